Context: an optimization exercise on an open-source flow, tuned for small area. The choices shown serve that exercise and are no tape-out recipe.
The RTL was checked by simulation tests, not by an equivalence proof against the original design.
The runs stand in the order in which they began. Some may have run side by side, so a run need not build on the results above it, and the first need not be the original design.
The series may have gaps, and a smaller design here may also do less where the tests do not look.
Power and IR drop assume default switching activity.

==> design/flow/design.v <==
module HalfAdder_1b ( A, B, S, CO );
	input			A, B;
	output			S, CO;
	assign {CO, S} = A + B;
endmodule
module FullAdder_1b ( A, B, CI, S, CO );
	input			A, B, CI;
	output			S, CO;
	assign {CO, S} = A + B + CI;
endmodule
module HalfAdder_4b ( A, B, S, CO );
	input	[3:0]	A, B;
	output	[3:0]	S;
	output			CO;
	wire	[2:0]	C;
	HalfAdder_1b a0 ( .A(A[0]), .B(B[0]),            .S(S[0]), .CO(C[0]) );
	FullAdder_1b a1 ( .A(A[1]), .B(B[1]), .CI(C[0]), .S(S[1]), .CO(C[1]) );
	FullAdder_1b a2 ( .A(A[2]), .B(B[2]), .CI(C[1]), .S(S[2]), .CO(C[2]) );
	FullAdder_1b a7 ( .A(A[3]), .B(B[3]), .CI(C[2]), .S(S[3]), .CO(CO) );
endmodule
module HalfAdder
	# ( parameter N=8 )
(
	input	wire	[N-1:0]	A, B,
	output	wire	[N-1:0]	S,
	output	wire			CO
);
	assign {CO, S} = A + B;
endmodule
module FullAdder
	# ( parameter N=8 )
(
	input	wire	[N-1:0]	A, B,
	input	wire			CI,
	output	wire	[N-1:0]	S,
	output	wire			CO
);
	assign {CO, S} = A + B + CI;
endmodule
module Register
# ( parameter N=8 )
(
	output	reg		[N-1:0]	Q,
	input	wire	[N-1:0]	DI,
	input	wire	CP, CLR_, CE
);
always @ ( posedge CP )
	if ( ~CLR_ )
		Q <= 0;
	else if ( CE )
		Q <= DI;
endmodule
module ShiftReg
# ( parameter N=8 )
(
	output	reg		[N-1:0]	Q,
	input	wire	DI,
	input	wire	CP, CLR_
);
always @ ( posedge CP )
	if ( ~CLR_ )
		Q <= {N{1'b0}};
	else
	begin
		Q[0]     <= DI;
		Q[N-1:1] <= Q[N-2:0];
	end
endmodule
module Multiplier_Flow_8x8b
(
	input	wire	[7:0]	A, B,
	output	wire	[15:0]	P,
	input	wire			CP, CLR_, CE
);
	reg		[7:0]	A_reg [6:0];
	reg		[7:0]	B_reg [6:0];
	wire	[7:0]	PP [7:0];
	wire	[8:0]	PPSum [6:1];
	wire	[15:0]	PPSum_reg [6:1];
	always @ ( posedge CP )
		if ( ~CLR_ )
		begin
			A_reg[0] <= 8'b0;
			A_reg[1] <= 8'b0;
			A_reg[2] <= 8'b0;
			A_reg[3] <= 8'b0;
			A_reg[4] <= 8'b0;
			A_reg[5] <= 8'b0;
			A_reg[6] <= 8'b0;
		end
		else if ( CE )
		begin
			A_reg[0] <= A;
			A_reg[1] <= A_reg[0];
			A_reg[2] <= A_reg[1];
			A_reg[3] <= A_reg[2];
			A_reg[4] <= A_reg[3];
			A_reg[5] <= A_reg[4];
			A_reg[6] <= A_reg[5];
		end
	always @ ( posedge CP )
		if ( ~CLR_ )
		begin
			B_reg[0] <= 8'b0;
			B_reg[1] <= 8'b0;
			B_reg[2] <= 8'b0;
			B_reg[3] <= 8'b0;
			B_reg[4] <= 8'b0;
			B_reg[5] <= 8'b0;
			B_reg[6] <= 8'b0;
		end
		else if ( CE )
		begin
			B_reg[0] <= B;
			B_reg[1] <= B_reg[0];
			B_reg[2] <= B_reg[1];
			B_reg[3] <= B_reg[2];
			B_reg[4] <= B_reg[3];
			B_reg[5] <= B_reg[4];
			B_reg[6] <= B_reg[5];
		end
	assign PP[0] = A_reg[0] & {8{B_reg[0][0]}};
	assign PP[1] = A_reg[0] & {8{B_reg[0][1]}};
	assign PP[2] = A_reg[1] & {8{B_reg[1][2]}};
	assign PP[3] = A_reg[2] & {8{B_reg[2][3]}};
	assign PP[4] = A_reg[3] & {8{B_reg[3][4]}};
	assign PP[5] = A_reg[4] & {8{B_reg[4][5]}};
	assign PP[6] = A_reg[5] & {8{B_reg[5][6]}};
	assign PP[7] = A_reg[6] & {8{B_reg[6][7]}};
	HalfAdder #(8) HA_1 ( .A({1'b0,PP[0][7:1]}), .B(PP[1]), .S(PPSum[1][7:0]), .CO(PPSum[1][8]) );
	Register #(10) REG_1 ( .DI({PPSum[1], PP[0][0]}), .Q(PPSum_reg[1][9:0]), 
							.CP(CP), .CLR_(CLR_), .CE(CE) );
	HalfAdder #(8) HA_2 ( .A(PPSum_reg[1][9:2]), .B(PP[2]), .S(PPSum[2][7:0]), .CO(PPSum[2][8]) );
	Register #(11) REG_2 ( .DI({PPSum[2], PPSum_reg[1][1:0]}), .Q(PPSum_reg[2][10:0]), 
							.CP(CP), .CLR_(CLR_), .CE(CE) );
	HalfAdder #(8) HA_3 ( .A(PPSum_reg[2][10:3]), .B(PP[3]), .S(PPSum[3][7:0]), .CO(PPSum[3][8]) );
	Register #(12) REG_3 ( .DI({PPSum[3], PPSum_reg[2][2:0]}), .Q(PPSum_reg[3][11:0]), 
							.CP(CP), .CLR_(CLR_), .CE(CE) );
	HalfAdder #(8) HA_4 ( .A(PPSum_reg[3][11:4]), .B(PP[4]), .S(PPSum[4][7:0]), .CO(PPSum[4][8]) );
	Register #(13) REG_4 ( .DI({PPSum[4], PPSum_reg[3][3:0]}), .Q(PPSum_reg[4][12:0]), 
							.CP(CP), .CLR_(CLR_), .CE(CE) );
	HalfAdder #(8) HA_5 ( .A(PPSum_reg[4][12:5]), .B(PP[5]), .S(PPSum[5][7:0]), .CO(PPSum[5][8]) );
	Register #(14) REG_5 ( .DI({PPSum[5], PPSum_reg[4][4:0]}), .Q(PPSum_reg[5][13:0]), 
							.CP(CP), .CLR_(CLR_), .CE(CE) );
	HalfAdder #(8) HA_6 ( .A(PPSum_reg[5][13:6]), .B(PP[6]), .S(PPSum[6][7:0]), .CO(PPSum[6][8]) );
	Register #(15) REG_6 ( .DI({PPSum[6], PPSum_reg[5][5:0]}), .Q(PPSum_reg[6][14:0]), 
							.CP(CP), .CLR_(CLR_), .CE(CE) );
	HalfAdder #(8) HA_7 ( .A(PPSum_reg[6][14:7]), .B(PP[7]), .S(P[14:7]), .CO(P[15]) );
	assign P[6:0] = PPSum_reg[6][6:0];
endmodule
module clkdiv 
# ( parameter in_freq = 50000000,
              out_freq = 1,
              width = 32,
              N = in_freq/out_freq
)
(
    input   wire    clk_in,
    output  reg     clk_out,
    output  reg     tick,
    input   wire    rst_
);
reg     [width-1:0] cnt;
always @ (posedge clk_in) begin
    if ( ~rst_ ) begin
        cnt     <= 0;
        clk_out <= 1'b0;
        tick    <= 1'b0;
    end
    else if ( cnt == N/2 ) begin
        cnt     <= cnt+1;
        clk_out <= ~clk_out;
        tick    <= ~clk_out;
    end
    else if ( cnt == N-1 ) begin
        cnt     <= 0;
        clk_out <= ~clk_out;
        tick    <= ~clk_out;
    end
    else if ( cnt > N-1 ) begin
        cnt     <= 0;
        tick    <= 1'b0;
    end
    else begin
        cnt     <= cnt+1;
        clk_out <= clk_out;
        tick    <= 1'b0;
    end
end
endmodule
module key_handler
(
    input   wire    key_in,
    output  wire    key_out,
    input   wire    clk, rst_, ce
);
reg     [2:0]   sta;
and uAnd(key_out, sta[2], sta[1], sta[0]);   
always @ (posedge clk) begin
    if (~rst_) begin
        sta[2:0] <= 3'b000;
    end
    else if (ce) begin
        sta[2:1] <= sta[1:0];
        sta[0]   <= ~key_in;     
    end
end
endmodule
module bcd2seg_ca(
    input   wire    [4:0]   bcd_code,
    output  reg     [7:0]   seg_code
);
always @ (bcd_code) begin
    case (bcd_code)
        5'h1: seg_code <= 8'b1111_1001;
        5'h2: seg_code <= 8'b1010_0100;
        5'h3: seg_code <= 8'b1011_0000;
        5'h4: seg_code <= 8'b1001_1001;
        5'h5: seg_code <= 8'b1001_0010;
        5'h6: seg_code <= 8'b1000_0010;
        5'h7: seg_code <= 8'b1111_1000;
        5'h8: seg_code <= 8'b1000_0000;
        5'h9: seg_code <= 8'b1001_0000;
        5'ha: seg_code <= 8'b1000_1000;
        5'hb: seg_code <= 8'b1000_0011;
        5'hc: seg_code <= 8'b1100_0110;
        5'hd: seg_code <= 8'b1010_0001;
        5'he: seg_code <= 8'b1000_0110;
        5'hf: seg_code <= 8'b1000_1110;  
        5'h0: seg_code <= 8'b1100_0000;
        5'h10: seg_code <= 8'b1111_1111;
        default: seg_code <= 8'b1111_1111;
    endcase
end
endmodule
module seg_display
(
    input   wire    [29:0]  bcd_data,
    output  wire    [7:0]   seg_data,
    output  reg     [5:0]   seg_cs,
    input   wire    clk, rst_, ce
);
reg     [4:0]   bcd;
reg     [3:0]   cnt;
bcd2seg_ca segdec(bcd, seg_data);
always @ (posedge clk) begin
    if ( ~rst_ ) begin
        cnt <= 4'b0;
        bcd <= 5'h10;
        seg_cs <= 6'b111111;
    end
    else if ( ce )
        case (cnt)
            4'h0: begin 
                seg_cs <= 6'b011111; 
                bcd <= bcd_data[4:0];   
                cnt <= cnt+1; end
            4'h1: begin 
                seg_cs <= 6'b101111; 
                bcd <= bcd_data[9:5];   
                cnt <= cnt+1; end
            4'h2: begin 
                seg_cs <= 6'b110111; 
                bcd <= bcd_data[14:10];  
                cnt <= cnt+1; end
            4'h3: begin 
                seg_cs <= 6'b111011; 
                bcd <= bcd_data[19:15]; 
                cnt <= cnt+1; end
            4'h4: begin 
                seg_cs <= 6'b111101; 
                bcd <= bcd_data[24:20]; 
                cnt <= cnt+1; end
            4'h5: begin 
                seg_cs <= 6'b111110; 
                bcd <= bcd_data[29:25]; 
                cnt <= 0;     end
            default: cnt <= 0;
        endcase
end
endmodule
module cd_top
(
    input   wire    clk_50mhz ,
    input   wire    rst_n ,
    output  wire    [7:0]   seg_data ,
    output  wire    [5:0]   seg_cs ,
    input   wire    [7:0]   key ,
    output  reg     [7:0]   led
);
wire    rst_;
wire    clk_300hz, clk_100hz, clk_2hz, clk_32khz, clk_128hz;
wire    tick_300hz, tick_100hz, tick_2hz, tick_32khz, tick_128hz;
clkdiv #(.N(48))   div_50m_300 (clk_50mhz, clk_300hz, tick_300hz, rst_);
clkdiv #(.N(176))  div_50m_100 (clk_50mhz, clk_100hz, tick_100hz, rst_);
clkdiv #(.N(6000)) div_50m_2   (clk_50mhz, clk_2hz,   tick_2hz,   rst_);
clkdiv #(.N(3))    div_50m_32k (clk_50mhz, clk_32khz, tick_32khz, rst_);
clkdiv #(.N(200))  div_50m_128 (clk_50mhz, clk_128hz, tick_128hz, rst_);
reg     [29:0]  seg_bcd_data;
seg_display segdpy (seg_bcd_data, seg_data, seg_cs, clk_50mhz, rst_, tick_300hz);
reg     [1:0]   led_mode;
reg     [1:0]   led_mode_last;
reg     [9:0]   breath_counter_gate_next[8];
wire    key_rst, key_2, key_incx, key_incy, key_ans, key_autoinc, key_bcd, key_ledmode;
key_handler k_rst     (key[0], key_rst,     clk_50mhz, rst_, tick_100hz);
key_handler k_2       (key[1], key_2,       clk_50mhz, rst_, tick_100hz);
key_handler k_incx    (key[2], key_incx,    clk_50mhz, rst_, tick_100hz);
key_handler k_incy    (key[3], key_incy,    clk_50mhz, rst_, tick_100hz);
key_handler k_ans     (key[4], key_ans,     clk_50mhz, rst_, tick_100hz);
key_handler k_autoinc (key[5], key_autoinc, clk_50mhz, rst_, tick_100hz);
key_handler k_bcd     (key[6], key_bcd,     clk_50mhz, rst_, tick_100hz);
key_handler k_ledmode (key[7], key_ledmode, clk_50mhz, rst_, tick_100hz);
assign rst_ = rst_n & ~key_rst;
reg     [7:0]   px, py;
wire    [15:0]  ans;
Multiplier_Flow_8x8b u_mul (px, py, ans, clk_50mhz, rst_, tick_300hz);
reg     [1:0]   sta_current, sta_next;
parameter   S2 = 2'b01, S3 = 2'b11, S4 = 2'b10;
always @ (posedge clk_50mhz) begin
    if (~rst_) begin
        sta_current <= S2;
    end
    else if (tick_100hz) begin
        sta_current <= sta_next;
    end
end
reg     key_2_last, key_incx_last, key_incy_last, key_ans_last, key_autoinc_last, key_bcd_last, key_ledmode_last;
reg     [6:0]   autoinc_hold_time;
reg             bcd_mode;
always @ (posedge clk_50mhz) begin
    if (~rst_) begin
        key_2_last <= 1'b0;
        key_incx_last <= 1'b0;
        key_incy_last <= 1'b0;
        key_ans_last <= 1'b0;
        key_autoinc_last <= 1'b0;
        key_bcd_last <= 1'b0;
        key_ledmode_last <= 1'b0;
        autoinc_hold_time <= 4'b0;
        bcd_mode <= 1'b0;
        led_mode <= 2'b00;
        px <= 8'b0;
        py <= 8'b0;
        sta_next <= S2;
    end
    else if (tick_100hz) begin
        if (key_2) begin
            key_2_last <= 1'b1;
            if (~key_2_last) begin
                sta_next <= (sta_current==S2)?S3:S2;
            end
        end
        else begin
            key_2_last <= 1'b0;
        end
        if (key_incx) begin
            key_incx_last <= 1'b1;
            if (~key_incx_last && sta_current==S3) begin
                px <= px+1;
            end
        end
        else begin
            key_incx_last <= 1'b0;
        end
        if (key_incy) begin
            key_incy_last <= 1'b1;
            if (~key_incy_last && sta_current==S3) begin
                py <= py+1;
            end
        end
        else begin
            key_incy_last <= 1'b0;
        end
        if (key_ans) begin
            key_ans_last <= 1'b1;
            if (~key_ans_last && sta_current==S3) begin
                sta_next <= S4;
            end
            else if (~key_ans_last && sta_current==S4) begin
                sta_next <= S3;
            end
        end
        else begin
            key_ans_last <= 1'b0;
        end
        if (key_autoinc) begin
            key_autoinc_last <= 1'b1;
            if (key_autoinc_last && sta_current==S3) begin
                if (autoinc_hold_time > 100) begin
                    autoinc_hold_time <= 0;
                    sta_next <= S4;
                end
                else begin
                    autoinc_hold_time <= autoinc_hold_time+1;
                end
            end
            else if (key_autoinc_last && sta_current==S4) begin
                if (autoinc_hold_time > 100) begin
                    autoinc_hold_time <= 0;
                    px <= px+1;
                    py <= py+1;
                    sta_next <= S3;
                end
                else begin
                    autoinc_hold_time <= autoinc_hold_time+1;
                end
            end
        end
        else begin
            key_autoinc_last <= 1'b0;
        end
        if (key_bcd) begin
            key_bcd_last <= 1'b1;
            if (~key_bcd_last && (sta_current==S3 || sta_current==S4)) begin
                bcd_mode <= ~bcd_mode;
            end
        end
        else begin
            key_bcd_last <= 1'b0;
        end
        if (key_ledmode) begin
            key_ledmode_last <= 1'b1;
            if (~key_ledmode_last && sta_current==S2) begin
                if (led_mode == 2'b00) begin
                    breath_counter_gate_next[0] <= 10'd0;
                    breath_counter_gate_next[1] <= 10'd0;
                    breath_counter_gate_next[2] <= 10'd0;
                    breath_counter_gate_next[3] <= 10'd0;
                    breath_counter_gate_next[4] <= 10'd0;
                    breath_counter_gate_next[5] <= 10'd0;
                    breath_counter_gate_next[6] <= 10'd0;
                    breath_counter_gate_next[7] <= 10'd0;
                    led_mode <= 2'b01;
                end
                else if (led_mode == 2'b01) begin
                    breath_counter_gate_next[0] <= 10'd0;
                    breath_counter_gate_next[1] <= 10'd0;
                    breath_counter_gate_next[2] <= 10'd0;
                    breath_counter_gate_next[3] <= 10'd24;
                    breath_counter_gate_next[4] <= 10'd32;
                    breath_counter_gate_next[5] <= 10'd40;
                    breath_counter_gate_next[6] <= 10'd48;
                    breath_counter_gate_next[7] <= 10'd56;
                    led_mode <= 2'b11;
                end
                else if (led_mode == 2'b11) begin
                    breath_counter_gate_next[0] <= 10'd0;
                    breath_counter_gate_next[1] <= 10'd32;
                    breath_counter_gate_next[2] <= 10'd0;
                    breath_counter_gate_next[3] <= 10'd32;
                    breath_counter_gate_next[4] <= 10'd0;
                    breath_counter_gate_next[5] <= 10'd32;
                    breath_counter_gate_next[6] <= 10'd0;
                    breath_counter_gate_next[7] <= 10'd32;
                    led_mode <= 2'b10;
                end
                else if (led_mode == 2'b10) begin
                    breath_counter_gate_next[0] <= 10'd0;
                    breath_counter_gate_next[1] <= 10'd8;
                    breath_counter_gate_next[2] <= 10'd16;
                    breath_counter_gate_next[3] <= 10'd24;
                    breath_counter_gate_next[4] <= 10'd32;
                    breath_counter_gate_next[5] <= 10'd40;
                    breath_counter_gate_next[6] <= 10'd48;
                    breath_counter_gate_next[7] <= 10'd56;
                    led_mode <= 2'b00;
                end
            end
        end
        else begin
            key_ledmode_last <= 1'b0;
        end
    end
end
reg     [11:0]  px_bcd, py_bcd;
reg     [19:0]  ans_bcd;
reg     [11:0]   px_bcd_temp, py_bcd_temp;
reg     [19:0]  ans_bcd_temp;
always @ (*) begin
    px_bcd[3:0] = px%10;
    px_bcd_temp = px/10;
    px_bcd[7:4] = px_bcd_temp%10;
    px_bcd[11:8] = px_bcd_temp/10;
    py_bcd[3:0] = py%10;
    py_bcd_temp = py/10;
    py_bcd[7:4] = py_bcd_temp%10;
    py_bcd[11:8] = py_bcd_temp/10;
    ans_bcd[3:0] = ans%10;
    ans_bcd_temp = ans/10;
    ans_bcd[7:4] = ans_bcd_temp%10;
    ans_bcd_temp = ans_bcd_temp/10;
    ans_bcd[11:8] = ans_bcd_temp%10;
    ans_bcd_temp = ans_bcd_temp/10;
    ans_bcd[15:12] = ans_bcd_temp%10;
    ans_bcd[19:16] = ans_bcd_temp/10;
end
always @ (*) begin
    if (sta_current == S2 || sta_current == 2'b00) seg_bcd_data = {5'h3, 5'h3, 5'h4, 5'h0, 5'h1, 5'h8};
    else if (sta_current == S3 && bcd_mode==1'b0) seg_bcd_data = {5'h10, 1'h0, px[7:4], 1'h0, px[3:0], 5'h10, 1'h0, py[7:4], 1'h0, py[3:0]};
    else if (sta_current == S4 && bcd_mode==1'b0) seg_bcd_data = {5'h10, 5'h10, 1'h0, ans[15:12], 1'h0, ans[11:8], 1'h0, ans[7:4], 1'h0, ans[3:0]};
    else if (sta_current == S3 && bcd_mode==1'b1) begin
        seg_bcd_data = {1'h0, px_bcd[11:8], 1'h0, px_bcd[7:4], 1'h0, px_bcd[3:0], 1'h0, py_bcd[11:8], 1'h0, py_bcd[7:4], 1'h0, py_bcd[3:0]};
    end
    else begin
        seg_bcd_data = {5'h10, 1'h0, ans_bcd[19:16], 1'h0, ans_bcd[15:12], 1'h0, ans_bcd[11:8], 1'h0, ans_bcd[7:4], 1'h0, ans_bcd[3:0]};
    end 
end
reg     [7:0]   led_flow;
reg     [7:0]   led_breath;
always @ (*) begin
    if (sta_current == S2) begin
        if (led_mode == 2'b0) begin
            led = led_flow;
        end
        else begin
            led = led_breath;
        end
    end
    else begin
        led = 8'b1111_1111;
    end
end
reg     [2:0]   sta_led;
always @ (posedge clk_50mhz) begin
    if (~rst_) begin
        sta_led <= 3'b000;
        led_flow <= 8'b1111_1111;
    end
    else if (tick_2hz && sta_current == S2) begin
        case (sta_led)
            3'h0: begin
                led_flow <= 8'b0111_1111;
                sta_led <= 3'h1;
            end
            3'h1: begin
                led_flow <= 8'b1011_1111;
                sta_led <= 3'h2;
            end
            3'h2: begin
                led_flow <= 8'b1101_1111;
                sta_led <= 3'h3;
            end
            3'h3: begin
                led_flow <= 8'b1110_1111;
                sta_led <= 3'h4;
            end
            3'h4: begin
                led_flow <= 8'b1111_0111;
                sta_led <= 3'h5;
            end
            3'h5: begin
                led_flow <= 8'b1111_1011;
                sta_led <= 3'h6;
            end
            3'h6: begin
                led_flow <= 8'b1111_1101;
                sta_led <= 3'h7;
            end
            3'h7: begin
                led_flow <= 8'b1111_1110;
                sta_led <= 3'h0;
            end
        endcase
    end
    else if (tick_2hz && sta_current == S3) begin
        led_flow <= 8'b1111_1111;
    end
end
reg     [9:0]   breath_counter_max;
reg     [9:0]   breath_counter_current;
reg     [9:0]   breath_counter_gate[8];
always @ (posedge clk_50mhz) begin
    if (~rst_) begin
        breath_counter_max <= 10'd64;
        breath_counter_current <= 10'd0;
    end
    else if (tick_32khz && clk_300hz) begin
        if (breath_counter_current == breath_counter_max) begin
            breath_counter_current <= 10'd0;
        end
        else begin
            breath_counter_current <= breath_counter_current+1;
        end
    end
end
reg     [7:0]   breath_gate_control;         
always @ (posedge clk_50mhz) begin
    if (~rst_) begin
        breath_gate_control <= 8'b0000_0000;
        breath_counter_gate[0] <= 10'd0;
        breath_counter_gate[1] <= 10'd8;
        breath_counter_gate[2] <= 10'd16;
        breath_counter_gate[3] <= 10'd24;
        breath_counter_gate[4] <= 10'd32;
        breath_counter_gate[5] <= 10'd40;
        breath_counter_gate[6] <= 10'd48;
        breath_counter_gate[7] <= 10'd56;
        led_mode_last <= 2'b00;
    end
    else if (tick_128hz) begin
        led_mode_last <= led_mode;
        if (led_mode_last != led_mode) begin
            breath_counter_gate[0] <= breath_counter_gate_next[0];
            breath_counter_gate[1] <= breath_counter_gate_next[1];
            breath_counter_gate[2] <= breath_counter_gate_next[2];
            breath_counter_gate[3] <= breath_counter_gate_next[3];
            breath_counter_gate[4] <= breath_counter_gate_next[4];
            breath_counter_gate[5] <= breath_counter_gate_next[5];
            breath_counter_gate[6] <= breath_counter_gate_next[6];
            breath_counter_gate[7] <= breath_counter_gate_next[7];
        end
        else begin
            if (~breath_gate_control[0]) begin        
                if (breath_counter_gate[0] == breath_counter_max) begin      
                    breath_gate_control[0] <= 1'b1;      
                end
                else begin                                                   
                    breath_counter_gate[0] <= breath_counter_gate[0] + 1;
                end
            end
            else begin                               
                if (breath_counter_gate[0] == 0) begin                       
                    breath_gate_control[0] <= 1'b0;      
                end
                else begin
                    breath_counter_gate[0] <= breath_counter_gate[0] - 1;
                end
            end
            if (~breath_gate_control[1]) begin        
                if (breath_counter_gate[1] == breath_counter_max) begin      
                    breath_gate_control[1] <= 1'b1;      
                end
                else begin                                                   
                    breath_counter_gate[1] <= breath_counter_gate[1] + 1;
                end
            end
            else begin                               
                if (breath_counter_gate[1] == 0) begin                       
                    breath_gate_control[1] <= 1'b0;      
                end
                else begin
                    breath_counter_gate[1] <= breath_counter_gate[1] - 1;
                end
            end
            if (~breath_gate_control[2]) begin        
                if (breath_counter_gate[2] == breath_counter_max) begin      
                    breath_gate_control[2] <= 1'b1;      
                end
                else begin                                                   
                    breath_counter_gate[2] <= breath_counter_gate[2] + 1;
                end
            end
            else begin                               
                if (breath_counter_gate[2] == 0) begin                       
                    breath_gate_control[2] <= 1'b0;      
                end
                else begin
                    breath_counter_gate[2] <= breath_counter_gate[2] - 1;
                end
            end
            if (~breath_gate_control[3]) begin        
                if (breath_counter_gate[3] == breath_counter_max) begin      
                    breath_gate_control[3] <= 1'b1;      
                end
                else begin                                                   
                    breath_counter_gate[3] <= breath_counter_gate[3] + 1;
                end
            end
            else begin                               
                if (breath_counter_gate[3] == 0) begin                       
                    breath_gate_control[3] <= 1'b0;      
                end
                else begin
                    breath_counter_gate[3] <= breath_counter_gate[3] - 1;
                end
            end
            if (~breath_gate_control[4]) begin        
                if (breath_counter_gate[4] == breath_counter_max) begin      
                    breath_gate_control[4] <= 1'b1;      
                end
                else begin                                                   
                    breath_counter_gate[4] <= breath_counter_gate[4] + 1;
                end
            end
            else begin                               
                if (breath_counter_gate[4] == 0) begin                       
                    breath_gate_control[4] <= 1'b0;      
                end
                else begin
                    breath_counter_gate[4] <= breath_counter_gate[4] - 1;
                end
            end
            if (~breath_gate_control[5]) begin        
                if (breath_counter_gate[5] == breath_counter_max) begin      
                    breath_gate_control[5] <= 1'b1;      
                end
                else begin                                                   
                    breath_counter_gate[5] <= breath_counter_gate[5] + 1;
                end
            end
            else begin                               
                if (breath_counter_gate[5] == 0) begin                       
                    breath_gate_control[5] <= 1'b0;      
                end
                else begin
                    breath_counter_gate[5] <= breath_counter_gate[5] - 1;
                end
            end
            if (~breath_gate_control[6]) begin        
                if (breath_counter_gate[6] == breath_counter_max) begin      
                    breath_gate_control[6] <= 1'b1;      
                end
                else begin                                                   
                    breath_counter_gate[6] <= breath_counter_gate[6] + 1;
                end
            end
            else begin                               
                if (breath_counter_gate[6] == 0) begin                       
                    breath_gate_control[6] <= 1'b0;      
                end
                else begin
                    breath_counter_gate[6] <= breath_counter_gate[6] - 1;
                end
            end
            if (~breath_gate_control[7]) begin        
                if (breath_counter_gate[7] == breath_counter_max) begin      
                    breath_gate_control[7] <= 1'b1;      
                end
                else begin                                                   
                    breath_counter_gate[7] <= breath_counter_gate[7] + 1;
                end
            end
            else begin                               
                if (breath_counter_gate[7] == 0) begin                       
                    breath_gate_control[7] <= 1'b0;      
                end
                else begin
                    breath_counter_gate[7] <= breath_counter_gate[7] - 1;
                end
            end
        end
    end
end
always @ (*) begin
    led_breath[0] = (breath_counter_gate[0] > breath_counter_current) ? 1'b1 : 1'b0;
    led_breath[1] = (breath_counter_gate[1] > breath_counter_current) ? 1'b1 : 1'b0;
    led_breath[2] = (breath_counter_gate[2] > breath_counter_current) ? 1'b1 : 1'b0;
    led_breath[3] = (breath_counter_gate[3] > breath_counter_current) ? 1'b1 : 1'b0;
    led_breath[4] = (breath_counter_gate[4] > breath_counter_current) ? 1'b1 : 1'b0;
    led_breath[5] = (breath_counter_gate[5] > breath_counter_current) ? 1'b1 : 1'b0;
    led_breath[6] = (breath_counter_gate[6] > breath_counter_current) ? 1'b1 : 1'b0;
    led_breath[7] = (breath_counter_gate[7] > breath_counter_current) ? 1'b1 : 1'b0;
end
endmodule
==> design/flow/run.sh <==
#!/bin/bash
# synth_recipe.tcl (not shown) runs the flow's synth.tcl, then flattens the netlist and writes it again
# the make line also repeats each setting of config.mk as NAME=value (left out here)
make -C /OpenROAD-flow-scripts/flow DESIGN_CONFIG=/design/flow/config.mk WORK_HOME=/design/flow/orfs CLKGATE_MAP_FILE= SYNTH_SCRIPT=/design/flow/synth_recipe.tcl finish
==> design/flow/config.mk <==
export PLATFORM = sky130hd
export DESIGN_NAME = cd_top
export DESIGN_NICKNAME = cd_top
export VERILOG_FILES = /design/flow/design.v
export SDC_FILE = /design/flow/constraint.sdc
export NUM_CORES = 4
export LEC_CHECK = 0
export CAP_MARGIN = 20
export CORE_MARGIN = 2
export CORE_UTILIZATION = 40
export SLEW_MARGIN = 20
==> design/flow/constraint.sdc <==
create_clock -name core_clock -period 25.0 [get_ports {clk_50mhz}]
set_input_delay 5.0000 -clock core_clock [delete_from_list [all_inputs] [get_ports {clk_50mhz}]]
set_output_delay 5.0000 -clock core_clock [all_outputs]
set_load 0.01 [all_outputs]
==> run summary, run 1 <==
outcome = finished clean
final hold vios = 0
R2R Setup Slk = 3400 ps
diode count = 0
Post-CTS Setup Repair Bufs = 0
Reg clk slew, reported paths = 60 ps
number of global-route vias before repair = 30748
CTS Hold Bufs = 0
1st-iter DRT viols = 2519
via count = 33833
Setup crit end = seg_data[1]
Worst-Margin Slew = 1250 ps
cell mode on critical path = ha_1
Mean Syn Cell Area = 8.06 um^2
number of flip-flops in the largest register = 80
hold path depth = 1
most frequent cells in the layout = nor2_1 (617), dfxtp_1 (533), a21oi_1 (360)
top cells by area, synth = dfxtp_1 (28%), ha_1 (8.8%), nor2_1 (6.1%), mux2i_1 (5.4%), a21oi_1 (4.8%)
clk root buf = clkbuf_16
Reg-to-Reg End = seg_data[1]
Top Ports = 32
PostCTS Resize Cnt = 0
Routed WL per cell = 16.7 um
Worst EP required = 25550 ps
worst slack, placed = 3970 ps
largest fanout on the critical path = 18
clk buf depth = 3
Cell Rows = 112
GRT Overall Usage = 20.0%
Layout area overhead = 10.7%
CP arrival = 22160 ps
Async SR Flop Fraction = 0%
HP Class = reg2reg
max cap viols = 0
die width = 311 um
crit end category = flip-flop
fmax = 46.3 MHz
number of synthesized flops with an enable pin = 4
Synth area leader = dfxtp_1
top cell type's share of synthesized area = 28.4%
first-pass GRT wire length = 163000 um
Initial Util = 40.4%
Synth Warn # = 22
RR Startpoint = u_mul.B_reg[6][7]
Worst Reg-to-Reg Cells = 75
remaining antenna violation count = 0
layout cell share with drive strength beyond 1 = 5.93%
Startpoint Class = flip-flop
min Tclk post-route = 21600 ps
critical path startpoint = u_mul.B_reg[6][7]
register bit total from synthesis = 539
Final Util = 44.7%
TritonRoute pass-1 iters = 6
CTS H-tree lvls = 2
Final WS setup = 3400 ps
Netlist cell types = 143
Final setup viols = 0
Worst slew margin = 15.5%
CP max stage cell = a211oi_2
gpl congestion = 0.950
Max Clock Skew = 28.2 ps
RSZ-0062 raised after global routing = no
TritonCTS Buffers = 60
Post-synth top flop = dfxtp_1
synthesized cell area = 37700 um^2
grt ovf = 0
slowest stage delay, CP = 880 ps
drt via density = 5.61
clk sinks = 539
initial antenna violation count = 0
CP Class = reg2reg
largest net degree at the start of global routing = 213
Skew-Pair Late Insertion Delay = 640 ps
Die Span Y = 311 um
DP Wirelength = 73200 um
Die ar. = 96700 um^2
synthesized instance count = 4680
crit share post-route = 86.4%
CTS tree = yes
sequential share of the synthesized area = 28.7%
commonest non-fill, non-tap cell in the layout = nor2_1
Final Routed Wirelength = 101000 um
core box area = 93300 um^2
Final nets = 5017
Port Buffers = 30
residual DRC count = 0
Max Slew Vio Count = 0
setup TNS = 0 ps
worst min-delay path by stage:
stage	to	startpoint	slack (ps)
after global placement	div_50m_100.tick	div_50m_100.clk_out	420
after floorplan	div_50m_32k.tick	div_50m_32k.clk_out	420
after global routing	div_50m_100.tick	div_50m_100.clk_out	460
after CTS	div_50m_100.tick	div_50m_100.clk_out	440
after detailed placement	div_50m_100.tick	div_50m_100.clk_out	430
final	div_50m_100.tick	div_50m_100.clk_out	440
synthesized netlist by cell type, drive strengths merged, types with 10 or more instances:
master,n
nor2,624
dfxtp,535
a21oi,366
nand2,328
ha,265
o21ai,245
mux2i,208
xnor2,183
inv,172
clkbuf,161
a21o,126
nand3,119
and2,106
nor3,105
xor2,81
nand4,73
o211ai,64
a211oi,62
a22oi,60
nor4,57
nor2b,54
buf,48
a31oi,44
o21bai,44
and3,40
nand2b,34
o22ai,34
o31ai,33
nor3b,27
o21a,22
or3,22
a21boi,21
a211o,19
o2111ai,19
o221ai,18
or2,18
a2111oi,16
fa,15
maj3,12
a311oi,11
a221oi,10
mux2,10
cells by family after synthesis:
group | share of synthesized area [%]
simple gates | 21.1
compound gates | 24.0
flops | 28.7
buf+inv | 4.05
fa+ha+maj | 9.91
xor+xnor | 6.20
mux | 5.96
other cells | 0.0199
critical path: cells and delay by family, from the launching register on:
kind	cells	cell delay, ps
AO/OA/AOI/OAI	27	9070
XOR/XNOR	4	1100
adder cells (fa/ha/maj)	6	1550
buffers and inverters	6	830
flip-flops	1	370
multiplexers	3	1120
AND/OR/NAND/NOR	29	7430
final cells by class:
| cell class | count | area [um^2] |
|---|---|---|
| fillers | 9436 | 51600 |
| multi-input cells | 3876 | 25800 |
| flip-flops and latches | 539 | 10800 |
| clock buffers | 89 | 1810 |
| well taps | 1254 | 1570 |
| inverters | 177 | 669 |
| repair buffers | 73 | 636 |
| clock inverters | 21 | 373 |
metal layers:
metal  share of wire [%]  up-vias  track usage (%)  wire length, um
met2                  43      821             30.5            43100
met4                 1.5        0             4.21             1560
met5                   0        -                0                0
met1                  50    15915             29.7            50400
met3                 5.7      114             2.80             5700
li1                    -    16983                -                -
stage by stage:
stage,hold slack (ps),instance area [um^2],std cells
global placement,422,39500,5919
CTS,440,41700,6029
detailed placement,431,39500,5919
global route,461,41700,6029
floorplan,420,38200,4801
finish,438,41700,6029
Power of run 1 is not shown: the default activity estimate is doubtful for this run.
==> run 2: changes to the inputs <==
==> design/flow/design.v (replaced) <==
module cd_top
(
    input   wire    clk_50mhz ,
    input   wire    rst_n ,
    output  wire    [7:0]   seg_data ,
    output  wire    [5:0]   seg_cs ,
    input   wire    [7:0]   key ,
    output  wire    [7:0]   led
);
localparam [1:0] S2 = 2'b01, S3 = 2'b11, S4 = 2'b10;
wire rst_;
reg [5:0] ta;
reg [3:0] tb;
reg [6:0] tc;
always @ (posedge clk_50mhz) begin
    if (~rst_) begin
        ta <= 6'd0;
        tb <= 4'd0;
        tc <= 7'd0;
    end
    else begin
        ta <= (ta == 6'd47) ? 6'd0 : ta + 6'd1;
        if (ta == 6'd47)
            tb <= (tb == 4'd10) ? 4'd0 : tb + 4'd1;
        tc <= (tc == 7'd124) ? 7'd0 : tc + 7'd1;
    end
end
wire tick_300hz = (ta == 6'd25);
wire tick_100hz = (tb == 4'd1 && ta == 6'd41) || (tb == 4'd5 && ta == 6'd25) || (tb == 4'd9 && ta == 6'd9);
wire tick_2hz   = (ta == 6'd25) && (tc == 7'd1);
wire tick_128hz = (ta[2:0] == 3'd5) && (tc == 7'd1 || tc == 7'd26 || tc == 7'd51 || tc == 7'd76 || tc == 7'd101);
wire breath_en  = (ta == 6'd26) || (ta == 6'd29) || (ta == 6'd32) || (ta == 6'd35) ||
                  (ta == 6'd38) || (ta == 6'd41) || (ta == 6'd44) || (ta == 6'd47);
reg [1:0] run_rst;
reg [2:0] run [1:7];
wire key_rst = (run_rst == 2'd3);
assign rst_ = rst_n & ~key_rst;
always @ (posedge clk_50mhz) begin
    if (~rst_)
        run_rst <= 2'd0;
    else if (tick_100hz)
        run_rst <= key[0] ? 2'd0 : (run_rst == 2'd3 ? 2'd3 : run_rst + 2'd1);
end
genvar gi;
generate
    for (gi = 1; gi < 8; gi = gi + 1) begin : g_key
        always @ (posedge clk_50mhz) begin
            if (~rst_)
                run[gi] <= 3'd0;
            else if (tick_100hz)
                run[gi] <= key[gi] ? 3'd0 : (run[gi][2] ? 3'd4 : run[gi] + 3'd1);
        end
    end
endgenerate
wire [7:1] kd, kl;
generate
    for (gi = 1; gi < 8; gi = gi + 1) begin : g_kd
        assign kd[gi] = run[gi][2] | (run[gi][1] & run[gi][0]);
        assign kl[gi] = run[gi][2];
    end
endgenerate
wire [7:1] kedge = kd & ~kl;
reg [1:0] sta_current, sta_next;
reg [6:0] hold;
reg       bcd_mode;
reg [1:0] led_mode;
reg [7:0] px, py;
reg       fx0, fx1, fy0, fy1;    
wire s2 = ~sta_current[1];
wire s3 = (sta_current == S3);
wire s4 = (sta_current == S4);
wire auto_act  = kd[5] & kl[5] & (s3 | s4);
wire auto_fire = auto_act & (hold > 7'd100);
wire inc_x = (kedge[2] & s3) | (auto_fire & s4);
wire inc_y = (kedge[3] & s3) | (auto_fire & s4);
wire led_chg = kedge[7] & s2;
reg [1:0] n1, n2;
always @ (*) begin
    n1 = kedge[1] ? (s2 ? S3 : S2) : sta_next;
    n2 = (kedge[4] & s3) ? S4 : (kedge[4] & s4) ? S3 : n1;
end
always @ (posedge clk_50mhz) begin
    if (~rst_)
        sta_current <= S2;
    else if (tick_100hz)
        sta_current <= sta_next;
end
always @ (posedge clk_50mhz) begin
    if (~rst_) begin
        sta_next <= S2;
        hold <= 7'd0;
        bcd_mode <= 1'b0;
        led_mode <= 2'b00;
        px <= 8'd0;
        py <= 8'd0;
        fx0 <= 1'b0; fx1 <= 1'b0;
        fy0 <= 1'b0; fy1 <= 1'b0;
    end
    else if (tick_100hz) begin
        sta_next <= auto_fire ? (s3 ? S4 : S3) : n2;
        if (auto_act)
            hold <= auto_fire ? 7'd0 : hold + 7'd1;
        if (kedge[6] & (s3 | s4))
            bcd_mode <= ~bcd_mode;
        if (led_chg)
            led_mode <= {led_mode[0], ~led_mode[1]};
        px <= px + {7'd0, inc_x};
        py <= py + {7'd0, inc_y};
        fx0 <= inc_x; fx1 <= fx0;
        fy0 <= inc_y; fy1 <= fy0;
    end
end
wire old_in = ~((tb == 4'd1 && ta >= 6'd26 && ta <= 6'd41) ||
                (tb == 4'd4 && ta >= 6'd26) ||
                (tb == 4'd5 && ta <= 6'd25) ||
                (tb == 4'd8 && ta >= 6'd26) ||
                (tb == 4'd9 && ta <= 6'd9));
wire [7:0] mx = px - {6'd0, fx0 & fx1 & old_in, fx0 ^ (fx1 & old_in)};
wire [7:0] my = py - {6'd0, fy0 & fy1 & old_in, fy0 ^ (fy1 & old_in)};
wire [15:0] ans = mx * my;
function [19:0] bin2bcd;
    input [15:0] v;
    integer i;
    reg [35:0] s;
    begin
        s = {20'd0, v};
        for (i = 0; i < 16; i = i + 1) begin
            if (s[19:16] >= 4'd5) s[19:16] = s[19:16] + 4'd3;
            if (s[23:20] >= 4'd5) s[23:20] = s[23:20] + 4'd3;
            if (s[27:24] >= 4'd5) s[27:24] = s[27:24] + 4'd3;
            if (s[31:28] >= 4'd5) s[31:28] = s[31:28] + 4'd3;
            if (s[35:32] >= 4'd5) s[35:32] = s[35:32] + 4'd3;
            s = s << 1;
        end
        bin2bcd = s[35:16];
    end
endfunction
reg [2:0] seg_k;         
reg [4:0] bcd;
wire [2:0] nk = (seg_k >= 3'd5) ? 3'd0 : seg_k + 3'd1;
wire        hi  = (nk >= 3'd3);
wire [15:0] dv  = s4 ? ans : {8'd0, hi ? px : py};
wire [2:0]  idx = s4 ? nk : (hi ? nk - 3'd3 : nk);
wire [19:0] dbcd = bcd_mode ? bin2bcd(dv) : {4'd0, dv};
wire [3:0]  dig = dbcd[idx*4 +: 4];
wire        dig_ok = bcd_mode ? (s4 ? (idx <= 3'd4) : (idx <= 3'd2))
                              : (s4 ? (idx <= 3'd3) : (idx <= 3'd1));
reg [4:0] code;
always @ (*) begin
    if (s2)
        case (nk)
            3'd0: code = 5'h8;
            3'd1: code = 5'h1;
            3'd2: code = 5'h0;
            3'd3: code = 5'h4;
            default: code = 5'h3;
        endcase
    else
        code = dig_ok ? {1'b0, dig} : 5'h10;
end
always @ (posedge clk_50mhz) begin
    if (~rst_) begin
        seg_k <= 3'd7;
        bcd <= 5'h10;
    end
    else if (tick_300hz) begin
        seg_k <= nk;
        bcd <= code;
    end
end
assign seg_cs = (seg_k == 3'd7) ? 6'b111111 : ~(6'b100000 >> seg_k);
reg [7:0] seg_code;
always @ (*) begin
    case (bcd)
        5'h1: seg_code = 8'b1111_1001;
        5'h2: seg_code = 8'b1010_0100;
        5'h3: seg_code = 8'b1011_0000;
        5'h4: seg_code = 8'b1001_1001;
        5'h5: seg_code = 8'b1001_0010;
        5'h6: seg_code = 8'b1000_0010;
        5'h7: seg_code = 8'b1111_1000;
        5'h8: seg_code = 8'b1000_0000;
        5'h9: seg_code = 8'b1001_0000;
        5'ha: seg_code = 8'b1000_1000;
        5'hb: seg_code = 8'b1000_0011;
        5'hc: seg_code = 8'b1100_0110;
        5'hd: seg_code = 8'b1010_0001;
        5'he: seg_code = 8'b1000_0110;
        5'hf: seg_code = 8'b1000_1110;
        5'h0: seg_code = 8'b1100_0000;
        default: seg_code = 8'b1111_1111;
    endcase
end
assign seg_data = seg_code;
reg       flow_blank;
reg [2:0] flow_pos;
always @ (posedge clk_50mhz) begin
    if (~rst_) begin
        flow_blank <= 1'b1;
        flow_pos <= 3'd0;
    end
    else if (tick_2hz && sta_current == S2) begin
        flow_blank <= 1'b0;
        flow_pos <= flow_pos + 3'd1;
    end
    else if (tick_2hz && s3) begin
        flow_blank <= 1'b1;
    end
end
wire [7:0] led_flow = flow_blank ? 8'hff : ~(8'h80 >> (flow_pos - 3'd1));
reg [6:0] bc;            
reg       reload;        
reg [6:0] g [0:7];       
reg [7:0] gdown;
always @ (posedge clk_50mhz) begin
    if (~rst_)
        bc <= 7'd0;
    else if (breath_en)
        bc <= (bc == 7'd64) ? 7'd0 : bc + 7'd1;
end
wire led_chg_now = tick_100hz & led_chg;
always @ (posedge clk_50mhz) begin
    if (~rst_)
        reload <= 1'b0;
    else if (tick_128hz)
        reload <= led_chg_now;
    else if (led_chg_now)
        reload <= 1'b1;
end
function [6:0] ramp_init;
    input [1:0] mode;
    input [2:0] ch;
    begin
        case (mode)
            2'b01: ramp_init = 7'd0;
            2'b11: ramp_init = (ch < 3'd3) ? 7'd0 : {1'b0, ch, 3'b000};
            2'b10: ramp_init = ch[0] ? 7'd32 : 7'd0;
            default: ramp_init = {1'b0, ch, 3'b000};
        endcase
    end
endfunction
wire [7:0] led_breath;
generate
    for (gi = 0; gi < 8; gi = gi + 1) begin : g_ch
        always @ (posedge clk_50mhz) begin
            if (~rst_) begin
                g[gi] <= gi * 8;
                gdown[gi] <= 1'b0;
            end
            else if (tick_128hz) begin
                if (reload)
                    g[gi] <= ramp_init(led_mode, gi);
                else if (~gdown[gi]) begin
                    if (g[gi] == 7'd64) gdown[gi] <= 1'b1;
                    else g[gi] <= g[gi] + 7'd1;
                end
                else begin
                    if (g[gi] == 7'd0) gdown[gi] <= 1'b0;
                    else g[gi] <= g[gi] - 7'd1;
                end
            end
        end
        assign led_breath[gi] = (g[gi] > bc);
    end
endgenerate
assign led = s2 ? ((led_mode == 2'b00) ? led_flow : led_breath) : 8'hff;
endmodule
==> run 2 against run 1 <==
Net effect: still clean on timing, DRC and antenna; synthesized cell count fell by 47%; synthesized area fell by 49%; non-clock buffer count shrank 29; die area decreased by 48%.
==> run summary, run 2 <==
Final Routed Wirelength = 48800 um (-52%)
synthesized instance count = 2498 (-47%)
Worst Reg-to-Reg Cells = 96 (+28%)
Synth area leader = dfxtp_1
Die Span Y = 223 um (-28%)
top cell type's share of synthesized area = 17.1% (-11 points)
slowest stage delay, CP = 630 ps (-250 ps)
Skew-Pair Late Insertion Delay = 450 ps (-190 ps)
CP Class = reg2reg
clk sinks = 165 (-69%)
Top Ports = 32 (unchanged)
Die ar. = 49900 um^2 (-48%)
TritonRoute pass-1 iters = 5 (-1)
via count = 17803 (-47%)
Post-synth top flop = dfxtp_1
global-route layer with the greatest usage = met2
setup TNS = 0 ps (unchanged)
Storage cell area = 3300 um^2 (-70%)
Worst EP required = 25360 ps (-190 ps)
GRT Overall Usage = 19.4% (-0.61 points)
Layout area overhead = 7.44%
sequential share of the synthesized area = 17.1% (-12 points)
HP Class = reg2reg
Routed WL per cell = 15.7 um (-6.2%)
clk buf depth = 2 (-1)
layout cell share with drive strength beyond 1 = 6.86% (+0.93 points)
synthesized cell area = 19300 um^2 (-49%)
fillers = 4833 (-49%)
Multi-input gate area = 15000 um^2 (-42%)
Mean Syn Cell Area = 7.71 um^2 (-4.3%)
Startpoint Class = flip-flop
largest fanout on the critical path = 10 (-8)
grt ovf = 0 (unchanged)
top cells by area, synth = dfxtp_1 (17%), ha_1 (15%), nor2_1 (5.7%), fa_1 (4.8%), a21oi_1 (4.7%)
met3 Track Usage GR = 2.23% (-0.57 points)
core box area = 47600 um^2 (-49%)
RSZ-0062 raised after global routing = no
Cell Rows = 80 (-29%)
CTS Hold Bufs = 0 (unchanged)
Netlist cell types = 120 (-16%)
R2R Setup Slk = 3000 ps (-400 ps)
Post-synth top cells = nor2_1 (293), ha_1 (229), nand2_1 (188)
TritonCTS Buffers = 17 (-72%)
RR Startpoint = ta[1]
crit end category = flip-flop
Final setup viols = 0 (unchanged)
Min-Delay Startpoint = fx1
met1 Resource Use GR = 26.3% (-3.4 points)
Worst-Margin Slew = 1180 ps (-77.5 ps)
DP Wirelength = 37800 um (-48%)
fmax = 45.5 MHz (-1.8%)
met2 usage = 32.3% (+1.8 points)
PostCTS Resize Cnt = 0 (unchanged)
remaining antenna violation count = 0 (unchanged)
Async SR Flop Fraction = 0% (unchanged)
residual DRC count = 0 (unchanged)
Max Clock Skew = 8.40 ps (-19.8 ps)
min Tclk post-route = 22000 ps (+395 ps)
cell mode on critical path = ha_1
CTS tree = yes
Worst slew margin = 21.2% (+5.8 points)
Max Slew Vio Count = 0 (unchanged)
largest net degree at the start of global routing = 64 (-70%)
Final nets = 2765 (-45%)
Port Buffers = 30 (unchanged)
Endpoint, Worst Hold = fx1
Reg with most FFs = g
register bit total from synthesis = 165 (-69%)
crit share post-route = 88.0% (+1.6 points)
Initial Util = 40.4% (about the same)
drt via density = 5.73 (+2.0%)
number of flip-flops in the largest register = 56 (-30%)
most frequent cells in the layout = nor2_1 (292), ha_1 (229), nand2_1 (187)
die width = 223 um (-28%)
clk root buf = clkbuf_16
Synth Warn # = 3 (-86%)
most common cell in the netlist = nor2_1
Post-CTS Setup Repair Bufs = 0 (unchanged)
Reg clk slew, reported paths = 70 ps (about the same)
CP max stage cell = mux2i_1
outcome = finished clean
number of synthesized flops with an enable pin = 0 (-4)
commonest non-fill, non-tap cell in the layout = nor2_1
CTS H-tree lvls = 4 (+2)
final hold vios = 0 (unchanged)
gpl congestion = 0.877 (-7.7%)
number of global-route vias before repair = 16856 (-45%)
initial antenna violation count = 2 (+2)
first-pass GRT wire length = 81900 um (-50%)
CP arrival = 22360 ps (+200 ps)
1st-iter DRT viols = 1032 (-59%)
max cap viols = 0 (unchanged)
hold path depth = 2 (+1)
==> run 2: changes by cell type in the layout (fill, tap and decap cells not counted), moves of 70 or more <==
cell | previous run | this run
conb_1 | 123 | 1
and2_1 | 99 | 25
o21ai_0 | 207 | 99
a21o_1 | 125 | 55
dfxtp_1 | 533 | 165
a21oi_1 | 360 | 178
nand2_1 | 323 | 187
nor2_1 | 617 | 292
mux2i_1 | 205 | 50
xnor2_1 | 182 | 70
==> run 2: worst max-delay path by stage <==
stage / startpoint / depth (start not counted) / slack (ps) / endpoint
5_1_grt: ta[1] / 96 / 1260 / flip-flop
3_5_place_dp: ta[1] / 96 / 3330 / flip-flop
3_3_place_gp: ta[1] / 97 / 4060 / flip-flop
2_1_floorplan: ta[0] / 97 / 5820 / flip-flop
4_1_cts: ta[1] / 97 / 3220 / flip-flop
6_report: ta[1] / 96 / 3000 / flip-flop
==> run 2: per-stage QoR <==
stage	std cells	util, %	worst slack (ps)	cell area [um^2]	hold slack (ps)
floorplan	2498	-	5820	19300	427
detailed placement	3075	42.2	3330	20100	442
CTS	3107	43.4	3220	20700	451
finish	3109	43.4	3000	20700	451
global route	3108	43.4	1260	20700	476
global placement	3075	42.2	4060	20100	441
==> run 2: cell type report <==
type | count | share of cell area (%)
antenna | 1 | 0.0121
clock buffer | 18 | 2.07
clock inverter | 14 | 0.689
inverter | 174 | 3.17
multi-input combinational | 2078 | 72.4
sequential | 165 | 16.0
tap | 615 | 3.72
timing repair buffer | 44 | 1.96
==> run 2: cell families (layout without fill, tap and decap cells) <==
family / Yosys count / in the layout / synth area share [%]
mux: 69 / 69 / 3.86
other cells: 1 / 2 / 0.0195
xor+xnor: 127 / 127 / 6.11
compound gates: 703 / 703 / 25.1
flops: 165 / 165 / 17.1
simple gates: 901 / 901 / 22.8
buf+inv: 255 / 250 / 5.15
fa+ha+maj: 277 / 277 / 19.8
==> run 2: metal layers <==
metal / share of wire [%] / vias to the layer above
met5: 0 / -
met4: 1.8 / 0
met3: 3.3 / 58
met2: 46 / 312
met1: 49 / 8439
li1: - / 8994
==> run 2: worst max-delay path: cells and delay by family, from the launching register on <==
kind	cells	cell delay (ps)
XOR/XNOR	5	1280
multiplexers	4	1390
flip-flops	1	350
AND/OR/NAND/NOR	25	5340
AO/OA/AOI/OAI	30	6570
buffers and inverters	13	1230
adder cells (fa/ha/maj)	19	5720
Power of run 2 is not shown: the default activity estimate is doubtful for this run.
==> run 3: changes to the inputs <==
==> design/flow/design.v (replaced) <==
module cd_top
(
    input   wire    clk_50mhz ,
    input   wire    rst_n ,
    output  wire    [7:0]   seg_data ,
    output  wire    [5:0]   seg_cs ,
    input   wire    [7:0]   key ,
    output  wire    [7:0]   led
);
localparam [1:0] S2 = 2'b01, S3 = 2'b11, S4 = 2'b10;
wire rst_;
localparam [127:0] DBL_TABLE = {
    4'he, 4'hb, 4'hc, 4'hf, 4'hc, 4'hb, 4'hc, 4'hb,
    4'ha, 4'h9, 4'h8, 4'h4, 4'h3, 4'h2, 4'h1, 4'h0,
    4'hf, 4'he, 4'hd, 4'hc, 4'hb, 4'ha, 4'h9, 4'h8,
    4'h7, 4'h6, 4'h5, 4'h4, 4'h3, 4'h2, 4'h1, 4'h0};
localparam [319:0] ADJ_TABLE = {
    5'h15, 5'h14, 5'h13, 5'h12, 5'h11, 5'h10, 5'h1f, 5'h1e,
    5'h1d, 5'h1c, 5'h1b, 5'h1a, 5'h19, 5'h18, 5'h17, 5'h16,
    5'h15, 5'h14, 5'h13, 5'h12, 5'h11, 5'h10, 5'h09, 5'h08,
    5'h07, 5'h06, 5'h05, 5'h04, 5'h03, 5'h02, 5'h01, 5'h00,
    5'h1f, 5'h1e, 5'h1d, 5'h1c, 5'h1b, 5'h1a, 5'h19, 5'h18,
    5'h17, 5'h16, 5'h15, 5'h14, 5'h13, 5'h12, 5'h11, 5'h10,
    5'h0f, 5'h0e, 5'h0d, 5'h0c, 5'h0b, 5'h0a, 5'h09, 5'h08,
    5'h07, 5'h06, 5'h05, 5'h04, 5'h03, 5'h02, 5'h01, 5'h00};
localparam [47:0] RUN_TABLE = {
    3'h0, 3'h0, 3'h0, 3'h0, 3'h0, 3'h0, 3'h0, 3'h0,
    3'h4, 3'h4, 3'h4, 3'h4, 3'h4, 3'h3, 3'h2, 3'h1};
function gt7;
    input [6:0] a, b;
    integer i;
    reg r;
    begin
        r = 1'b0;
        for (i = 0; i < 7; i = i + 1)
            r = (a[i] & ~b[i]) | ((a[i] | ~b[i]) & r);
        gt7 = r;
    end
endfunction
reg [5:0] ta;
reg [3:0] tb;
reg [6:0] tc;
wire ta_end = (ta[5:4] == 2'b10) & (ta[3:0] == 4'hf);      
wire tb_end = tb[3] & tb[1];                                
wire tc_end = (tc == 7'd124);
always @ (posedge clk_50mhz) begin
    if (~rst_) begin
        ta <= 6'd0;
        tb <= 4'd0;
        tc <= 7'd0;
    end
    else begin
        ta <= ta_end ? 6'd0 : ta + 6'd1;
        if (ta_end)
            tb <= tb_end ? 4'd0 : tb + 4'd1;
        tc <= tc_end ? 7'd0 : tc + 7'd1;
    end
end
wire tick_300hz = (ta == 6'd25);
wire tick_100hz = (tb == 4'd1 && ta == 6'd41) || (tb == 4'd5 && ta == 6'd25) || (tb == 4'd9 && ta == 6'd9);
wire tick_2hz   = tick_300hz && (tc == 7'd1);
wire tick_128hz = (ta[2:0] == 3'd5) && (tc == 7'd1 || tc == 7'd26 || tc == 7'd51 || tc == 7'd76 || tc == 7'd101);
wire breath_en  = (ta == 6'd26) || (ta == 6'd29) || (ta == 6'd32) || (ta == 6'd35) ||
                  (ta == 6'd38) || (ta == 6'd41) || (ta == 6'd44) || (ta == 6'd47);
reg [1:0] run_rst;
reg [2:0] run [1:7];
wire key_rst = run_rst[1] & run_rst[0];
assign rst_ = rst_n & ~key_rst;
always @ (posedge clk_50mhz) begin
    if (~rst_)
        run_rst <= 2'd0;
    else if (tick_100hz)
        run_rst <= key[0] ? 2'd0 : {run_rst[1] | run_rst[0], run_rst[1] | ~run_rst[0]};
end
genvar gi;
generate
    for (gi = 1; gi < 8; gi = gi + 1) begin : g_key
        always @ (posedge clk_50mhz) begin
            if (~rst_)
                run[gi] <= 3'd0;
            else if (tick_100hz)
                run[gi] <= RUN_TABLE[{key[gi], run[gi]}*3 +: 3];
        end
    end
endgenerate
wire [7:1] kd, kl;
generate
    for (gi = 1; gi < 8; gi = gi + 1) begin : g_kd
        assign kd[gi] = run[gi][2] | (run[gi][1] & run[gi][0]);
        assign kl[gi] = run[gi][2];
    end
endgenerate
wire [7:1] kedge = kd & ~kl;
reg [1:0] sta_current, sta_next;
reg [6:0] hold;
reg       bcd_mode;
reg [1:0] led_mode;
reg [7:0] px, py;
reg       fx0, fx1, fy0, fy1;    
wire s2 = ~sta_current[1];
wire s3 = sta_current[1] & sta_current[0];
wire s4 = sta_current[1] & ~sta_current[0];
wire auto_act  = kd[5] & kl[5] & sta_current[1];
wire auto_fire = auto_act & hold[6] & hold[5] & hold[2] & hold[0];
wire inc_x = (kedge[2] & s3) | (auto_fire & s4);
wire inc_y = (kedge[3] & s3) | (auto_fire & s4);
wire led_chg = kedge[7] & s2;
reg [1:0] n1, n2;
always @ (*) begin
    n1 = kedge[1] ? (s2 ? S3 : S2) : sta_next;
    n2 = (kedge[4] & s3) ? S4 : (kedge[4] & s4) ? S3 : n1;
end
always @ (posedge clk_50mhz) begin
    if (~rst_)
        sta_current <= S2;
    else if (tick_100hz)
        sta_current <= sta_next;
end
always @ (posedge clk_50mhz) begin
    if (~rst_) begin
        sta_next <= S2;
        hold <= 7'd0;
        bcd_mode <= 1'b0;
        led_mode <= 2'b00;
        px <= 8'd0;
        py <= 8'd0;
        fx0 <= 1'b0; fx1 <= 1'b0;
        fy0 <= 1'b0; fy1 <= 1'b0;
    end
    else if (tick_100hz) begin
        sta_next <= auto_fire ? (s3 ? S4 : S3) : n2;
        if (auto_act)
            hold <= auto_fire ? 7'd0 : hold + 7'd1;
        if (kedge[6] & sta_current[1])
            bcd_mode <= ~bcd_mode;
        if (led_chg)
            led_mode <= {led_mode[0], ~led_mode[1]};
        px <= px + {7'd0, inc_x};
        py <= py + {7'd0, inc_y};
        fx0 <= inc_x; fx1 <= fx0;
        fy0 <= inc_y; fy1 <= fy0;
    end
end
function [9:0] bin2bcd8;
    input [7:0] v;
    integer i;
    reg [3:0] t0, t1, t2;
    reg [11:0] s;
    begin
        s = 12'd0;
        for (i = 7; i >= 0; i = i - 1) begin
            t0 = DBL_TABLE[{1'b1, s[3:0]}*4 +: 4];
            t1 = DBL_TABLE[{1'b1, s[7:4]}*4 +: 4];
            t2 = DBL_TABLE[{1'b1, s[11:8]}*4 +: 4];
            s = {t2[2:0], t1[3], t1[2:0], t0[3], t0[2:0], v[i]};
        end
        bin2bcd8 = s[9:0];
    end
endfunction
reg [2:0] seg_k;         
reg [4:0] bcd;
wire [2:0] nk = (seg_k == 3'd5 || seg_k == 3'd7) ? 3'd0 : seg_k + 3'd1;
wire       hi = (nk >= 3'd3);
wire [7:0] mx = px - {6'd0, fx0 & fx1 & (tb != 4'd5), fx0 ^ (fx1 & (tb != 4'd5))};
wire [7:0] my = py - {6'd0, fy0 & fy1 & (tb != 4'd5), fy0 ^ (fy1 & (tb != 4'd5))};
wire [7:0] ex = s4 ? mx : (hi ? px : py);
wire [7:0] ey = s4 ? my : 8'd1;
wire [11:0] xr = bcd_mode ? {2'b00, bin2bcd8(ex)} : {4'd0, ex};
reg  [18:0] R;
wire        first = (ta == 6'd17);
reg         ybit;
always @ (*) begin
    case (ta[4:0])
        5'd17: ybit = ey[7];
        5'd18: ybit = ey[6];
        5'd19: ybit = ey[5];
        5'd20: ybit = ey[4];
        5'd21: ybit = ey[3];
        5'd22: ybit = ey[2];
        5'd23: ybit = ey[1];
        default: ybit = ey[0];
    endcase
end
reg [19:0] rn;
reg [3:0]  t, dd;
reg [4:0]  ds, adj;
reg        co, cy;
integer    di;
always @ (*) begin
    co = 1'b0;
    cy = 1'b0;
    for (di = 0; di < 5; di = di + 1) begin
        t  = DBL_TABLE[{bcd_mode, (di == 4) ? {1'b0, R[18:16]} : R[di*4 +: 4]}*4 +: 4];
        dd = first ? 4'd0 : {t[2:0], co};
        co = t[3];
        ds = {1'b0, dd} + {4'd0, cy} + ((ybit && di < 3) ? {1'b0, xr[di*4 +: 4]} : 5'd0);
        adj = ADJ_TABLE[{bcd_mode, ds}*5 +: 5];
        rn[di*4 +: 4] = adj[3:0];
        cy = adj[4];
    end
end
always @ (posedge clk_50mhz)
    R <= rn[18:0];
wire [2:0] idx = s4 ? nk : (hi ? nk - 3'd3 : nk);
wire [19:0] rr = {1'b0, R};
wire [3:0] dig = rr[idx*4 +: 4];
wire dig_ok = bcd_mode ? (s4 ? (idx <= 3'd4) : (idx <= 3'd2))
                       : (s4 ? (idx <= 3'd3) : (idx <= 3'd1));
reg [4:0] code;
always @ (*) begin
    if (s2)
        case (nk)
            3'd0: code = 5'h8;
            3'd1: code = 5'h1;
            3'd2: code = 5'h0;
            3'd3: code = 5'h4;
            default: code = 5'h3;
        endcase
    else
        code = dig_ok ? {1'b0, dig} : 5'h10;
end
always @ (posedge clk_50mhz) begin
    if (~rst_) begin
        seg_k <= 3'd7;
        bcd <= 5'h10;
    end
    else if (tick_300hz) begin
        seg_k <= nk;
        bcd <= code;
    end
end
assign seg_cs = (seg_k == 3'd7) ? 6'b111111 : ~(6'b100000 >> seg_k);
localparam [255:0] SEG_TABLE = {
    8'b1111_1111, 8'b1111_1111, 8'b1111_1111, 8'b1111_1111,
    8'b1111_1111, 8'b1111_1111, 8'b1111_1111, 8'b1111_1111,
    8'b1111_1111, 8'b1111_1111, 8'b1111_1111, 8'b1111_1111,
    8'b1111_1111, 8'b1111_1111, 8'b1111_1111, 8'b1111_1111,
    8'b1000_1110, 8'b1000_0110, 8'b1010_0001, 8'b1100_0110,
    8'b1000_0011, 8'b1000_1000, 8'b1001_0000, 8'b1000_0000,
    8'b1111_1000, 8'b1000_0010, 8'b1001_0010, 8'b1001_1001,
    8'b1011_0000, 8'b1010_0100, 8'b1111_1001, 8'b1100_0000};
wire [7:0] seg_code = SEG_TABLE[bcd*8 +: 8];
assign seg_data = seg_code;
reg       flow_blank;
reg [2:0] flow_pos;
always @ (posedge clk_50mhz) begin
    if (~rst_) begin
        flow_blank <= 1'b1;
        flow_pos <= 3'd0;
    end
    else if (tick_2hz && s2) begin
        flow_blank <= 1'b0;
        flow_pos <= flow_pos + 3'd1;
    end
    else if (tick_2hz && s3) begin
        flow_blank <= 1'b1;
    end
end
wire [7:0] led_flow = ~(8'h80 >> (flow_pos - 3'd1)) | {8{flow_blank}};
reg [6:0] bc;            
reg       reload;        
reg [6:0] g [0:7];       
reg [7:0] gdown;
always @ (posedge clk_50mhz) begin
    if (~rst_)
        bc <= 7'd0;
    else if (breath_en)
        bc <= bc[6] ? 7'd0 : bc + 7'd1;
end
wire led_chg_now = tick_100hz & led_chg;
always @ (posedge clk_50mhz) begin
    if (~rst_)
        reload <= 1'b0;
    else if (tick_128hz)
        reload <= led_chg_now;
    else if (led_chg_now)
        reload <= 1'b1;
end
function [6:0] ramp_init;
    input [1:0] mode;
    input [2:0] ch;
    begin
        case (mode)
            2'b01: ramp_init = 7'd0;
            2'b11: ramp_init = (ch < 3'd3) ? 7'd0 : {1'b0, ch, 3'b000};
            2'b10: ramp_init = ch[0] ? 7'd32 : 7'd0;
            default: ramp_init = {1'b0, ch, 3'b000};
        endcase
    end
endfunction
wire       br_load = ~rst_ | (tick_128hz & reload);
wire       br_step = rst_ & tick_128hz & ~reload;
wire [1:0] br_mode = led_mode & {2{rst_}};
wire [7:0] led_breath;
generate
    for (gi = 0; gi < 8; gi = gi + 1) begin : g_ch
        wire at_end = gdown[gi] ? ~|g[gi] : g[gi][6];
        wire [6:0] init = ramp_init(br_mode, gi);
        reg [6:0] gn;
        reg       c;
        integer   j;
        always @ (*) begin
            c = br_step & ~at_end;
            for (j = 0; j < 7; j = j + 1) begin
                gn[j] = br_load ? init[j] : g[gi][j] ^ c;
                c = c & (g[gi][j] ^ gdown[gi]);
            end
        end
        always @ (posedge clk_50mhz) begin
            g[gi] <= gn;
            gdown[gi] <= rst_ & (gdown[gi] ^ (br_step & at_end));
        end
        assign led_breath[gi] = gt7(g[gi], bc);
    end
endgenerate
assign led = s2 ? ((led_mode == 2'b00) ? led_flow : led_breath) : 8'hff;
endmodule
--- a/design/flow/config.mk
+++ b/design/flow/config.mk
@@ -6,4 +6,5 @@
 export NUM_CORES = 4
 export LEC_CHECK = 0
+export ABC_AREA = 1
 export CAP_MARGIN = 20
 export CORE_MARGIN = 2
==> run 3 against run 2 <==
Net effect: register-to-register slack better by 12000 ps; fmax grew 120%; via count decreased by 33%.
==> run summary, run 3 <==
drt via density = 5.29 (-7.7%)
via count = 12013 (-33%)
Max Slew Vio Count = 0 (unchanged)
HP Class = reg2reg
number of synthesized flops with an enable pin = 0 (unchanged)
P_leak = 5.69 nW
Synth area leader = dfxtp_1
crit share post-route = 39.9% (-48 points)
Post-synth top flop = dfxtp_1
Post-CTS Setup Repair Bufs = 0 (unchanged)
hold slack = 466 ps (+14.3 ps)
Die ar. = 32600 um^2 (-35%)
remaining antenna violation count = 0 (unchanged)
fin area = 13700 um^2 (-34%)
Pwr Density = 42.3 nW/um^2
clock share of power = 46.8%
1st-iter DRT viols = 815 (-21%)
Reg clk slew, reported paths = 70 ps (about the same)
synthesized cell area = 12500 um^2 (-35%)
Psw = 146 uW
clk root buf = clkbuf_16
Top Ports = 32 (unchanged)
RSZ-0062 raised after global routing = no
Async SR Flop Fraction = 0% (unchanged)
largest net degree at the start of global routing = 52 (-19%)
worst vdd ir = 0.0485 mV
final hold vios = 0 (unchanged)
CP arrival = 10340 ps (-12020 ps)
largest fanout on the critical path = 5 (-5)
Post-synth top cells = nand2_1 (334), inv_1 (267), o21ai_0 (182)
Final Routed Wirelength = 31600 um (-35%)
max cap viols = 0 (unchanged)
fillers = 3163 (-35%)
TritonCTS Buffers = 17 (unchanged)
Cell Rows = 64 (-20%)
CTS H-tree lvls = 4 (unchanged)
diode count = 0 (-1)
Reg with most FFs = g
most common cell in the netlist = nand2_1
Final Instance Count excl. Fillers = 2273 (-27%)
Layout area overhead = 9.56%
clk buf depth = 2 (unchanged)
GRT Overall Usage = 19.4% (+0.020 points)
Sequential Power Share = 49.6%
Reg-to-Reg End = R[17]
hold path depth = 2 (unchanged)
outcome = finished clean
RR Startpoint = tb[1]
grt ovf = 0 (unchanged)
gpl congestion = 0.881 (+0.49%)
Endpoint, Worst Hold = sta_next[0]
commonest non-fill, non-tap cell in the layout = nand2_1
most frequent cells in the layout = nand2_1 (333), inv_1 (267), o21ai_0 (181)
min Tclk post-route = 9960 ps (-12030 ps)
core box area = 30700 um^2 (-36%)
Cell Count Post-Placement = 2241 (-27%)
Min-Delay Startpoint = sta_next[0]
Initial Util = 40.6% (+0.21 points)
setup TNS = 0 ps (unchanged)
R2R Setup Slk = 15040 ps (+12030 ps)
register bit total from synthesis = 177 (+7.3%)
Worst EP required = 25370 ps (about the same)
Die Span Y = 181 um (-19%)
Final setup viols = 0 (unchanged)
PostCTS Resize Cnt = 0 (unchanged)
Combinational Power Share = 3.6%
CP max stage cell = fa_1
switching share of total power = 25.2%
CTS tree = yes
Placement Cell Area = 13100 um^2 (-35%)
number of flip-flops in the largest register = 56 (unchanged)
Synth Warn # = 5 (+2)
initial antenna violation count = 0 (-2)
residual DRC count = 0 (unchanged)
top cells by area, synth = dfxtp_1 (28%), nand2_1 (10%), ha_1 (8.7%), inv_1 (8.0%), o21ai_0 (7.3%)
sequential share of the synthesized area = 28.4% (+11 points)
Routed WL per cell = 13.9 um (-11%)
CTS Hold Bufs = 0 (unchanged)
layout cell share with drive strength beyond 1 = 6.23% (-0.63 points)
TritonRoute pass-1 iters = 9 (+4)
die width = 181 um (-19%)
clk sinks = 177 (+7.3%)
Final nets = 1967 (-29%)
Int Pwr = 432 uW
Worst-Margin Slew = 1010 ps (-166 ps)
first-pass GRT wire length = 53000 um (-35%)
top cell type's share of synthesized area = 28.4% (+11 points)
Max Clock Skew = 13.6 ps (+5.20 ps)
DP Wirelength = 22400 um (-41%)
cell mode on critical path = ha_1
crit end category = flip-flop
Skew-Pair Late Insertion Delay = 450 ps (about the same)
Worst slew margin = 32.4% (+11 points)
Netlist cell types = 62 (-48%)
Mean Syn Cell Area = 6.70 um^2 (-13%)
slowest stage delay, CP = 460 ps (-170 ps)
Worst Reg-to-Reg Cells = 59 (-39%)
CP Class = reg2reg
fmax = 100 MHz (+120%)
synthesized instance count = 1860 (-26%)
Port Buffers = 30 (unchanged)
number of global-route vias before repair = 11085 (-34%)
Startpoint Class = flip-flop
-- run 3: cells by family after synthesis --
logic type,share of synthesized area (%)
AND/OR/NAND/NOR,26.7
AO/OA/AOI/OAI,22.6
buffers and inverters,10.4
flip-flops,28.4
adder cells (fa/ha/maj),9.70
XOR/XNOR,2.11
other,0.0301
-- run 3: area by class of cell --
| class | instances | area (um^2) | area share, % |
|---|---|---|---|
| multi-input combinational | 1349 | 7620 | 55.8 |
| sequential | 177 | 3540 | 26.0 |
| inverter | 282 | 1060 | 7.79 |
| tap | 396 | 495 | 3.63 |
| clock buffer | 17 | 425 | 3.12 |
| timing repair buffer | 37 | 353 | 2.58 |
| clock inverter | 15 | 150 | 1.10 |
-- run 3: power groups by stage --
stage / combinational (mW) / sequential, mW / clock (mW)
after floorplan: 0.0144 / 0.292 / 0
after global placement: 0.0206 / 0.293 / 0
after detailed placement: 0.0209 / 0.293 / 0
after CTS: 0.0210 / 0.286 / 0.277
after global routing: 0.0239 / 0.287 / 0.286
final: 0.0210 / 0.287 / 0.270
-- run 3: how the worst max path moves through the flow --
stage	depth (start not counted)	endpoint	slack, ps	start
4_1_cts	59	R[17]	15010	tb[1]
2_1_floorplan	58	R[17]	16110	tb[1]
3_5_place_dp	59	R[17]	15030	tb[1]
3_3_place_gp	59	R[17]	15480	tb[1]
6_report	59	R[17]	15040	tb[1]
5_1_grt	59	R[17]	14090	tb[1]
-- run 3: metal layers --
layer / GRT usage [%] / share of wire [%]
met3: 2.81 / 3.2
met5: 0 / 0
met4: 7.06 / 2.6
met2: 32.8 / 46
met1: 25.1 / 49
-- run 3: worst max-delay path: cells and delay by family, from the launching register on --
family          cells  cell delay, ps
simple gates       23            2670
flops               1             360
xor+xnor            3             800
compound gates      7            1110
buf+inv            10             790
fa+ha+maj          16            4190
-- run 3: through the flow --
stage / power (mW) / setup slack (ps) / utilization, %
after detailed placement: 0.314 / 15030 / 42.6
after global placement: 0.314 / 15480 / 42.6
final: 0.578 / 15040 / 44.5
after floorplan: 0.307 / 16110 / -
after global routing: 0.597 / 14090 / 44.5
after CTS: 0.584 / 15010 / 44.5
==> run 4: changes to the inputs <==
==> design/flow/design.v (replaced) <==
module cd_breath
(
    input   wire            clk, rst_,
    input   wire            breath_en, tick_128hz,
    input   wire            led_chg_now,
    input   wire    [1:0]   led_mode,
    output  wire    [7:0]   led_breath
);
function gt7;
    input [6:0] a, b;
    integer i;
    reg r;
    begin
        r = 1'b0;
        for (i = 0; i < 7; i = i + 1)
            r = (a[i] & ~b[i]) | ((a[i] | ~b[i]) & r);
        gt7 = r;
    end
endfunction
reg [6:0] bc;            
reg       reload;        
reg [6:0] g [0:7];       
reg [7:0] gdown;
always @ (posedge clk) begin
    if (~rst_)
        bc <= 7'd0;
    else if (breath_en)
        bc <= bc[6] ? 7'd0 : bc + 7'd1;
end
always @ (posedge clk) begin
    if (~rst_)
        reload <= 1'b0;
    else if (tick_128hz)
        reload <= led_chg_now;
    else if (led_chg_now)
        reload <= 1'b1;
end
function [6:0] ramp_init;
    input [1:0] mode;
    input [2:0] ch;
    begin
        case (mode)
            2'b01: ramp_init = 7'd0;
            2'b11: ramp_init = (ch < 3'd3) ? 7'd0 : {1'b0, ch, 3'b000};
            2'b10: ramp_init = ch[0] ? 7'd32 : 7'd0;
            default: ramp_init = {1'b0, ch, 3'b000};
        endcase
    end
endfunction
wire       br_load = ~rst_ | (tick_128hz & reload);
wire       br_step = rst_ & tick_128hz & ~reload;
wire [1:0] br_mode = led_mode & {2{rst_}};
genvar gi;
generate
    for (gi = 0; gi < 8; gi = gi + 1) begin : g_ch
        wire at_end = gdown[gi] ? ~|g[gi] : g[gi][6];
        wire [6:0] init = ramp_init(br_mode, gi);
        reg [6:0] gn;
        reg       c;
        integer   j;
        always @ (*) begin
            c = br_step & ~at_end;
            for (j = 0; j < 7; j = j + 1) begin
                gn[j] = br_load ? init[j] : g[gi][j] ^ c;
                c = c & (g[gi][j] ^ gdown[gi]);
            end
        end
        always @ (posedge clk) begin
            g[gi] <= gn;
            gdown[gi] <= rst_ & (gdown[gi] ^ (br_step & at_end));
        end
        assign led_breath[gi] = gt7(g[gi], bc);
    end
endgenerate
endmodule
module cd_engine
(
    input   wire            clk,
    input   wire    [5:0]   ta,
    input   wire            dec,
    input   wire    [7:0]   ex, ey,
    output  reg     [18:0]  R
);
function [3:0] dbl;
    input       dec;
    input [3:0] d;
    begin
        if (dec)
            dbl = { d[3] | (d[2] & (d[1] | d[0])),
                    (d[3] & d[0]) | (d[2] & ~d[1] & ~d[0]),
                    (~d[3] & ~d[2] & d[1]) | (d[2] & d[1] & d[0]) | (d[3] & ~d[0]),
                    (~d[3] & ~d[2] & d[0]) | (d[2] & d[1] & ~d[0]) | (d[3] & ~d[0]) };
        else
            dbl = d;
    end
endfunction
function [9:0] bin2bcd8;
    input [7:0] v;
    integer i;
    reg [3:0] t0, t1, t2;
    reg [11:0] s;
    begin
        s = 12'd0;
        for (i = 7; i >= 0; i = i - 1) begin
            t0 = dbl(1'b1, s[3:0]);
            t1 = dbl(1'b1, s[7:4]);
            t2 = dbl(1'b1, s[11:8]);
            s = {t2[2:0], t1[3], t1[2:0], t0[3], t0[2:0], v[i]};
        end
        bin2bcd8 = s[9:0];
    end
endfunction
wire [11:0] xr = dec ? {2'b00, bin2bcd8(ex)} : {4'd0, ex};
wire        first = (ta == 6'd17);
reg         ybit;
always @ (*) begin
    case (ta[4:0])
        5'd17: ybit = ey[7];
        5'd18: ybit = ey[6];
        5'd19: ybit = ey[5];
        5'd20: ybit = ey[4];
        5'd21: ybit = ey[3];
        5'd22: ybit = ey[2];
        5'd23: ybit = ey[1];
        default: ybit = ey[0];
    endcase
end
wire [11:0] xa = xr & {12{ybit}};
reg [19:0] rn;
reg [3:0]  t, dd, xd, s;
reg        co, cy, c, k;
integer    di, bi;
always @ (*) begin
    co = 1'b0;
    cy = 1'b0;
    for (di = 0; di < 5; di = di + 1) begin
        t  = dbl(dec, (di == 4) ? {1'b0, R[18:16]} : R[di*4 +: 4]);
        dd = {t[2:0], co} & {4{~first}};
        co = t[3];
        xd = (di < 3) ? xa[di*4 +: 4] : 4'd0;
        c  = cy;
        for (bi = 0; bi < 4; bi = bi + 1) begin
            s[bi] = dd[bi] ^ xd[bi] ^ c;
            c = (dd[bi] & xd[bi]) | (c & (dd[bi] ^ xd[bi]));
        end
        k = c | (dec & s[3] & (s[2] | s[1]));
        rn[di*4]     = s[0];
        rn[di*4 + 1] = s[1] ^ (dec & k);
        rn[di*4 + 2] = s[2] ^ (dec & k & ~s[1]);
        rn[di*4 + 3] = s[3] ^ (dec & k & (s[2] | s[1]));
        cy = k;
    end
end
always @ (posedge clk)
    R <= rn[18:0];
endmodule
module cd_top
(
    input   wire    clk_50mhz ,
    input   wire    rst_n ,
    output  wire    [7:0]   seg_data ,
    output  wire    [5:0]   seg_cs ,
    input   wire    [7:0]   key ,
    output  wire    [7:0]   led
);
localparam [1:0] S2 = 2'b01, S3 = 2'b11, S4 = 2'b10;
wire rst_;
localparam [47:0] RUN_TABLE = {
    3'h0, 3'h0, 3'h0, 3'h0, 3'h0, 3'h0, 3'h0, 3'h0,
    3'h4, 3'h4, 3'h4, 3'h4, 3'h4, 3'h3, 3'h2, 3'h1};
function gt7;
    input [6:0] a, b;
    integer i;
    reg r;
    begin
        r = 1'b0;
        for (i = 0; i < 7; i = i + 1)
            r = (a[i] & ~b[i]) | ((a[i] | ~b[i]) & r);
        gt7 = r;
    end
endfunction
reg [5:0] ta;
reg [3:0] tb;
reg [6:0] tc;
wire ta_end = (ta[5:4] == 2'b10) & (ta[3:0] == 4'hf);      
wire tb_end = tb[3] & tb[1];                                
wire tc_end = (tc == 7'd124);
always @ (posedge clk_50mhz) begin
    if (~rst_) begin
        ta <= 6'd0;
        tb <= 4'd0;
        tc <= 7'd0;
    end
    else begin
        ta <= ta_end ? 6'd0 : ta + 6'd1;
        if (ta_end)
            tb <= tb_end ? 4'd0 : tb + 4'd1;
        tc <= tc_end ? 7'd0 : tc + 7'd1;
    end
end
wire tick_300hz = (ta == 6'd25);
wire tick_100hz = (tb == 4'd1 && ta == 6'd41) || (tb == 4'd5 && ta == 6'd25) || (tb == 4'd9 && ta == 6'd9);
wire tick_2hz   = tick_300hz && (tc == 7'd1);
wire tick_128hz = (ta[2:0] == 3'd5) && (tc == 7'd1 || tc == 7'd26 || tc == 7'd51 || tc == 7'd76 || tc == 7'd101);
wire breath_en  = (ta == 6'd26) || (ta == 6'd29) || (ta == 6'd32) || (ta == 6'd35) ||
                  (ta == 6'd38) || (ta == 6'd41) || (ta == 6'd44) || (ta == 6'd47);
reg [1:0] run_rst;
reg [2:0] run [1:7];
wire key_rst = run_rst[1] & run_rst[0];
assign rst_ = rst_n & ~key_rst;
always @ (posedge clk_50mhz) begin
    if (~rst_)
        run_rst <= 2'd0;
    else if (tick_100hz)
        run_rst <= key[0] ? 2'd0 : {run_rst[1] | run_rst[0], run_rst[1] | ~run_rst[0]};
end
genvar gi;
generate
    for (gi = 1; gi < 8; gi = gi + 1) begin : g_key
        always @ (posedge clk_50mhz) begin
            if (~rst_)
                run[gi] <= 3'd0;
            else if (tick_100hz)
                run[gi] <= RUN_TABLE[{key[gi], run[gi]}*3 +: 3];
        end
    end
endgenerate
wire [7:1] kd, kl;
generate
    for (gi = 1; gi < 8; gi = gi + 1) begin : g_kd
        assign kd[gi] = run[gi][2] | (run[gi][1] & run[gi][0]);
        assign kl[gi] = run[gi][2];
    end
endgenerate
wire [7:1] kedge = kd & ~kl;
reg [1:0] sta_current, sta_next;
reg [6:0] hold;
reg       bcd_mode;
reg [1:0] led_mode;
reg [7:0] px, py;
reg       fx0, fx1, fy0, fy1;    
wire s2 = ~sta_current[1];
wire s3 = sta_current[1] & sta_current[0];
wire s4 = sta_current[1] & ~sta_current[0];
wire auto_act  = kd[5] & kl[5] & sta_current[1];
wire auto_fire = auto_act & hold[6] & hold[5] & hold[2] & hold[0];
wire inc_x = (kedge[2] & s3) | (auto_fire & s4);
wire inc_y = (kedge[3] & s3) | (auto_fire & s4);
wire led_chg = kedge[7] & s2;
reg [1:0] n1, n2;
always @ (*) begin
    n1 = kedge[1] ? (s2 ? S3 : S2) : sta_next;
    n2 = (kedge[4] & s3) ? S4 : (kedge[4] & s4) ? S3 : n1;
end
always @ (posedge clk_50mhz) begin
    if (~rst_)
        sta_current <= S2;
    else if (tick_100hz)
        sta_current <= sta_next;
end
always @ (posedge clk_50mhz) begin
    if (~rst_) begin
        sta_next <= S2;
        hold <= 7'd0;
        bcd_mode <= 1'b0;
        led_mode <= 2'b00;
        px <= 8'd0;
        py <= 8'd0;
        fx0 <= 1'b0; fx1 <= 1'b0;
        fy0 <= 1'b0; fy1 <= 1'b0;
    end
    else if (tick_100hz) begin
        sta_next <= auto_fire ? (s3 ? S4 : S3) : n2;
        if (auto_act)
            hold <= auto_fire ? 7'd0 : hold + 7'd1;
        if (kedge[6] & sta_current[1])
            bcd_mode <= ~bcd_mode;
        if (led_chg)
            led_mode <= {led_mode[0], ~led_mode[1]};
        px <= px + {7'd0, inc_x};
        py <= py + {7'd0, inc_y};
        fx0 <= inc_x; fx1 <= fx0;
        fy0 <= inc_y; fy1 <= fy0;
    end
end
reg [2:0] seg_k;         
reg [4:0] bcd;
reg [2:0] nk;
always @ (*) begin
    case (seg_k)
        3'b000: nk = 3'b001;
        3'b001: nk = 3'b010;
        3'b010: nk = 3'b100;
        3'b100: nk = 3'b101;
        3'b101: nk = 3'b110;
        default: nk = 3'b000;
    endcase
end
wire       hi = nk[2];
function [7:0] sub012;
    input [7:0] v;
    input       n1, n0;
    integer i;
    reg b;
    begin
        sub012[0] = v[0] ^ n0;
        b = (~v[0] & n0) | n1;
        for (i = 1; i < 8; i = i + 1) begin
            sub012[i] = v[i] ^ b;
            b = ~v[i] & b;
        end
    end
endfunction
wire old_in = (tb != 4'd5);
wire [7:0] mx = sub012(px, fx0 & fx1 & old_in, fx0 ^ (fx1 & old_in));
wire [7:0] my = sub012(py, fy0 & fy1 & old_in, fy0 ^ (fy1 & old_in));
wire [7:0] ex = s4 ? mx : (hi ? px : py);
wire [7:0] ey = s4 ? my : 8'd1;
wire [18:0] R;
cd_engine u_eng (.clk(clk_50mhz), .ta(ta), .dec(bcd_mode), .ex(ex), .ey(ey), .R(R));
reg [4:0] code;
always @ (*) begin
    if (s2)
        case (nk)
            3'b000: code = 5'h8;
            3'b001: code = 5'h1;
            3'b010: code = 5'h0;
            3'b100: code = 5'h4;
            default: code = 5'h3;
        endcase
    else if (~s4)
        case ({bcd_mode, nk[1:0]})
            3'b000, 3'b100: code = {1'b0, R[3:0]};
            3'b001, 3'b101: code = {1'b0, R[7:4]};
            3'b110:         code = {1'b0, R[11:8]};
            default:        code = 5'h10;
        endcase
    else
        case ({bcd_mode, nk})
            4'b0000, 4'b1000: code = {1'b0, R[3:0]};
            4'b0001, 4'b1001: code = {1'b0, R[7:4]};
            4'b0010, 4'b1010: code = {1'b0, R[11:8]};
            4'b0100, 4'b1100: code = {1'b0, R[15:12]};
            4'b1101:          code = {2'b00, R[18:16]};
            default:          code = 5'h10;
        endcase
end
always @ (posedge clk_50mhz) begin
    if (~rst_) begin
        seg_k <= 3'b111;
        bcd <= 5'h10;
    end
    else if (tick_300hz) begin
        seg_k <= nk;
        bcd <= code;
    end
end
reg [5:0] cs;
always @ (*) begin
    case (seg_k)
        3'b000: cs = 6'b011111;
        3'b001: cs = 6'b101111;
        3'b010: cs = 6'b110111;
        3'b100: cs = 6'b111011;
        3'b101: cs = 6'b111101;
        3'b110: cs = 6'b111110;
        default: cs = 6'b111111;
    endcase
end
assign seg_cs = cs;
localparam [255:0] SEG_TABLE = {
    8'b1111_1111, 8'b1111_1111, 8'b1111_1111, 8'b1111_1111,
    8'b1111_1111, 8'b1111_1111, 8'b1111_1111, 8'b1111_1111,
    8'b1111_1111, 8'b1111_1111, 8'b1111_1111, 8'b1111_1111,
    8'b1111_1111, 8'b1111_1111, 8'b1111_1111, 8'b1111_1111,
    8'b1000_1110, 8'b1000_0110, 8'b1010_0001, 8'b1100_0110,
    8'b1000_0011, 8'b1000_1000, 8'b1001_0000, 8'b1000_0000,
    8'b1111_1000, 8'b1000_0010, 8'b1001_0010, 8'b1001_1001,
    8'b1011_0000, 8'b1010_0100, 8'b1111_1001, 8'b1100_0000};
wire [7:0] seg_code = SEG_TABLE[bcd*8 +: 8];
assign seg_data = seg_code;
reg       flow_blank;
reg [2:0] flow_pos;      
always @ (posedge clk_50mhz) begin
    if (~rst_) begin
        flow_blank <= 1'b1;
        flow_pos <= 3'd7;
    end
    else if (tick_2hz && s2) begin
        flow_blank <= 1'b0;
        flow_pos <= flow_pos + 3'd1;
    end
    else if (tick_2hz && s3) begin
        flow_blank <= 1'b1;
    end
end
wire [7:0] led_flow = ~(8'h80 >> flow_pos) | {8{flow_blank}};
wire [7:0] led_breath;
cd_breath u_br (.clk(clk_50mhz), .rst_(rst_), .breath_en(breath_en), .tick_128hz(tick_128hz),
                .led_chg_now(tick_100hz & led_chg), .led_mode(led_mode), .led_breath(led_breath));
assign led = s2 ? ((led_mode == 2'b00) ? led_flow : led_breath) : 8'hff;
endmodule
==> run 4 against run 3 <==
Net effect: still clean; clock power barely moved; power about the same; worst setup slack lost 1200 ps; synthesized cell count down 6.5%; combinational power about the same.
==> run summary, run 4 <==
PostCTS Resize Cnt = 0 (unchanged)
Cell Rows = 63 (-1.6%)
TritonCTS Buffers = 17 (unchanged)
Final setup viols = 0 (unchanged)
DP Wirelength = 21300 um (-5.1%)
Max Clock Skew = 15.4 ps (+1.78 ps)
number of global-route vias before repair = 10535 (-5.0%)
core box area = 29400 um^2 (-4.1%)
top cell type's share of synthesized area = 29.9% (+1.5 points)
CP arrival = 11460 ps (+1120 ps)
via count = 11238 (-6.5%)
RSZ-0062 raised after global routing = no
Layout area overhead = 10.1%
number of flip-flops in the largest register = 56 (unchanged)
Worst EP required = 25320 ps (-50 ps)
worst vdd ir = 0.0450 mV (-7.1%)
Routed WL per cell = 14.0 um (+0.86%)
first-pass GRT wire length = 50800 um (-4.2%)
Tot Pwr = 577 uW (about the same)
Synth area leader = dfxtp_1
Port Buffers = 30 (unchanged)
number of synthesized flops with an enable pin = 0 (unchanged)
largest net degree at the start of global routing = 51 (-1.9%)
gpl congestion = 0.816 (-7.4%)
min Tclk post-route = 11130 ps (+1170 ps)
residual DRC count = 0 (unchanged)
R2R Setup Slk = 13870 ps (-1170 ps)
Synth Warn # = 5 (unchanged)
crit share post-route = 44.5% (+4.7 points)
clk root buf = clkbuf_16
Final Routed Wirelength = 30100 um (-4.8%)
Pwr Density = 44.2 nW/um^2 (+4.5%)
CP max stage cell = fa_1
cell mode on critical path = ha_1
Max Slew Vio Count = 0 (unchanged)
Top Ports = 32 (unchanged)
Worst-Margin Slew = 1070 ps (+57.7 ps)
Die ar. = 31000 um^2 (-4.8%)
largest fanout on the critical path = 5 (unchanged)
Worst Reg-to-Reg Cells = 67 (+14%)
commonest non-fill, non-tap cell in the layout = nand2_1
Post-CTS Setup Repair Bufs = 0 (unchanged)
TritonRoute pass-1 iters = 5 (-4)
Reg with most FFs = u_br.g
Netlist cell types = 59 (-4.8%)
Die Span Y = 176 um (-2.4%)
Worst slew margin = 28.5% (-3.9 points)
most frequent cells in the layout = nand2_1 (307), inv_1 (241), dfxtp_1 (177)
Min-Delay Startpoint = hold[6]
CTS Hold Bufs = 0 (unchanged)
Initial Util = 40.3% (-0.31 points)
die width = 176 um (-2.4%)
remaining antenna violation count = 0 (unchanged)
CP bufs+invs = 8 (-2)
Reg clk slew, reported paths = 70 ps (about the same)
layout cell share with drive strength beyond 1 = 6.50% (+0.26 points)
final hold vios = 0 (unchanged)
critical path startpoint = tb[1]
Mean Syn Cell Area = 6.82 um^2 (+1.8%)
Worst path depth = 67 (+14%)
hold path depth = 1 (-1)
Post-synth top cells = nand2_1 (308), inv_1 (241), dfxtp_1 (177)
top cells by area, synth = dfxtp_1 (30%), nand2_1 (9.8%), ha_1 (7.8%), inv_1 (7.6%), o21ai_0 (7.1%)
most common cell in the netlist = nand2_1
crit end category = flip-flop
CTS tree = yes
Post-synth top flop = dfxtp_1
synthesized instance count = 1739 (-6.5%)
setup TNS = 0 ps (unchanged)
slowest stage delay, CP = 510 ps (+50 ps)
diode count = 0 (unchanged)
clk sinks = 177 (unchanged)
1st-iter DRT viols = 872 (+7.0%)
Startpoint Class = flip-flop
clk buf depth = 2 (unchanged)
CP Class = reg2reg
fmax = 89.8 MHz (-11%)
CTS H-tree lvls = 4 (unchanged)
sequential share of the synthesized area = 29.9% (+1.5 points)
GRT Overall Usage = 19.9% (+0.51 points)
grt ovf = 0 (unchanged)
register bit total from synthesis = 177 (unchanged)
Final nets = 1835 (-6.7%)
HP Class = reg2reg
RR Startpoint = tb[1]
Skew-Pair Late Insertion Delay = 440 ps (about the same)
synthesized cell area = 11900 um^2 (-4.9%)
cell family with most CP delay = adder cells
initial antenna violation count = 0 (unchanged)
P_leak = 5.17 nW (-9.1%)
drt via density = 5.24 (-0.87%)
Async SR Flop Fraction = 0% (unchanged)
outcome = finished clean
max cap viols = 0 (unchanged)
## run 4: path summary, 6_finish.rpt
check | endpoint
worst max-delay path | u_eng.R[18]
worst min register to register | hold[6]
worst min-delay path | hold[6]
worst max register to register | u_eng.R[18]
## run 4: cell families after synthesis
family	count (synthesis)	share of synthesized area, %
compound gates	470	23.0
xor+xnor	26	1.92
fa+ha+maj	82	9.16
buf+inv	314	10.4
flops	177	29.9
other cells	1	0.0316
simple gates	669	25.6
## run 4: power by group
group          internal, mW  switching [mW]  total (mW)
sequential            0.284         0.00263       0.287
combinational       0.00712          0.0138      0.0209
clock                 0.149           0.121       0.270
total                 0.440           0.137       0.577
## run 4: stage by stage
step / hold WS (ps) / setup WS (ps) / cells / util, % / instance area, um^2
6_report: 457 / 13870 / 2145 / 44.4 / 13100
5_1_grt: 492 / 13030 / 2145 / 44.4 / 13100
4_1_cts: 461 / 13830 / 2145 / 44.4 / 13100
3_5_place_dp: 448 / 13830 / 2114 / 42.4 / 12500
3_3_place_gp: 434 / 14190 / 2114 / 42.4 / 12500
2_1_floorplan: 423 / 14710 / 1739 / - / 11900
## run 4: per-layer routing
metal  global-route usage [%]  vias up  wire [um]  part of all wire [%]
li1                         -     5872          -                     -
met1                     27.4     5114      14800                    49
met2                     32.5      225      13500                    45
met3                     3.36       27       1420                   4.7
met4                     4.75        0        372                   1.2
met5                        0        -          0                     0
## run 4: final cells by class
class                           instances  area (um^2)
Inverter                              259          976
Clock buffer                           22          484
Multi-Input combinational cell       1248         7090
Sequential cell                       177         3540
Tap cell                              390          488
Timing Repair Buffer                   40          375
Fill cell                            2985        16400
Clock inverter                          9         98.8
==> run 5: changes to the inputs <==
--- a/design/flow/config.mk
+++ b/design/flow/config.mk
@@ -10,3 +10,6 @@
 export CORE_MARGIN = 2
 export CORE_UTILIZATION = 40
+export CTS_BUF_LIST = sky130_fd_sc_hd__clkbuf_8
+export CTS_CLUSTER_DIAMETER = 150
+export CTS_CLUSTER_SIZE = 40
 export SLEW_MARGIN = 20
==> run 5 against run 4 <==
Net effect: wire length shrank 0.28%; worst setup slack lost 15 ps; count of clock-buffer cells in the layout shrank 1; synthesized cell count is the same; still clean; synthesized area is the same; utilization shrank 0.65 points; critical path depth is the same; die area is the same; via count grew 0.37%; final area shrank 1.5%; register-to-register slack is essentially flat; non-clock buffer count is the same.
==> run summary, run 5 <==
outcome = finished clean
RR Startpoint = tb[1]
min Tclk post-route = 11150 ps (+14.6 ps)
max cap viols = 0 (unchanged)
PostCTS Resize Cnt = 0 (unchanged)
Final Util = 43.7% (-0.65 points)
clk sinks = 177 (unchanged)
Cell Count Post-Placement = 2114 (unchanged)
gpl congestion = 0.816 (unchanged)
Layout area overhead = 8.46%
residual DRC count = 0 (unchanged)
top cell type's share of synthesized area = 29.9% (unchanged)
Final Routed Wirelength = 30000 um (-0.28%)
die width = 176 um (unchanged)
Tot Pwr = 510 uW (-12%)
largest fanout on the critical path = 5 (unchanged)
Final Instance Count excl. Fillers = 2145 (unchanged)
Min-Delay Startpoint = hold[6]
synthesized cell area = 11900 um^2 (unchanged)
number of global-route vias before repair = 10522 (-0.12%)
CTS H-tree lvls = 4 (unchanged)
Top Ports = 32 (unchanged)
Setup crit end = u_eng.R[18]
Synth Warn # = 5 (unchanged)
TritonRoute pass-1 iters = 5 (unchanged)
Synth area leader = dfxtp_1
drt via density = 5.26 (+0.37%)
clk root buf = clkbuf_8
HP Class = reg2reg
Final WS setup = 13850 ps (-14.6 ps)
register bit total from synthesis = 177 (unchanged)
Worst-Margin Slew = 1050 ps (-20.1 ps)
clk buf depth = 2 (unchanged)
Async SR Flop Fraction = 0% (unchanged)
Die ar. = 31000 um^2 (unchanged)
TritonCTS Buffers = 17 (unchanged)
most frequent cells in the layout = nand2_1 (307), inv_1 (242), dfxtp_1 (177)
Final nets = 1835 (unchanged)
layout cell share with drive strength beyond 1 = 6.50% (unchanged)
Reg clk slew, reported paths = 90 ps (+20 ps)
core box area = 29400 um^2 (unchanged)
Initial Util = 40.3% (unchanged)
commonest non-fill, non-tap cell in the layout = nand2_1
most common cell in the netlist = nand2_1
via count = 11280 (+0.37%)
sequential share of the synthesized area = 29.9% (unchanged)
fin area = 12900 um^2 (-1.5%)
Mean Syn Cell Area = 6.82 um^2 (unchanged)
Port Buffers = 30 (unchanged)
R2R Setup Slk = 13850 ps (about the same)
Startpoint Class = flip-flop
Worst EP required = 25380 ps (+60 ps)
diode count = 0 (unchanged)
Netlist cell types = 59 (unchanged)
first-pass GRT wire length = 50700 um (-0.12%)
hold slack = 461 ps (+3.69 ps)
crit share post-route = 44.6% (+0.058 points)
worst slack, placed = 13830 ps (unchanged)
1st-iter DRT viols = 862 (-1.1%)
fillers = 3002 (+0.57%)
Final setup viols = 0 (unchanged)
Post-CTS Setup Repair Bufs = 0 (unchanged)
P_leak = 5.09 nW (-1.6%)
Worst slew margin = 29.9% (+1.3 points)
number of synthesized flops with an enable pin = 0 (unchanged)
critical path startpoint = tb[1]
Die Span Y = 176 um (unchanged)
RSZ-0062 raised after global routing = no
Reg-to-Reg End = u_eng.R[18]
CP arrival = 11520 ps (+60 ps)
DP Wirelength = 21300 um (unchanged)
Max Clock Skew = 23.9 ps (+8.55 ps)
Max Slew Vio Count = 0 (unchanged)
Cell Rows = 63 (unchanged)
CP Class = reg2reg
synthesized instance count = 1739 (unchanged)
remaining antenna violation count = 0 (unchanged)
fmax = 89.7 MHz (-0.13%)
Post-synth top cells = nand2_1 (308), inv_1 (241), dfxtp_1 (177)
CTS tree = yes
Reg with most FFs = u_br.g
grt ovf = 0 (unchanged)
slowest stage delay, CP = 510 ps (about the same)
Skew-Pair Late Insertion Delay = 490 ps (+50 ps)
Post-synth top flop = dfxtp_1
worst vdd ir = 0.0294 mV (-35%)
top cells by area, synth = dfxtp_1 (30%), nand2_1 (9.8%), ha_1 (7.8%), inv_1 (7.6%), o21ai_0 (7.1%)
final hold vios = 0 (unchanged)
Routed WL per cell = 14.0 um (-0.28%)
initial antenna violation count = 0 (unchanged)
Worst Reg-to-Reg Cells = 67 (unchanged)
CTS Hold Bufs = 0 (unchanged)
setup TNS = 0 ps (unchanged)
Pwr Density = 39.6 nW/um^2 (-10%)
cell mode on critical path = ha_1
crit end category = flip-flop
number of flip-flops in the largest register = 56 (unchanged)
CP max stage cell = fa_1
GRT Overall Usage = 19.9% (-0.050 points)
largest net degree at the start of global routing = 51 (unchanged)
Placement Cell Area = 12500 um^2 (unchanged)
[run 5: cell counts after synthesis]
No cell type changed its count.
[run 5: report_power, final]
| group | switching [mW] | leakage, nW | internal [mW] |
|---|---|---|---|
| logic | 0.0138 | 3.46 | 0.00712 |
| registers | 0.00264 | 1.43 | 0.284 |
| clock network | 0.112 | 0.194 | 0.0900 |
| total | 0.129 | 5.09 | 0.381 |
[run 5: worst max-delay path: cells and delay by family (launching register included)]
kind | cells | cell delay (ps)
simple gates | 27 | 3230
flops | 1 | 400
compound gates | 4 | 360
fa+ha+maj | 27 | 6490
xor+xnor | 1 | 140
buf+inv | 8 | 450
[run 5: area by class of cell]
| class | count | area, um^2 | share of cell area, % |
|---|---|---|---|
| Multi-Input combinational cell | 1248 | 7090 | 55.1 |
| Sequential cell | 177 | 3540 | 27.6 |
| Inverter | 259 | 976 | 7.59 |
| Tap cell | 390 | 488 | 3.79 |
| Timing Repair Buffer | 40 | 375 | 2.92 |
| Clock buffer | 21 | 289 | 2.25 |
| Clock inverter | 10 | 103 | 0.798 |
[run 5: cell families after synthesis]
group | after synthesis | synth area share, %
DFF | 177 | 29.9
other | 1 | 0.0316
buffers and inverters | 314 | 10.4
and+or+nand+nor | 669 | 25.6
AOI/OAI and AO/OA | 470 | 23.0
adders and majority gates | 82 | 9.16
xor gates and xnor gates | 26 | 1.92
[run 5: metal layers]
| metal | GRT usage [%] | vias up | part of all wire [%] |
|---|---|---|---|
| met2 | 32.6 | 255 | 44 |
| met1 | 27.3 | 5134 | 49 |
| li1 | - | 5859 | - |
| met5 | 0 | - | 0 |
| met4 | 4.58 | 0 | 1.3 |
| met3 | 3.29 | 32 | 5.3 |
[run 5: how the worst min path moves through the flow]
stage	endpoint	slack [ps]	depth (start not counted)
after global routing	ta[0]	500	1
after floorplan	hold[6]	420	1
final	hold[6]	460	1
after global placement	hold[6]	430	1
after detailed placement	sta_next[0]	450	2
after CTS	hold[6]	470	1

==> what the ideal ports hide <==
No port has a modelled driver above. Below, the same layouts with a new extraction and two added sets of constraints. Step 1 sets driving cells, clkbuf_16 on the clock port and buf_2 on the other inputs (assumed; they add their load-dependent delay and slew). Step 2 also shifts input and output timing later by t, the mid clock arrival at the registers, as if the neighbouring blocks saw the same clock. Three values: ideal, step 1, step 2; two values: the first two.
| run | shift t [ns] | setup slack, ns | worst setup path after step 2 | worst register clock-pin slew, ns |
|---|---|---|---|---|
| run 1 | 0.699 | 3.396 / 3.396 / 3.396 | register to register | 0.06 / 0.06 |
| run 2 | 0.496 | 3.001 / 3.001 / 3.001 | register to register | 0.07 / 0.07 |
| run 3 | 0.496 | 15.035 / 15.035 / 15.035 | register to register | 0.08 / 0.08 |
| run 4 | 0.481 | 13.866 / 13.866 / 13.866 | register to register | 0.08 / 0.08 |
| run 5 | 0.518 | 13.851 / 13.851 / 13.851 | register to register | 0.11 / 0.11 |
After both steps setup and hold are still met in every run listed.
